This design comes from an exercise in tuning for small area on the open sky130 flow, not from production work.
Runs are listed by start time; runs that overlapped did not see each other's results, and the first one shown may already differ from the original design.
Some runs may be left out. An edit can pass the tests and still lose a function that they never use.
No functional check of the RTL was part of any run shown here.
Power and IR drop assume default switching activity.

===== flow/config.mk =====
export PLATFORM = sky130hd
export DESIGN_NAME = mem_iso_top
export DESIGN_NICKNAME = mem_iso_top
export VERILOG_FILES = /design/flow/design.v
export SDC_FILE = /design/flow/constraint.sdc
export NUM_CORES = 4
export LEC_CHECK = 0
export CAP_MARGIN = 20
export CORE_MARGIN = 2
export CORE_UTILIZATION = 40
export SLEW_MARGIN = 20

===== flow/run.sh =====
#!/bin/bash
# synth_recipe.tcl (not shown) runs the flow's synth.tcl, then flattens the netlist and writes it again
# the make line also repeats each setting of config.mk as NAME=value (left out here)
make -C /OpenROAD-flow-scripts/flow DESIGN_CONFIG=/design/flow/config.mk WORK_HOME=/design/flow/orfs CLKGATE_MAP_FILE= SYNTH_SCRIPT=/design/flow/synth_recipe.tcl finish

===== flow/design.v =====
`timescale 1ns / 1ps
`default_nettype none
module simple_fifo
#(
    parameter DATA_WIDTH = 8,
    parameter BUFFER_DEPTH_LOG2 = 8
)
(
    input wire [DATA_WIDTH-1:0]     din,
    input wire                      wr_en,
    output wire                     full,
    output wire [DATA_WIDTH-1:0]    dout,
    input wire                      rd_en,
    output wire                     empty,
    input wire  clk,
    input wire  rst
);
    localparam BUFFER_DEPTH = 2 ** BUFFER_DEPTH_LOG2;
    localparam BUFFER_DEPTH_CBITS = BUFFER_DEPTH_LOG2 + 1;
    reg [DATA_WIDTH-1:0]   fifo_data [BUFFER_DEPTH-1:0];
    reg [BUFFER_DEPTH_CBITS-1:0]   fifo_count;
    reg [BUFFER_DEPTH_LOG2-1:0]    fifo_rd_pointer;
    reg [BUFFER_DEPTH_LOG2-1:0]    fifo_wr_pointer;
    assign empty = (fifo_count == 0);
    assign full = (fifo_count == BUFFER_DEPTH);
    wire fifo_wr_en = (wr_en && !full);
    wire fifo_rd_en = (rd_en && !empty);
    always@(posedge clk) begin
        if(rst) begin
            fifo_count <= 0;
            fifo_rd_pointer <= 0;
            fifo_wr_pointer <= 0;
        end
        else if(fifo_rd_en && fifo_wr_en) begin
            fifo_rd_pointer <= fifo_rd_pointer + 1;
            fifo_wr_pointer <= fifo_wr_pointer + 1;
        end
        else if(fifo_rd_en) begin
            fifo_count <= fifo_count - 1;
            fifo_rd_pointer <= fifo_rd_pointer + 1;
        end
        else if(fifo_wr_en) begin
            fifo_count <= fifo_count + 1;
            fifo_wr_pointer <= fifo_wr_pointer + 1;
        end
    end
    assign dout = fifo_data[fifo_rd_pointer];
    always@(posedge clk) begin
        if(fifo_wr_en) begin
            fifo_data[fifo_wr_pointer] <= din;
        end
    end
endmodule
`default_nettype wire
`timescale 1ns / 1ps
`default_nettype none
module reg_slice_full
#(
    parameter DATA_WIDTH = 64
)
(
    input wire [DATA_WIDTH-1:0]       in_data,
    input wire                        in_valid,
    output wire                       in_ready,
    output wire [DATA_WIDTH-1:0]      out_data,
    output wire                       out_valid,
    input wire                        out_ready,
    input wire  clk,
    input wire  resetn
);
    reg [DATA_WIDTH-1:0]      reg_data[1:0];
    reg [1:0]                 reg_count;
    always@(posedge clk) begin
        if(~resetn) reg_count <= 0;
        else if(in_valid && in_ready && out_valid && out_ready)
            reg_count <= reg_count;
        else if(in_valid && in_ready)
            reg_count <= reg_count + 1;
        else if(out_valid && out_ready)
            reg_count <= reg_count -1;
    end
    always@(posedge clk) begin
        if(in_valid && in_ready) begin
            reg_data[0] <= in_data;
            if(!out_ready) reg_data[1] <= reg_data[0];
        end
    end
    assign out_data = (reg_count >= 2 ? reg_data[1] : reg_data[0]);
    assign out_valid = (reg_count > 0);
    assign in_ready = (reg_count < 2);
endmodule
`default_nettype wire
`timescale 1ns / 1ps
`default_nettype none
module axi4_master_decoupler
#(
    parameter AXI_ID_WIDTH = 4,
    parameter AXI_ADDR_WIDTH = 32,
    parameter AXI_DATA_WIDTH = 128,
    parameter OUTSTANDING_WREQ = 8,
    parameter OUTSTANDING_RREQ = 8,
    parameter INCLUDE_BACKPRESSURE = 1,
    parameter W_BEFORE_AW_CAPABLE = 0
)
(
    input wire [AXI_ID_WIDTH-1:0]           axi_s_awid,
    input wire [AXI_ADDR_WIDTH-1:0]         axi_s_awaddr,
    input wire [7:0]                        axi_s_awlen,
    input wire [2:0]                        axi_s_awsize,
    input wire [1:0]                        axi_s_awburst,
    input wire                              axi_s_awvalid,
    output wire                             axi_s_awready,
    input wire [AXI_DATA_WIDTH-1:0]         axi_s_wdata,
    input wire [(AXI_DATA_WIDTH/8)-1:0]     axi_s_wstrb,
    input wire                              axi_s_wlast,
    input wire                              axi_s_wvalid,
    output wire                             axi_s_wready,
    output wire [AXI_ID_WIDTH-1:0]          axi_s_bid,
    output wire [1:0]                       axi_s_bresp,
    output wire                             axi_s_bvalid,
    input wire                              axi_s_bready,
    input wire [AXI_ID_WIDTH-1:0]           axi_s_arid,
    input wire [AXI_ADDR_WIDTH-1:0]         axi_s_araddr,
    input wire [7:0]                        axi_s_arlen,
    input wire [2:0]                        axi_s_arsize,
    input wire [1:0]                        axi_s_arburst,
    input wire                              axi_s_arvalid,
    output wire                             axi_s_arready,
    output wire [AXI_ID_WIDTH-1:0]          axi_s_rid,
    output wire [AXI_DATA_WIDTH-1:0]        axi_s_rdata,
    output wire [1:0]                       axi_s_rresp,
    output wire                             axi_s_rlast,
    output wire                             axi_s_rvalid,
    input wire                              axi_s_rready,
    output wire [AXI_ID_WIDTH-1:0]          axi_m_awid,
    output reg [AXI_ADDR_WIDTH-1:0]         axi_m_awaddr,
    output wire [7:0]                       axi_m_awlen,
    output reg [2:0]                        axi_m_awsize,
    output reg [1:0]                        axi_m_awburst,
    output wire                             axi_m_awvalid,
    input wire                              axi_m_awready,
    output wire [AXI_DATA_WIDTH-1:0]        axi_m_wdata,
    output reg [(AXI_DATA_WIDTH/8)-1:0]     axi_m_wstrb,
    output wire                             axi_m_wlast,
    output wire                             axi_m_wvalid,
    input wire                              axi_m_wready,
    input wire [AXI_ID_WIDTH-1:0]           axi_m_bid,
    input wire [1:0]                        axi_m_bresp,
    input wire                              axi_m_bvalid,
    output wire                             axi_m_bready,
    output wire [AXI_ID_WIDTH-1:0]          axi_m_arid,
    output wire [AXI_ADDR_WIDTH-1:0]        axi_m_araddr,
    output wire [7:0]                       axi_m_arlen,
    output wire [2:0]                       axi_m_arsize,
    output wire [1:0]                       axi_m_arburst,
    output wire                             axi_m_arvalid,
    input wire                              axi_m_arready,
    input wire [AXI_ID_WIDTH-1:0]           axi_m_rid,
    input wire [AXI_DATA_WIDTH-1:0]         axi_m_rdata,
    input wire [1:0]                        axi_m_rresp,
    input wire                              axi_m_rlast,
    input wire                              axi_m_rvalid,
    output wire                             axi_m_rready,
    input wire              decouple,
    input wire              decouple_force,
    output wire             decouple_done,
    output wire [4:0]       decouple_status_vector,
    input wire  aclk,
    input wire  aresetn
);
    wire decoup_any = decouple || decouple_force;
    wire safe_awdecoup;
    reg effective_awvalid;
    reg effective_awready;
    reg [7:0] effective_awlen;
    reg sticky_awvalid;
    always@(*) begin
        if(safe_awdecoup) begin
            effective_awvalid = 0;
            effective_awready = 0;
            effective_awlen = axi_s_awlen;
            axi_m_awburst = axi_s_awburst;
            axi_m_awaddr = axi_s_awaddr;
            axi_m_awsize = axi_s_awsize;
        end
        else if(decouple_force && W_BEFORE_AW_CAPABLE && !sticky_awvalid) begin
            effective_awready = axi_m_awready;
            effective_awlen = (4096/(AXI_DATA_WIDTH/8)) - 1;   
            axi_m_awburst = 2'b01;                           
            axi_m_awaddr[11:0] = 0;                          
            axi_m_awsize = $clog2(AXI_DATA_WIDTH/8);
            effective_awvalid = 1;
            axi_m_awaddr[AXI_ADDR_WIDTH-1:12] = axi_s_awaddr[AXI_ADDR_WIDTH-1:12];
        end
        else begin
            effective_awlen = axi_s_awlen;
            axi_m_awburst = axi_s_awburst;
            axi_m_awaddr = axi_s_awaddr;
            axi_m_awsize = axi_s_awsize;
            effective_awvalid = axi_s_awvalid || sticky_awvalid;  
            effective_awready = axi_m_awready;
        end
    end
    assign axi_m_awlen = effective_awlen;
    assign axi_m_awvalid = effective_awvalid;
    assign axi_s_awready = effective_awready;
    assign axi_m_awid = axi_s_awid;
    wire safe_wdecoup;
    reg effective_wvalid;
    reg effective_wready;
    always@(*) begin
        if(safe_wdecoup) begin
           effective_wvalid = 0;
           effective_wready = 0;
           axi_m_wstrb = axi_s_wstrb;
        end
        else if(decouple_force) begin
           effective_wready = axi_m_wready;
           axi_m_wstrb = 0;
           effective_wvalid = 1;
        end
        else begin
            axi_m_wstrb = axi_s_wstrb;
            effective_wvalid = axi_s_wvalid;
            effective_wready = axi_m_wready;
        end
    end
    assign axi_m_wvalid = effective_wvalid;
    assign axi_s_wready = effective_wready;
    assign axi_m_wdata = axi_s_wdata;
    assign axi_m_wlast = axi_s_wlast;  
    wire safe_bdecoup;
    reg effective_bvalid;
    reg effective_bready;
    always@(*) begin
        if(safe_bdecoup) begin
           effective_bvalid = 0;
           effective_bready = 0;
        end
        else if(decouple_force) begin
           effective_bvalid = axi_m_bvalid;
           effective_bready = 1;
        end
        else begin
            effective_bvalid = axi_m_bvalid;
            effective_bready = axi_s_bready;
        end
    end
    assign axi_m_bready = effective_bready;
    assign axi_s_bvalid = effective_bvalid;
    assign axi_s_bid = axi_m_bid;
    assign axi_s_bresp = axi_m_bresp;
    reg [$clog2(OUTSTANDING_WREQ+1)-1:0] outst_wresp;
    wire no_outst_wresp = (outst_wresp == 0);
    wire aw_full = (outst_wresp >= OUTSTANDING_WREQ);
    always @(posedge aclk) begin
        if(~aresetn) 
            outst_wresp <= 0;
        else if(effective_awvalid && effective_awready && effective_bvalid && effective_bready)
            outst_wresp <= outst_wresp;
        else if(effective_awvalid && effective_awready)
            outst_wresp <= outst_wresp + 1;
        else if(effective_bvalid && effective_bready)
            outst_wresp <= outst_wresp - 1;
    end
    localparam OUTSTANDING_BEATS = OUTSTANDING_WREQ * 256 * (1 + W_BEFORE_AW_CAPABLE);
    reg signed [$clog2(OUTSTANDING_BEATS+1)-1:0] outst_wdata;
    wire no_outst_wdata = (outst_wdata == 0);
    wire neg_outst_data = W_BEFORE_AW_CAPABLE && (outst_wdata < 1'sb0);
    always @(posedge aclk) begin
        if(~aresetn)
            outst_wdata <= 0;
        else if(effective_awvalid && effective_awready && effective_wvalid && effective_wready)
            outst_wdata <= outst_wdata + effective_awlen;
        else if(effective_awvalid && effective_awready)
            outst_wdata <= outst_wdata + effective_awlen + 1;
        else if(effective_wvalid && effective_wready)
            outst_wdata <= outst_wdata - 1;
    end
    always@(posedge aclk) begin
    	if(~aresetn) sticky_awvalid <= 0;
    	else if(axi_s_awvalid && !axi_m_awready && !decoup_any) sticky_awvalid <= 1;
    	else if(axi_m_awready) sticky_awvalid <= 0;
    end 
    assign safe_awdecoup = (decoup_any && !neg_outst_data && !sticky_awvalid) || (aw_full && INCLUDE_BACKPRESSURE);
    assign safe_wdecoup = (decoup_any && (no_outst_wdata || neg_outst_data));
    assign safe_bdecoup = (decoup_any && no_outst_wresp);
    wire awdecoupled = (decoup_any && !neg_outst_data && !sticky_awvalid);  
    wire wdecoupled  = safe_wdecoup && safe_awdecoup;
    wire bdecoupled = safe_bdecoup && safe_awdecoup;
    reg sticky_arvalid;
    wire safe_ardecoup;
    wire effective_arvalid = (safe_ardecoup ? 0 : axi_s_arvalid || sticky_arvalid);
    wire effective_arready = (safe_ardecoup ? 0 : axi_m_arready);
    assign axi_m_arvalid = effective_arvalid;
    assign axi_s_arready = effective_arready;
    assign axi_m_araddr = axi_s_araddr;
    assign axi_m_arid = axi_s_arid;
    assign axi_m_arburst = axi_s_arburst;
    assign axi_m_arsize = axi_s_arsize;
    assign axi_m_arlen = axi_s_arlen;
    wire safe_rdecoup;
    reg effective_rvalid;
    reg effective_rready;
    always@(*) begin
        if(safe_rdecoup) begin
           effective_rvalid = 0;
           effective_rready = 0;
        end
        else if(decouple_force) begin
           effective_rvalid = axi_m_rvalid;
           effective_rready = 1;
        end
        else begin
            effective_rvalid = axi_m_rvalid;
            effective_rready = axi_s_rready;
        end
    end
    assign axi_s_rvalid = effective_rvalid;
    assign axi_m_rready = effective_rready;
    assign axi_s_rid = axi_m_rid;
    assign axi_s_rresp = axi_m_rresp;
    assign axi_s_rdata = axi_m_rdata;
    assign axi_s_rlast = axi_m_rlast; 
    reg [$clog2(OUTSTANDING_RREQ+1)-1:0] outst_rresp_last;
    wire no_outst_rresp = (outst_rresp_last == 0);
    wire ar_full = (outst_rresp_last >= OUTSTANDING_RREQ);
    always @(posedge aclk) begin
        if(~aresetn)
            outst_rresp_last <= 0;
        else if(effective_arvalid && effective_arready && effective_rvalid && effective_rready && axi_m_rlast)
            outst_rresp_last <= outst_rresp_last;
        else if(effective_arvalid && effective_arready)
            outst_rresp_last <= outst_rresp_last + 1;
        else if(effective_rvalid && effective_rready && axi_m_rlast)
            outst_rresp_last <= outst_rresp_last - 1;
    end
    always@(posedge aclk) begin
    	if(~aresetn) sticky_arvalid <= 0;
    	else if(axi_s_arvalid && !axi_m_arready && !decoup_any) sticky_arvalid <= 1;
    	else if(axi_m_arready) sticky_arvalid <= 0;
    end 
    assign safe_ardecoup = (decoup_any && !sticky_arvalid) || (ar_full && INCLUDE_BACKPRESSURE);
    assign safe_rdecoup = (decoup_any & no_outst_rresp);
    wire ardecoupled = (decoup_any && !sticky_arvalid);  
    wire rdecoupled = safe_rdecoup;
    assign decouple_done = no_outst_wdata && no_outst_wresp && no_outst_rresp && !sticky_awvalid && !sticky_arvalid && decouple;
    assign decouple_status_vector[0] = awdecoupled;
    assign decouple_status_vector[1] = wdecoupled;
    assign decouple_status_vector[2] = bdecoupled;
    assign decouple_status_vector[3] = ardecoupled;
    assign decouple_status_vector[4] = rdecoupled;
endmodule
`default_nettype wire
`timescale 1ns / 1ps
`default_nettype none
module axi4_master_verifier
#(
    parameter AXI_ID_WIDTH = 4,
    parameter AXI_ADDR_WIDTH = 32,
    parameter AXI_DATA_WIDTH = 128,
    parameter WTIMEOUT_CYCLES = 15,
    parameter BTIMEOUT_CYCLES = 15,
    parameter RTIMEOUT_CYCLES = 15,
    parameter OUTSTANDING_WREQ = 8
)
(
    input wire [AXI_ID_WIDTH-1:0]           axi_s_awid,
    input wire [AXI_ADDR_WIDTH-1:0]         axi_s_awaddr,
    input wire [7:0]                        axi_s_awlen,
    input wire [2:0]                        axi_s_awsize,
    input wire [1:0]                        axi_s_awburst,
    input wire                              axi_s_awvalid,
    output wire                             axi_s_awready,
    input wire [AXI_DATA_WIDTH-1:0]         axi_s_wdata,
    input wire [(AXI_DATA_WIDTH/8)-1:0]     axi_s_wstrb,
    input wire                              axi_s_wlast,
    input wire                              axi_s_wvalid,
    output wire                             axi_s_wready,
    output wire [AXI_ID_WIDTH-1:0]          axi_s_bid,
    output wire [1:0]                       axi_s_bresp,
    output wire                             axi_s_bvalid,
    input wire                              axi_s_bready,
    input wire [AXI_ID_WIDTH-1:0]           axi_s_arid,
    input wire [AXI_ADDR_WIDTH-1:0]         axi_s_araddr,
    input wire [7:0]                        axi_s_arlen,
    input wire [2:0]                        axi_s_arsize,
    input wire [1:0]                        axi_s_arburst,
    input wire                              axi_s_arvalid,
    output wire                             axi_s_arready,
    output wire [AXI_ID_WIDTH-1:0]          axi_s_rid,
    output wire [AXI_DATA_WIDTH-1:0]        axi_s_rdata,
    output wire [1:0]                       axi_s_rresp,
    output wire                             axi_s_rlast,
    output wire                             axi_s_rvalid,
    input wire                              axi_s_rready,
    output wire [AXI_ID_WIDTH-1:0]          axi_m_awid,
    output wire [AXI_ADDR_WIDTH-1:0]        axi_m_awaddr,
    output wire [7:0]                       axi_m_awlen,
    output wire [2:0]                       axi_m_awsize,
    output wire [1:0]                       axi_m_awburst,
    output wire [0:0]                       axi_m_awuser,
    output wire                             axi_m_awvalid,
    input wire                              axi_m_awready,
    output wire [AXI_DATA_WIDTH-1:0]        axi_m_wdata,
    output wire [(AXI_DATA_WIDTH/8)-1:0]    axi_m_wstrb,
    output wire                             axi_m_wlast,
    output wire                             axi_m_wvalid,
    input wire                              axi_m_wready,
    input wire [AXI_ID_WIDTH-1:0]           axi_m_bid,
    input wire [1:0]                        axi_m_bresp,
    input wire                              axi_m_bvalid,
    output wire                             axi_m_bready,
    output wire [AXI_ID_WIDTH-1:0]          axi_m_arid,
    output wire [AXI_ADDR_WIDTH-1:0]        axi_m_araddr,
    output wire [7:0]                       axi_m_arlen,
    output wire [2:0]                       axi_m_arsize,
    output wire [1:0]                       axi_m_arburst,
    output wire [0:0]                       axi_m_aruser,
    output wire                             axi_m_arvalid,
    input wire                              axi_m_arready,
    input wire [AXI_ID_WIDTH-1:0]           axi_m_rid,
    input wire [AXI_DATA_WIDTH-1:0]         axi_m_rdata,
    input wire [1:0]                        axi_m_rresp,
    input wire                              axi_m_rlast,
    input wire                              axi_m_rvalid,
    output wire                             axi_m_rready,
    output wire         timeout_error_irq,
    output wire [2:0]   timeout_status_vector,
    input wire          timeout_error_clear,
    input wire  aclk,
    input wire  aresetn
);
    wire [2:0] effective_awsize;
    wire [1:0] effective_awburst;
    wire [AXI_ADDR_WIDTH-1:0] effective_awaddr;
    wire effective_awready;
    wire effective_awvalid;
    localparam MAX_AWSIZE = $clog2(AXI_DATA_WIDTH/8);
    assign effective_awsize = (axi_s_awsize <= MAX_AWSIZE ? axi_s_awsize : MAX_AWSIZE);
    wire write_is_burst = (axi_s_awburst == 2'b10);
    wire write_is_valid_burst_len = 
        (axi_s_awlen == 8'd15) ||
        (axi_s_awlen == 8'd7 ) ||
        (axi_s_awlen == 8'd3 ) ||
        (axi_s_awlen == 8'd1 );
    assign effective_awburst = ((write_is_burst && !write_is_valid_burst_len) ? 2'b01 : axi_s_awburst);
    wire [AXI_ADDR_WIDTH-1:0] awaddr_align_masks [7:0];
    genvar j;
    generate
        for(j = 0; j < 8; j = j + 1) begin : align_mask_asgn
            assign awaddr_align_masks[j] = {(AXI_ADDR_WIDTH){1'b1}} << j;
        end
    endgenerate
    wire [AXI_ADDR_WIDTH-1:0] awaddr_aligned = axi_s_awaddr & awaddr_align_masks[effective_awsize];
    assign effective_awaddr = (effective_awburst == 2'b10 ? awaddr_aligned : axi_s_awaddr);
    wire [AXI_ADDR_WIDTH:0] write_last_addrp1 =  awaddr_aligned + ((axi_s_awlen + 1) << effective_awsize);
    wire [AXI_ADDR_WIDTH:0] write_last_addr = write_last_addrp1 - 1;
    wire aw4kcrossing = (effective_awburst == 2'b01) && (write_last_addr[AXI_ADDR_WIDTH-1:12] != axi_s_awaddr[AXI_ADDR_WIDTH-1:12]);
    wire fifo_rd_en;
    wire fifo_wr_en;
    wire fifo_full;
    wire fifo_empty;
    wire [7:0] awlen_fifo_out;
    simple_fifo
    #(
        .DATA_WIDTH (8),
        .BUFFER_DEPTH_LOG2 ($clog2(OUTSTANDING_WREQ))
    )
    awlen_fifo
    (
        .din        (axi_s_awlen),
        .wr_en      (fifo_wr_en),
        .full       (fifo_full),
        .dout       (awlen_fifo_out),
        .rd_en      (fifo_rd_en),
        .empty      (fifo_empty),
        .clk        (aclk),
        .rst        (~aresetn)
    );
    assign fifo_wr_en = effective_awvalid && effective_awready;
    reg [AXI_ID_WIDTH-1:0]          reg_awid;
    reg [AXI_ADDR_WIDTH-1:0]        reg_awaddr;
    reg [7:0]                       reg_awlen;
    reg [2:0]                       reg_awsize;
    reg [1:0]                       reg_awburst;
    reg [0:0]                       reg_awuser;
    reg                             reg_awvalid;
    wire                            reg_awready;
    always@(posedge aclk) begin
        if(~aresetn) reg_awvalid <= 0;
        else if(effective_awvalid && reg_awready) begin
            reg_awid <= axi_s_awid;
            reg_awaddr <= effective_awaddr;
            reg_awlen <= axi_s_awlen;
            reg_awsize <= effective_awsize;
            reg_awburst <= effective_awburst;
            reg_awuser <= {aw4kcrossing};
            reg_awvalid <= 1;
        end 
        else if(axi_m_awready) reg_awvalid <= 0;
    end 
    assign reg_awready = (axi_m_awready || !reg_awvalid);
    assign effective_awvalid = axi_s_awvalid && !fifo_full;
    assign effective_awready = reg_awready && !fifo_full;
    assign axi_m_awid = reg_awid;
    assign axi_m_awaddr = reg_awaddr;
    assign axi_m_awlen = reg_awlen;
    assign axi_m_awsize = reg_awsize;
    assign axi_m_awburst = reg_awburst;
    assign axi_m_awuser = reg_awuser;
    assign axi_m_awvalid = reg_awvalid;
    assign axi_s_awready = effective_awready;
    wire effective_wready;
    wire effective_wvalid;
    wire effective_wlast;
    reg [8:0] write_count;
    assign effective_wlast = (write_count == awlen_fifo_out);
    assign fifo_rd_en = effective_wlast & effective_wready & effective_wvalid;
    always@(posedge aclk) begin
       if(~aresetn)
           write_count <= 0;
       else if(effective_wready & effective_wvalid)
           if(effective_wlast) write_count <= 0;
           else write_count <= write_count + 1;
    end
    reg [$clog2(WTIMEOUT_CYCLES+2)-1:0] wtime_count;
    wire wtimeout = (wtime_count > WTIMEOUT_CYCLES);
    always@(posedge aclk) begin
       if(~aresetn || (effective_wready && effective_wvalid) || timeout_error_clear)
           wtime_count <= 1;
       else if(effective_wready && ~effective_wvalid)
           wtime_count <= wtime_count + 1;
    end
    reg [AXI_DATA_WIDTH-1:0]        reg_wdata;
    reg [(AXI_DATA_WIDTH/8)-1:0]    reg_wstrb;
    reg                             reg_wlast;
    reg                             reg_wvalid;
    wire 							reg_wready;
    always@(posedge aclk) begin
        if(~aresetn) reg_wvalid <= 0;
        else if(effective_wvalid && reg_wready) begin
            reg_wdata <= axi_s_wdata;
            reg_wstrb <= axi_s_wstrb;
            reg_wlast <= effective_wlast;
            reg_wvalid <= 1;
        end
        else if(axi_m_wready) reg_wvalid <= 0;
    end 
    assign reg_wready = (axi_m_wready || !reg_wvalid);
    assign effective_wready = reg_wready && !fifo_empty;
    assign effective_wvalid = axi_s_wvalid && !fifo_empty;
    assign axi_m_wdata = reg_wdata;
    assign axi_m_wstrb = reg_wstrb;
    assign axi_m_wlast = reg_wlast;  
    assign axi_m_wvalid = reg_wvalid;
    assign axi_s_wready = effective_wready;
    reg [$clog2(BTIMEOUT_CYCLES+2)-1:0] btime_count;
    wire btimeout = (btime_count > BTIMEOUT_CYCLES);
    always@(posedge aclk) begin
        if(~aresetn || (axi_s_bready && axi_m_bvalid) || timeout_error_clear)
            btime_count <= 1;
        else if(axi_m_bvalid && !axi_s_bready)
            btime_count <= btime_count + 1;
    end
    assign axi_m_bready = axi_s_bready;
    assign axi_s_bid = axi_m_bid;
    assign axi_s_bresp = axi_m_bresp;
    assign axi_s_bvalid = axi_m_bvalid;
    wire [2:0] effective_arsize;
    wire [1:0] effective_arburst;
    wire [AXI_ADDR_WIDTH-1:0] effective_araddr;
    localparam MAX_ARSIZE = $clog2(AXI_DATA_WIDTH/8);
    assign effective_arsize = (axi_s_arsize <= MAX_ARSIZE ? axi_s_arsize : MAX_ARSIZE);
    wire read_is_burst = (axi_s_arburst == 2'b10);
    wire read_is_valid_burst_len = 
        (axi_s_arlen == 8'd15) ||
        (axi_s_arlen == 8'd7 ) ||
        (axi_s_arlen == 8'd3 ) ||
        (axi_s_arlen == 8'd1 );
    assign effective_arburst = ((read_is_burst && !read_is_valid_burst_len) ? 2'b01 : axi_s_arburst);
    wire [AXI_ADDR_WIDTH-1:0] araddr_align_masks [7:0];
    generate
        for(j = 0; j < 8; j = j + 1) begin : align_mask_asgn2
            assign araddr_align_masks[j] = {(AXI_ADDR_WIDTH){1'b1}} << j;
        end
    endgenerate
    wire [AXI_ADDR_WIDTH-1:0] araddr_aligned = axi_s_araddr & araddr_align_masks[effective_arsize];
    assign effective_araddr = (effective_arburst == 2'b10 ? araddr_aligned : axi_s_araddr);
    wire [AXI_ADDR_WIDTH:0] read_last_addrp1 =  araddr_aligned + ((axi_s_arlen + 1) << effective_arsize);
    wire [AXI_ADDR_WIDTH:0] read_last_addr = read_last_addrp1 - 1;
    wire ar4kcrossing = (effective_arburst == 2'b01) && (read_last_addr[AXI_ADDR_WIDTH-1:12] != axi_s_araddr[AXI_ADDR_WIDTH-1:12]);
    reg [AXI_ID_WIDTH-1:0]          reg_arid;
    reg [AXI_ADDR_WIDTH-1:0]        reg_araddr;
    reg [7:0]                       reg_arlen;
    reg [2:0]                       reg_arsize;
    reg [1:0]                       reg_arburst;
    reg [0:0]                       reg_aruser;
    reg                             reg_arvalid;
    wire 							reg_arready;
    always@(posedge aclk) begin
        if(~aresetn) reg_arvalid <= 0;
        else if(axi_s_arvalid && reg_arready) begin
            reg_arid <= axi_s_arid;
            reg_araddr <= effective_araddr;
            reg_arlen <= axi_s_arlen;
            reg_arsize <= effective_arsize;
            reg_arburst <= effective_arburst;
            reg_aruser <= {ar4kcrossing};
            reg_arvalid <= axi_s_arvalid;
        end 
        else if(axi_m_arready) reg_arvalid <= 0;
    end 
    assign reg_arready = (axi_m_arready || !reg_arvalid);
    assign axi_m_arid = reg_arid;
    assign axi_m_araddr = reg_araddr;
    assign axi_m_arlen = reg_arlen;
    assign axi_m_arsize = reg_arsize;
    assign axi_m_arburst = reg_arburst;
    assign axi_m_aruser = reg_aruser;
    assign axi_m_arvalid = reg_arvalid;  
    assign axi_s_arready = reg_arready;
    reg [$clog2(RTIMEOUT_CYCLES+2)-1:0] rtime_count;
    wire rtimeout = (rtime_count > RTIMEOUT_CYCLES);
    always@(posedge aclk) begin
        if(~aresetn || (axi_s_rready && axi_m_rvalid)  || timeout_error_clear)
            rtime_count <= 1;
        else if(axi_m_rvalid && !axi_s_rready)
            rtime_count <= rtime_count + 1;
    end
    assign axi_m_rready = axi_s_rready;
    assign axi_s_rid = axi_m_rid;
    assign axi_s_rdata = axi_m_rdata;
    assign axi_s_rresp = axi_m_rresp;
    assign axi_s_rlast = axi_m_rlast;
    assign axi_s_rvalid = axi_m_rvalid;
    reg wtimeout_error;
    reg btimeout_error;
    reg rtimeout_error;
    reg timeout_error;
    always@(posedge aclk) begin
        if(~aresetn || timeout_error_clear) begin
            wtimeout_error <= 0;
            btimeout_error <= 0;
            rtimeout_error <= 0;
            timeout_error <= 0;
        end
        else begin
            if(wtimeout) wtimeout_error <= 1;
            if(btimeout) btimeout_error <= 1;
            if(rtimeout) rtimeout_error <= 1;
            if(wtimeout || btimeout || rtimeout) timeout_error <= 1;
        end
    end
    assign timeout_status_vector[0] = (wtimeout_error);
    assign timeout_status_vector[1] = (btimeout_error);
    assign timeout_status_vector[2] = (rtimeout_error);
    assign timeout_error_irq = wtimeout || btimeout || rtimeout || timeout_error;
endmodule
`default_nettype wire
`timescale 1ns / 1ps
`default_nettype none
module axi4_bw_shaper
#(
    parameter AXI_ID_WIDTH = 4,
    parameter AXI_ADDR_WIDTH = 32,
    parameter AXI_DATA_WIDTH = 128,
    parameter AXI_AX_USER_WIDTH = 1,
    parameter TOKEN_COUNT_INT_WIDTH = 16,
    parameter TOKEN_COUNT_FRAC_WIDTH = 8,
    parameter WTIMEOUT_CYCLES = 15,
    parameter BTIMEOUT_CYCLES = 15,
    parameter RTIMEOUT_CYCLES = 15,
    parameter OUTSTANDING_WREQ = 8,
    parameter AW_RETIMING_STAGES = 1,
    parameter AR_RETIMING_STAGES = 1
)
(
    input wire [AXI_ID_WIDTH-1:0]           axi_s_awid,
    input wire [AXI_ADDR_WIDTH-1:0]         axi_s_awaddr,
    input wire [7:0]                        axi_s_awlen,
    input wire [2:0]                        axi_s_awsize,
    input wire [1:0]                        axi_s_awburst,
    input wire [AXI_AX_USER_WIDTH-1:0]      axi_s_awuser,
    input wire                              axi_s_awvalid,
    output wire                             axi_s_awready,
    input wire [AXI_DATA_WIDTH-1:0]         axi_s_wdata,
    input wire [(AXI_DATA_WIDTH/8)-1:0]     axi_s_wstrb,
    input wire                              axi_s_wlast,
    input wire                              axi_s_wvalid,
    output wire                             axi_s_wready,
    output wire [AXI_ID_WIDTH-1:0]          axi_s_bid,
    output wire [1:0]                       axi_s_bresp,
    output wire                             axi_s_bvalid,
    input wire                              axi_s_bready,
    input wire [AXI_ID_WIDTH-1:0]           axi_s_arid,
    input wire [AXI_ADDR_WIDTH-1:0]         axi_s_araddr,
    input wire [7:0]                        axi_s_arlen,
    input wire [2:0]                        axi_s_arsize,
    input wire [1:0]                        axi_s_arburst,
    input wire [AXI_AX_USER_WIDTH-1:0]      axi_s_aruser,
    input wire                              axi_s_arvalid,
    output wire                             axi_s_arready,
    output wire [AXI_ID_WIDTH-1:0]          axi_s_rid,
    output wire [AXI_DATA_WIDTH-1:0]        axi_s_rdata,
    output wire [1:0]                       axi_s_rresp,
    output wire                             axi_s_rlast,
    output wire                             axi_s_rvalid,
    input wire                              axi_s_rready,
    output wire [AXI_ID_WIDTH-1:0]          axi_m_awid,
    output wire [AXI_ADDR_WIDTH-1:0]        axi_m_awaddr,
    output wire [7:0]                       axi_m_awlen,
    output wire [2:0]                       axi_m_awsize,
    output wire [1:0]                       axi_m_awburst,
    output wire [AXI_AX_USER_WIDTH-1:0]     axi_m_awuser,
    output wire                             axi_m_awvalid,
    input wire                              axi_m_awready,
    output wire [AXI_DATA_WIDTH-1:0]        axi_m_wdata,
    output wire [(AXI_DATA_WIDTH/8)-1:0]    axi_m_wstrb,
    output wire                             axi_m_wlast,
    output wire                             axi_m_wvalid,
    input wire                              axi_m_wready,
    input wire [AXI_ID_WIDTH-1:0]           axi_m_bid,
    input wire [1:0]                        axi_m_bresp,
    input wire                              axi_m_bvalid,
    output wire                             axi_m_bready,
    output wire [AXI_ID_WIDTH-1:0]          axi_m_arid,
    output wire [AXI_ADDR_WIDTH-1:0]        axi_m_araddr,
    output wire [7:0]                       axi_m_arlen,
    output wire [2:0]                       axi_m_arsize,
    output wire [1:0]                       axi_m_arburst,
    output wire [AXI_AX_USER_WIDTH-1:0]     axi_m_aruser,
    output wire                             axi_m_arvalid,
    input wire                              axi_m_arready,
    input wire [AXI_ID_WIDTH-1:0]           axi_m_rid,
    input wire [AXI_DATA_WIDTH-1:0]         axi_m_rdata,
    input wire [1:0]                        axi_m_rresp,
    input wire                              axi_m_rlast,
    input wire                              axi_m_rvalid,
    output wire                             axi_m_rready,
    input wire [TOKEN_COUNT_INT_WIDTH-1:0]  aw_init_token,
    input wire [TOKEN_COUNT_FRAC_WIDTH:0]   aw_upd_token,
    input wire [TOKEN_COUNT_INT_WIDTH-1:0]  ar_init_token,
    input wire [TOKEN_COUNT_FRAC_WIDTH:0]   ar_upd_token,
    input wire  aclk,
    input wire  aresetn
);
    localparam TOKEN_COUNT_TOTAL_WIDTH = TOKEN_COUNT_INT_WIDTH + TOKEN_COUNT_FRAC_WIDTH;
    wire aw_decouple;
    wire w_decouple;
    wire ar_decouple;
    assign axi_m_awid = axi_s_awid;
    assign axi_m_awaddr = axi_s_awaddr;
    assign axi_m_awlen = axi_s_awlen;
    assign axi_m_awsize = axi_s_awsize;
    assign axi_m_awburst = axi_s_awburst;
    assign axi_m_awuser = axi_s_awuser;
    assign axi_m_awvalid = (aw_decouple ? 1'b0 : axi_s_awvalid);
    assign axi_s_awready = (aw_decouple ? 1'b0 : axi_m_awready);
    assign axi_m_wdata = axi_s_wdata;
    assign axi_m_wstrb = axi_s_wstrb;
    assign axi_m_wlast = axi_s_wlast;
    assign axi_m_wvalid = (w_decouple ? 1'b0 : axi_s_wvalid);
    assign axi_s_wready = (w_decouple ? 1'b0 : axi_m_wready);
    assign axi_s_bid = axi_m_bid;
    assign axi_s_bresp = axi_m_bresp;
    assign axi_s_bvalid = axi_m_bvalid;
    assign axi_m_bready = axi_s_bready;
    assign axi_m_arid = axi_s_arid;
    assign axi_m_araddr = axi_s_araddr;
    assign axi_m_arlen = axi_s_arlen;
    assign axi_m_arsize = axi_s_arsize;
    assign axi_m_arburst = axi_s_arburst;
    assign axi_m_aruser = axi_s_aruser;
    assign axi_m_arvalid = (ar_decouple ? 1'b0 : axi_s_arvalid);
    assign axi_s_arready = (ar_decouple ? 1'b0 : axi_m_arready);
    assign axi_s_rid = axi_m_rid;
    assign axi_s_rdata = axi_m_rdata;
    assign axi_s_rresp = axi_m_rresp;
    assign axi_s_rlast = axi_m_rlast;
    assign axi_s_rvalid = axi_m_rvalid;
    assign axi_m_rready = axi_s_rready;
    wire aw_accepted = (axi_s_awvalid && axi_m_awready && !aw_decouple);
    wire w_last = (axi_s_wvalid && axi_m_wready && axi_s_wlast && !w_decouple);
    localparam WREQ_CBITS = $clog2(OUTSTANDING_WREQ + 1);
    reg unsigned [WREQ_CBITS-1:0] outst_trans;
    assign w_decouple = (outst_trans == 0);
    wire aw_fifo_decouple = (outst_trans >= OUTSTANDING_WREQ);
    always @(posedge aclk) begin
        if(~aresetn)
            outst_trans <= 0;
        else if(aw_accepted && w_last)
            outst_trans <= outst_trans;
        else if(aw_accepted)
            outst_trans <= outst_trans + 1;
        else if(w_last)
            outst_trans <= outst_trans - 1;
    end
    localparam EXTRA_BITS_OF = 2;
    reg [TOKEN_COUNT_TOTAL_WIDTH-1:0] current_aw_tokens;
    wire [TOKEN_COUNT_TOTAL_WIDTH+EXTRA_BITS_OF-1:0] token_aw_update;
    wire aw_overflow = |(token_aw_update[TOKEN_COUNT_TOTAL_WIDTH+:EXTRA_BITS_OF]);
    wire aw_token_gt_init = (current_aw_tokens > { aw_init_token, {TOKEN_COUNT_FRAC_WIDTH{1'b0}} });
    always@(posedge aclk) begin
        if(~aresetn) current_aw_tokens <= 0;
        else if(axi_m_awready && aw_token_gt_init && !axi_s_awvalid && w_decouple)  
            current_aw_tokens <= { aw_init_token, {TOKEN_COUNT_FRAC_WIDTH{1'b0}} };
        else if(aw_overflow) current_aw_tokens <= '1;  
        else current_aw_tokens <= token_aw_update[TOKEN_COUNT_TOTAL_WIDTH-1:0];  
    end 
    wire [TOKEN_COUNT_TOTAL_WIDTH-1:0] w_add;
    wire [TOKEN_COUNT_TOTAL_WIDTH-1:0] b_add;
    reg [TOKEN_COUNT_TOTAL_WIDTH-1:0] aw_all_sum [AW_RETIMING_STAGES:0];
    assign aw_all_sum[0] = w_add + b_add + aw_upd_token;
    generate for(genvar j = 0; j < AW_RETIMING_STAGES; j = j + 1) begin :retim_aw
        always@(posedge aclk) begin
            if(~aresetn) aw_all_sum[j+1] <= 0;
            else aw_all_sum[j+1] <= aw_all_sum[j];
        end 
    end endgenerate
    wire [TOKEN_COUNT_TOTAL_WIDTH-1:0] aw_token_need =
        { ( (axi_s_awlen+1)*(WTIMEOUT_CYCLES+1) + BTIMEOUT_CYCLES ), {TOKEN_COUNT_FRAC_WIDTH{1'b0}} };
    wire do_aw = (axi_s_awvalid && axi_m_awready && !aw_decouple);
    assign token_aw_update = current_aw_tokens + aw_all_sum[AW_RETIMING_STAGES] - (do_aw ? aw_token_need : 0);
    reg [$clog2(WTIMEOUT_CYCLES+1)-1:0] w_add_back;
    always@(posedge aclk) begin
        if(~aresetn || axi_s_wvalid) w_add_back <= WTIMEOUT_CYCLES;
        else if(axi_m_wready && !w_decouple && w_add_back != 0) w_add_back <= w_add_back - 1;
    end  
    assign w_add = ((axi_s_wvalid && axi_m_wready && !w_decouple) ? { w_add_back, {TOKEN_COUNT_FRAC_WIDTH{1'b0}} } : 0);
    reg [$clog2(BTIMEOUT_CYCLES+1)-1:0] b_add_back;
    always@(posedge aclk) begin
        if(~aresetn || axi_s_bready) b_add_back <= BTIMEOUT_CYCLES;
        else if(axi_m_bvalid && b_add_back != 0) b_add_back <= b_add_back - 1;
    end  
    assign b_add = ((axi_m_bvalid && axi_s_bready) ? { b_add_back, {TOKEN_COUNT_FRAC_WIDTH{1'b0}} } : 0);
    wire aw_throttled = (aw_token_need > current_aw_tokens);
    assign aw_decouple = aw_fifo_decouple || aw_throttled;
    reg [TOKEN_COUNT_TOTAL_WIDTH-1:0] current_ar_tokens;
    wire [TOKEN_COUNT_TOTAL_WIDTH+EXTRA_BITS_OF-1:0] token_ar_update;
    wire ar_overflow = |(token_ar_update[TOKEN_COUNT_TOTAL_WIDTH+:EXTRA_BITS_OF]);
    wire ar_token_gt_init = (current_ar_tokens > { ar_init_token, {TOKEN_COUNT_FRAC_WIDTH{1'b0}} });
    always@(posedge aclk) begin
        if(~aresetn) current_ar_tokens <= 0;
        else if(axi_m_arready && ar_token_gt_init && !axi_s_arvalid) 
            current_ar_tokens <= { ar_init_token, {TOKEN_COUNT_FRAC_WIDTH{1'b0}} };
        else if(ar_overflow) current_ar_tokens <= '1;
        else current_ar_tokens <= token_ar_update[TOKEN_COUNT_TOTAL_WIDTH-1:0];
    end 
    wire [TOKEN_COUNT_TOTAL_WIDTH-1:0] r_add;
    reg [TOKEN_COUNT_TOTAL_WIDTH-1:0] ar_all_sum [AR_RETIMING_STAGES:0];
    assign ar_all_sum[0] = r_add + ar_upd_token;
    generate for(genvar j = 0; j < AR_RETIMING_STAGES; j = j + 1) begin :retime_ar
        always@(posedge aclk) begin
            if(~aresetn) ar_all_sum[j+1] <= 0;
            else ar_all_sum[j+1] <= ar_all_sum[j];
        end 
    end endgenerate
    wire [TOKEN_COUNT_TOTAL_WIDTH-1:0] ar_token_need =
        { ( (axi_s_arlen+1)*(RTIMEOUT_CYCLES+1) ), {TOKEN_COUNT_FRAC_WIDTH{1'b0}} };
    wire do_ar = (axi_s_arvalid && axi_m_arready && !ar_decouple);
    assign token_ar_update = current_ar_tokens + ar_all_sum[AR_RETIMING_STAGES] - (do_ar ? ar_token_need : 0);
    reg [$clog2(RTIMEOUT_CYCLES+1)-1:0] r_add_back;
    always@(posedge aclk) begin
        if(~aresetn || axi_s_rready) r_add_back <= RTIMEOUT_CYCLES;
        else if(axi_m_rvalid && r_add_back != 0) r_add_back <= r_add_back - 1;
    end  
    assign r_add = ((axi_m_rvalid && axi_s_rready) ? { r_add_back, {TOKEN_COUNT_FRAC_WIDTH{1'b0}} } : 0);
    wire ar_throttled = (ar_token_need > current_ar_tokens);
    assign ar_decouple =  ar_throttled;
endmodule
`default_nettype wire
`timescale 1ns / 1ps
`default_nettype none
module axi4_bw_shaper_unified
#(
    parameter AXI_ID_WIDTH = 4,
    parameter AXI_ADDR_WIDTH = 32,
    parameter AXI_DATA_WIDTH = 128,
    parameter AXI_AX_USER_WIDTH = 1,
    parameter TOKEN_COUNT_INT_WIDTH = 16,
    parameter TOKEN_COUNT_FRAC_WIDTH = 8,
    parameter WTIMEOUT_CYCLES = 15,
    parameter BTIMEOUT_CYCLES = 15,
    parameter RTIMEOUT_CYCLES = 15,
    parameter OUTSTANDING_WREQ = 8,
    parameter SUM_RETIMING_STAGES = 1,
    parameter ALLOW_RD_WR_SAME_TIME = 1
)
(
    input wire [AXI_ID_WIDTH-1:0]           axi_s_awid,
    input wire [AXI_ADDR_WIDTH-1:0]         axi_s_awaddr,
    input wire [7:0]                        axi_s_awlen,
    input wire [2:0]                        axi_s_awsize,
    input wire [1:0]                        axi_s_awburst,
    input wire [AXI_AX_USER_WIDTH-1:0]      axi_s_awuser,
    input wire                              axi_s_awvalid,
    output wire                             axi_s_awready,
    input wire [AXI_DATA_WIDTH-1:0]         axi_s_wdata,
    input wire [(AXI_DATA_WIDTH/8)-1:0]     axi_s_wstrb,
    input wire                              axi_s_wlast,
    input wire                              axi_s_wvalid,
    output wire                             axi_s_wready,
    output wire [AXI_ID_WIDTH-1:0]          axi_s_bid,
    output wire [1:0]                       axi_s_bresp,
    output wire                             axi_s_bvalid,
    input wire                              axi_s_bready,
    input wire [AXI_ID_WIDTH-1:0]           axi_s_arid,
    input wire [AXI_ADDR_WIDTH-1:0]         axi_s_araddr,
    input wire [7:0]                        axi_s_arlen,
    input wire [2:0]                        axi_s_arsize,
    input wire [1:0]                        axi_s_arburst,
    input wire [AXI_AX_USER_WIDTH-1:0]      axi_s_aruser,
    input wire                              axi_s_arvalid,
    output wire                             axi_s_arready,
    output wire [AXI_ID_WIDTH-1:0]          axi_s_rid,
    output wire [AXI_DATA_WIDTH-1:0]        axi_s_rdata,
    output wire [1:0]                       axi_s_rresp,
    output wire                             axi_s_rlast,
    output wire                             axi_s_rvalid,
    input wire                              axi_s_rready,
    output wire [AXI_ID_WIDTH-1:0]          axi_m_awid,
    output wire [AXI_ADDR_WIDTH-1:0]        axi_m_awaddr,
    output wire [7:0]                       axi_m_awlen,
    output wire [2:0]                       axi_m_awsize,
    output wire [1:0]                       axi_m_awburst,
    output wire [AXI_AX_USER_WIDTH-1:0]     axi_m_awuser,
    output wire                             axi_m_awvalid,
    input wire                              axi_m_awready,
    output wire [AXI_DATA_WIDTH-1:0]        axi_m_wdata,
    output wire [(AXI_DATA_WIDTH/8)-1:0]    axi_m_wstrb,
    output wire                             axi_m_wlast,
    output wire                             axi_m_wvalid,
    input wire                              axi_m_wready,
    input wire [AXI_ID_WIDTH-1:0]           axi_m_bid,
    input wire [1:0]                        axi_m_bresp,
    input wire                              axi_m_bvalid,
    output wire                             axi_m_bready,
    output wire [AXI_ID_WIDTH-1:0]          axi_m_arid,
    output wire [AXI_ADDR_WIDTH-1:0]        axi_m_araddr,
    output wire [7:0]                       axi_m_arlen,
    output wire [2:0]                       axi_m_arsize,
    output wire [1:0]                       axi_m_arburst,
    output wire [AXI_AX_USER_WIDTH-1:0]     axi_m_aruser,
    output wire                             axi_m_arvalid,
    input wire                              axi_m_arready,
    input wire [AXI_ID_WIDTH-1:0]           axi_m_rid,
    input wire [AXI_DATA_WIDTH-1:0]         axi_m_rdata,
    input wire [1:0]                        axi_m_rresp,
    input wire                              axi_m_rlast,
    input wire                              axi_m_rvalid,
    output wire                             axi_m_rready,
    input wire [TOKEN_COUNT_INT_WIDTH-1:0]  init_token,
    input wire [TOKEN_COUNT_FRAC_WIDTH:0]   upd_token,
    input wire  aclk,
    input wire  aresetn
);
    localparam TOKEN_COUNT_TOTAL_WIDTH = TOKEN_COUNT_INT_WIDTH + TOKEN_COUNT_FRAC_WIDTH;
    wire aw_decouple;
    wire w_decouple;
    wire ar_decouple;
    assign axi_m_awid = axi_s_awid;
    assign axi_m_awaddr = axi_s_awaddr;
    assign axi_m_awlen = axi_s_awlen;
    assign axi_m_awsize = axi_s_awsize;
    assign axi_m_awburst = axi_s_awburst;
    assign axi_m_awuser = axi_s_awuser;
    assign axi_m_awvalid = (aw_decouple ? 1'b0 : axi_s_awvalid);
    assign axi_s_awready = (aw_decouple ? 1'b0 : axi_m_awready);
    assign axi_m_wdata = axi_s_wdata;
    assign axi_m_wstrb = axi_s_wstrb;
    assign axi_m_wlast = axi_s_wlast;
    assign axi_m_wvalid = (w_decouple ? 1'b0 : axi_s_wvalid);
    assign axi_s_wready = (w_decouple ? 1'b0 : axi_m_wready);
    assign axi_s_bid = axi_m_bid;
    assign axi_s_bresp = axi_m_bresp;
    assign axi_s_bvalid = axi_m_bvalid;
    assign axi_m_bready = axi_s_bready;
    assign axi_m_arid = axi_s_arid;
    assign axi_m_araddr = axi_s_araddr;
    assign axi_m_arlen = axi_s_arlen;
    assign axi_m_arsize = axi_s_arsize;
    assign axi_m_arburst = axi_s_arburst;
    assign axi_m_aruser = axi_s_aruser;
    assign axi_m_arvalid = (ar_decouple ? 1'b0 : axi_s_arvalid);
    assign axi_s_arready = (ar_decouple ? 1'b0 : axi_m_arready);
    assign axi_s_rid = axi_m_rid;
    assign axi_s_rdata = axi_m_rdata;
    assign axi_s_rresp = axi_m_rresp;
    assign axi_s_rlast = axi_m_rlast;
    assign axi_s_rvalid = axi_m_rvalid;
    assign axi_m_rready = axi_s_rready;
    wire aw_accepted = (axi_s_awvalid && axi_m_awready && !aw_decouple);
    wire ar_accepted = (axi_s_arvalid && axi_m_arready && !ar_decouple);
    wire w_last = (axi_s_wvalid && axi_m_wready && axi_s_wlast && !w_decouple);
    localparam WREQ_CBITS = $clog2(OUTSTANDING_WREQ + 1);
    reg unsigned [WREQ_CBITS-1:0] outst_trans;
    assign w_decouple = (outst_trans == 0);
    wire aw_fifo_decouple = (outst_trans >= OUTSTANDING_WREQ);
    always @(posedge aclk) begin
        if(~aresetn)
            outst_trans <= 0;
        else if(aw_accepted && w_last)
            outst_trans <= outst_trans;
        else if(aw_accepted)
            outst_trans <= outst_trans + 1;
        else if(w_last)
            outst_trans <= outst_trans - 1;
    end
    localparam EXTRA_BITS_OF = 2;
    reg [TOKEN_COUNT_TOTAL_WIDTH-1:0] current_tokens;
    wire [TOKEN_COUNT_TOTAL_WIDTH+EXTRA_BITS_OF-1:0] token_update;
    wire token_overflow = |(token_update[TOKEN_COUNT_TOTAL_WIDTH+:EXTRA_BITS_OF]);
    wire token_gt_init = (current_tokens > { init_token, {TOKEN_COUNT_FRAC_WIDTH{1'b0}} });
    always@(posedge aclk) begin
        if(~aresetn) current_tokens <= 0;
        else if(  ( (axi_m_awready && !axi_s_awvalid) ||
                    (axi_m_arready && !axi_s_arvalid) ) &&
                  w_decouple && token_gt_init )
            current_tokens <= { init_token, {TOKEN_COUNT_FRAC_WIDTH{1'b0}} };
        else if(token_overflow) current_tokens <= '1;
        else current_tokens <= token_update[TOKEN_COUNT_TOTAL_WIDTH-1:0];
    end 
    wire [TOKEN_COUNT_TOTAL_WIDTH-1:0] w_add;
    wire [TOKEN_COUNT_TOTAL_WIDTH-1:0] b_add;
    wire [TOKEN_COUNT_TOTAL_WIDTH-1:0] r_add;
    reg [TOKEN_COUNT_TOTAL_WIDTH-1:0] all_sum [SUM_RETIMING_STAGES:0];
    assign all_sum[0] = w_add + b_add + r_add + upd_token;
    generate for(genvar j = 0; j < SUM_RETIMING_STAGES; j = j + 1) begin :retim
        always@(posedge aclk) begin
            if(~aresetn) all_sum[j+1] <= 0;
            else all_sum[j+1] <= all_sum[j];
        end 
    end endgenerate
    wire [TOKEN_COUNT_TOTAL_WIDTH-1:0] aw_token_need =
        { ( (axi_s_awlen+1)*(WTIMEOUT_CYCLES+1) + BTIMEOUT_CYCLES ), {TOKEN_COUNT_FRAC_WIDTH{1'b0}} };
    wire [TOKEN_COUNT_TOTAL_WIDTH-1:0] ar_token_need =
        { ( (axi_s_arlen+1)*(RTIMEOUT_CYCLES+1) ), {TOKEN_COUNT_FRAC_WIDTH{1'b0}} };
    wire do_aw = (axi_s_awvalid && axi_m_awready && !aw_decouple);
    wire do_ar = (axi_s_arvalid && axi_m_arready && !ar_decouple);
    generate if(ALLOW_RD_WR_SAME_TIME)
        assign token_update = current_tokens + all_sum[SUM_RETIMING_STAGES] - (do_aw ? aw_token_need : 0) - (do_ar ? ar_token_need : 0);
    else
        assign token_update = current_tokens + all_sum[SUM_RETIMING_STAGES] - ( do_aw ? aw_token_need : (do_ar ? ar_token_need : 0) );
    endgenerate
    reg [$clog2(WTIMEOUT_CYCLES+1)-1:0] w_add_back;
    always@(posedge aclk) begin
        if(~aresetn || axi_s_wvalid) w_add_back <= WTIMEOUT_CYCLES;
        else if(axi_m_wready && !w_decouple && w_add_back != 0) w_add_back <= w_add_back - 1;
    end  
    assign w_add = ((axi_s_wvalid && axi_m_wready && !w_decouple) ? { w_add_back, {TOKEN_COUNT_FRAC_WIDTH{1'b0}} } : 0);
    reg [$clog2(BTIMEOUT_CYCLES+1)-1:0] b_add_back;
    always@(posedge aclk) begin
        if(~aresetn || axi_s_bready) b_add_back <= BTIMEOUT_CYCLES;
        else if(axi_m_bvalid && b_add_back != 0) b_add_back <= b_add_back - 1;
    end  
    assign b_add = (axi_m_bvalid && axi_s_bready) ? { b_add_back, {TOKEN_COUNT_FRAC_WIDTH{1'b0}} } : 0;
    reg [$clog2(RTIMEOUT_CYCLES+1)-1:0] r_add_back;
    always@(posedge aclk) begin
        if(~aresetn || axi_s_rready) r_add_back <= RTIMEOUT_CYCLES;
        else if(axi_m_rvalid && r_add_back != 0) r_add_back <= r_add_back - 1;
    end  
    assign r_add = ((axi_m_rvalid && axi_s_rready) ? { r_add_back, {TOKEN_COUNT_FRAC_WIDTH{1'b0}} } : 0);
    wire aw_throttled = (aw_token_need > current_tokens) || aw_fifo_decouple;
    wire ar_throttled = (ar_token_need > current_tokens);
    wire enough_for_both = ( (aw_token_need + ar_token_need) <= current_tokens);
    reg aw_has_priority;
    always@(posedge aclk) begin
        if(~aresetn) aw_has_priority <= 0;
        else if(aw_accepted) aw_has_priority <= 0;
        else if(ar_accepted) aw_has_priority <= 1;
    end
    reg sticky_awvalid;
    always@(posedge aclk) begin
        if(~aresetn) sticky_awvalid <= 0;
        else if(axi_m_awready) sticky_awvalid <= 0;
        else if(axi_s_awvalid && !aw_decouple) sticky_awvalid <= 1;
    end
    reg sticky_arvalid;
    always@(posedge aclk) begin
        if(~aresetn) sticky_arvalid <= 0;
        else if(axi_m_arready) sticky_arvalid <= 0;
        else if(axi_s_arvalid && !ar_decouple) sticky_arvalid <= 1;
    end
    assign aw_decouple =    !sticky_awvalid &&  
                            !( enough_for_both && ALLOW_RD_WR_SAME_TIME ) &&  
                            ( aw_throttled || sticky_arvalid || (!aw_has_priority && axi_s_arvalid && !ar_throttled) );  
    assign ar_decouple =    !sticky_arvalid &&  
                            !( enough_for_both && ALLOW_RD_WR_SAME_TIME ) &&  
                            ( ar_throttled || sticky_awvalid || (aw_has_priority && axi_s_awvalid && !aw_throttled) );  
endmodule
`default_nettype wire
`timescale 1ns / 1ps
`default_nettype none
module mem_iso_reg_file
#(
    parameter TOKEN_COUNT_INT_WIDTH = 16,
    parameter TOKEN_COUNT_FRAC_WIDTH = 8
)
(
    input wire  [31:0]                 awaddr,
    input wire                         awvalid,
    output reg                         awready,
    input wire  [31:0]                 wdata,
    input wire                         wvalid,
    output reg                         wready,
    output reg [1:0]                   bresp,
    output reg                         bvalid,
    input wire                         bready,
    input wire  [31:0]                 araddr,
    input wire                         arvalid,
    output reg                         arready,
    output reg [31:0]                  rdata,
    output reg [1:0]                   rresp,
    output reg                         rvalid,
    input wire                         rready,
    output reg          decouple,
    input wire          decouple_done,
    input wire [4:0]    decouple_status_vector,
    input wire          timeout_error_irq,
    output reg          timeout_error_clear,
    input wire [2:0]    timeout_status_vector,
    output reg [TOKEN_COUNT_INT_WIDTH-1:0]  aw_init_token,
    output reg [TOKEN_COUNT_FRAC_WIDTH:0]   aw_upd_token,
    output reg [TOKEN_COUNT_INT_WIDTH-1:0]  ar_init_token,
    output reg [TOKEN_COUNT_FRAC_WIDTH:0]   ar_upd_token,
    input wire aclk,
    input wire aresetn
);
    localparam DECOUPLE_REG_ADDR = 0;  
    localparam VERIFIER_REG_ADDR = 1;  
    localparam AW_INIT_REG_ADDR = 2;
    localparam AW_UPD_REG_ADDR = 3;
    localparam AR_INIT_REG_ADDR = 4;
    localparam AR_UPD_REG_ADDR = 5;
    reg [31:0]         awaddr_reg;
    reg [31:0]         araddr_reg;
    reg [31:0]         reg_data_out;
    always @(posedge aclk) begin
        if (~aresetn) awready <= 1'b0;
        else if (~awready && awvalid && wvalid) awready <= 1'b1;
        else awready <= 1'b0;
    end 
    always @(posedge aclk) begin
        if (~aresetn) awaddr_reg <= 0;
        else if (~awready && awvalid && wvalid) awaddr_reg <= awaddr; 
    end
    always @(posedge aclk) begin
        if (~aresetn) wready <= 1'b0;
        else if (~wready && wvalid && awvalid) wready <= 1'b1;
        else wready <= 1'b0;
    end
    always @(posedge aclk) begin
        if (~aresetn) begin
            bvalid  <= 1'b0;
            bresp   <= 2'b0;
        end else if (awready && awvalid && ~bvalid && wready && wvalid) begin
            bvalid <= 1'b1;
            bresp  <= 2'b0;  
        end else if (bready && bvalid)  begin
            bvalid <= 1'b0; 
            bresp  <= 2'b0;
        end  
    end
    always @(posedge aclk) begin
        if (~aresetn) arready <= 1'b0;
        else if (~arready && arvalid) arready <= 1'b1;
        else arready <= 1'b0;
    end
    always @(posedge aclk) begin
        if (~aresetn) araddr_reg  <= 32'b0;
        else if (~arready && arvalid) araddr_reg  <= araddr;
    end
    always @(posedge aclk) begin
        if (~aresetn) begin
            rvalid <= 1'b0;
            rresp  <= 1'b0;
        end else if (arready && arvalid && ~rvalid) begin
            rvalid <= 1'b1;
            rresp  <= 2'b0;  
        end else if (rvalid && rready) begin
            rvalid <= 1'b0;
            rresp  <= 2'b0;
        end                
    end
    wire slv_reg_wren = wready && wvalid && awready && awvalid;
    wire slv_reg_rden = arready & arvalid & ~rvalid;
    always @(posedge aclk) begin
        if (~aresetn) rdata  <= 0;
        else if (slv_reg_rden) rdata <= reg_data_out;
    end
    localparam ADDR_LSB = 2;
    localparam ADDR_WIDTH_ALIGNED = 12 - ADDR_LSB;
    wire [ADDR_WIDTH_ALIGNED-1:0]   wr_addr = awaddr_reg[ADDR_LSB+:ADDR_WIDTH_ALIGNED];
    always @(posedge aclk) begin
        timeout_error_clear <= 0;
        if(~aresetn) begin
            decouple <= 0;
            timeout_error_clear <= 0;
            aw_init_token <= 0;
            ar_init_token <= 0;
            aw_upd_token <= 0;
            ar_upd_token <= 0;
        end else if(slv_reg_wren) begin
            if(wr_addr == DECOUPLE_REG_ADDR) begin
                decouple <= wdata[0];
            end
            else if(wr_addr == VERIFIER_REG_ADDR) begin
                timeout_error_clear <= wdata[0];
            end
            else if(wr_addr == AW_INIT_REG_ADDR) begin
                aw_init_token <= wdata[0+:TOKEN_COUNT_INT_WIDTH];
            end 
            else if(wr_addr == AW_UPD_REG_ADDR) begin
                aw_upd_token <= wdata[0+:TOKEN_COUNT_FRAC_WIDTH+1];
            end
            else if(wr_addr == AR_INIT_REG_ADDR) begin
                ar_init_token <= wdata[0+:TOKEN_COUNT_INT_WIDTH];
            end 
            else if(wr_addr == AR_UPD_REG_ADDR) begin
                ar_upd_token <= wdata[0+:TOKEN_COUNT_FRAC_WIDTH+1];
            end
        end
    end 
    wire [ADDR_WIDTH_ALIGNED-1:0]   rd_addr = araddr_reg[ADDR_LSB+:ADDR_WIDTH_ALIGNED];
    always @(*) begin
        reg_data_out = 0;
        if(rd_addr == DECOUPLE_REG_ADDR) begin
            reg_data_out = {decouple_status_vector,decouple_done,decouple};
        end
        else if(rd_addr == VERIFIER_REG_ADDR) begin
            reg_data_out = {timeout_status_vector,timeout_error_irq,timeout_error_clear};
        end
        else if(rd_addr == AW_INIT_REG_ADDR) begin
            reg_data_out = aw_init_token;
        end 
        else if(rd_addr == AW_UPD_REG_ADDR) begin
            reg_data_out = aw_upd_token;
        end
        else if(rd_addr == AR_INIT_REG_ADDR) begin
            reg_data_out = ar_init_token;
        end 
        else if(rd_addr == AR_UPD_REG_ADDR) begin
            reg_data_out = ar_upd_token;
        end
    end 
endmodule
`default_nettype wire
`timescale 1ns / 1ps
`default_nettype none
module mem_iso_top
#(
    parameter AXI_ID_WIDTH = 5,
    parameter AXI_ADDR_WIDTH = 33,
    parameter AXI_DATA_WIDTH = 128,
    parameter INCLUDE_BW_SHAPER_SEP = 1,
    parameter INCLUDE_BW_SHAPER_UNI = 0,
    parameter OUTSTANDING_WREQ = 8,
    parameter OUTSTANDING_RREQ = 8,
    parameter WTIMEOUT_CYCLES = 15,
    parameter BTIMEOUT_CYCLES = 15,
    parameter RTIMEOUT_CYCLES = 15,
    parameter TOKEN_COUNT_INT_WIDTH = 16,
    parameter TOKEN_COUNT_FRAC_WIDTH = 8,
    parameter SUM_RETIMING_STAGES = 1
)
(
    input wire [AXI_ID_WIDTH-1:0]           axi_s_awid,
    input wire [AXI_ADDR_WIDTH-1:0]         axi_s_awaddr,
    input wire [7:0]                        axi_s_awlen,
    input wire [2:0]                        axi_s_awsize,
    input wire [1:0]                        axi_s_awburst,
    input wire                              axi_s_awvalid,
    output wire                             axi_s_awready,
    input wire [AXI_DATA_WIDTH-1:0]         axi_s_wdata,
    input wire [(AXI_DATA_WIDTH/8)-1:0]     axi_s_wstrb,
    input wire                              axi_s_wlast,
    input wire                              axi_s_wvalid,
    output wire                             axi_s_wready,
    output wire [AXI_ID_WIDTH-1:0]          axi_s_bid,
    output wire [1:0]                       axi_s_bresp,
    output wire                             axi_s_bvalid,
    input wire                              axi_s_bready,
    input wire [AXI_ID_WIDTH-1:0]           axi_s_arid,
    input wire [AXI_ADDR_WIDTH-1:0]         axi_s_araddr,
    input wire [7:0]                        axi_s_arlen,
    input wire [2:0]                        axi_s_arsize,
    input wire [1:0]                        axi_s_arburst,
    input wire                              axi_s_arvalid,
    output wire                             axi_s_arready,
    output wire [AXI_ID_WIDTH-1:0]          axi_s_rid,
    output wire [AXI_DATA_WIDTH-1:0]        axi_s_rdata,
    output wire [1:0]                       axi_s_rresp,
    output wire                             axi_s_rlast,
    output wire                             axi_s_rvalid,
    input wire                              axi_s_rready,
    output wire [AXI_ID_WIDTH-1:0]          axi_m_awid,
    output wire [AXI_ADDR_WIDTH-1:0]        axi_m_awaddr,
    output wire [7:0]                       axi_m_awlen,
    output wire [2:0]                       axi_m_awsize,
    output wire [1:0]                       axi_m_awburst,
    output wire                             axi_m_awuser,  
    output wire                             axi_m_awvalid,
    input wire                              axi_m_awready,
    output wire [AXI_DATA_WIDTH-1:0]        axi_m_wdata,
    output wire [(AXI_DATA_WIDTH/8)-1:0]    axi_m_wstrb,
    output wire                             axi_m_wlast,
    output wire                             axi_m_wvalid,
    input wire                              axi_m_wready,
    input wire [AXI_ID_WIDTH-1:0]           axi_m_bid,
    input wire [1:0]                        axi_m_bresp,
    input wire                              axi_m_bvalid,
    output wire                             axi_m_bready,
    output wire [AXI_ID_WIDTH-1:0]          axi_m_arid,
    output wire [AXI_ADDR_WIDTH-1:0]        axi_m_araddr,
    output wire [7:0]                       axi_m_arlen,
    output wire [2:0]                       axi_m_arsize,
    output wire [1:0]                       axi_m_arburst,
    output wire                             axi_m_aruser,
    output wire                             axi_m_arvalid,
    input wire                              axi_m_arready,
    input wire [AXI_ID_WIDTH-1:0]           axi_m_rid,
    input wire [AXI_DATA_WIDTH-1:0]         axi_m_rdata,
    input wire [1:0]                        axi_m_rresp,
    input wire                              axi_m_rlast,
    input wire                              axi_m_rvalid,
    output wire                             axi_m_rready,
    input wire  [31:0]                      ctrl_awaddr,
    input wire                              ctrl_awvalid,
    output reg                              ctrl_awready,
    input wire  [31:0]                      ctrl_wdata,
    input wire                              ctrl_wvalid,
    output reg                              ctrl_wready,
    output reg [1:0]                        ctrl_bresp,
    output reg                              ctrl_bvalid,
    input wire                              ctrl_bready,
    input wire  [31:0]                      ctrl_araddr,
    input wire                              ctrl_arvalid,
    output reg                              ctrl_arready,
    output reg [31:0]                       ctrl_rdata,
    output reg [1:0]                        ctrl_rresp,
    output reg                              ctrl_rvalid,
    input wire                              ctrl_rready,
    input wire  aclk,
    input wire  aresetn
);
    wire [AXI_ID_WIDTH-1:0]          axi_decoupled_awid;
    wire [AXI_ADDR_WIDTH-1:0]        axi_decoupled_awaddr;
    wire [7:0]                       axi_decoupled_awlen;
    wire [2:0]                       axi_decoupled_awsize;
    wire [1:0]                       axi_decoupled_awburst;
    wire                             axi_decoupled_awvalid;
    wire                             axi_decoupled_awready;
    wire [AXI_DATA_WIDTH-1:0]        axi_decoupled_wdata;
    wire [(AXI_DATA_WIDTH/8)-1:0]    axi_decoupled_wstrb;
    wire                             axi_decoupled_wlast;
    wire                             axi_decoupled_wvalid;
    wire                             axi_decoupled_wready;
    wire [AXI_ID_WIDTH-1:0]          axi_decoupled_bid;
    wire [1:0]                       axi_decoupled_bresp;
    wire                             axi_decoupled_bvalid;
    wire                             axi_decoupled_bready;
    wire [AXI_ID_WIDTH-1:0]          axi_decoupled_arid;
    wire [AXI_ADDR_WIDTH-1:0]        axi_decoupled_araddr;
    wire [7:0]                       axi_decoupled_arlen;
    wire [2:0]                       axi_decoupled_arsize;
    wire [1:0]                       axi_decoupled_arburst;
    wire                             axi_decoupled_arvalid;
    wire                             axi_decoupled_arready;
    wire [AXI_ID_WIDTH-1:0]          axi_decoupled_rid;
    wire [AXI_DATA_WIDTH-1:0]        axi_decoupled_rdata;
    wire [1:0]                       axi_decoupled_rresp;
    wire                             axi_decoupled_rlast;
    wire                             axi_decoupled_rvalid;
    wire                             axi_decoupled_rready;
    wire             decouple;
    wire             decouple_force;
    wire             decouple_done;
    wire [4:0]       decouple_status_vector;
    axi4_master_decoupler
    #(
        .AXI_ID_WIDTH            (AXI_ID_WIDTH),
        .AXI_ADDR_WIDTH          (AXI_ADDR_WIDTH),
        .AXI_DATA_WIDTH          (AXI_DATA_WIDTH),
        .OUTSTANDING_WREQ        (OUTSTANDING_WREQ),
        .OUTSTANDING_RREQ        (OUTSTANDING_RREQ),
        .INCLUDE_BACKPRESSURE    (1),
        .W_BEFORE_AW_CAPABLE     (0)  
    )
    decoupler_inst
    (
        .axi_s_awid             (axi_s_awid),
        .axi_s_awaddr           (axi_s_awaddr),
        .axi_s_awlen            (axi_s_awlen),
        .axi_s_awsize           (axi_s_awsize),
        .axi_s_awburst          (axi_s_awburst),
        .axi_s_awvalid          (axi_s_awvalid),
        .axi_s_awready          (axi_s_awready),
        .axi_s_wdata            (axi_s_wdata),
        .axi_s_wstrb            (axi_s_wstrb),
        .axi_s_wlast            (axi_s_wlast),
        .axi_s_wvalid           (axi_s_wvalid),
        .axi_s_wready           (axi_s_wready),
        .axi_s_bid              (axi_s_bid),
        .axi_s_bresp            (axi_s_bresp),
        .axi_s_bvalid           (axi_s_bvalid),
        .axi_s_bready           (axi_s_bready),
        .axi_s_arid             (axi_s_arid),
        .axi_s_araddr           (axi_s_araddr),
        .axi_s_arlen            (axi_s_arlen),
        .axi_s_arsize           (axi_s_arsize),
        .axi_s_arburst          (axi_s_arburst),
        .axi_s_arvalid          (axi_s_arvalid),
        .axi_s_arready          (axi_s_arready),
        .axi_s_rid              (axi_s_rid),
        .axi_s_rdata            (axi_s_rdata),
        .axi_s_rresp            (axi_s_rresp),
        .axi_s_rlast            (axi_s_rlast),
        .axi_s_rvalid           (axi_s_rvalid),
        .axi_s_rready           (axi_s_rready),
        .axi_m_awid           (axi_decoupled_awid),
        .axi_m_awaddr         (axi_decoupled_awaddr),
        .axi_m_awlen          (axi_decoupled_awlen),
        .axi_m_awsize         (axi_decoupled_awsize),
        .axi_m_awburst        (axi_decoupled_awburst),
        .axi_m_awvalid        (axi_decoupled_awvalid),
        .axi_m_awready        (axi_decoupled_awready),
        .axi_m_wdata          (axi_decoupled_wdata),
        .axi_m_wstrb          (axi_decoupled_wstrb),
        .axi_m_wlast          (axi_decoupled_wlast),
        .axi_m_wvalid         (axi_decoupled_wvalid),
        .axi_m_wready         (axi_decoupled_wready),
        .axi_m_bid            (axi_decoupled_bid),
        .axi_m_bresp          (axi_decoupled_bresp),
        .axi_m_bvalid         (axi_decoupled_bvalid),
        .axi_m_bready         (axi_decoupled_bready),
        .axi_m_arid           (axi_decoupled_arid),
        .axi_m_araddr         (axi_decoupled_araddr),
        .axi_m_arlen          (axi_decoupled_arlen),
        .axi_m_arsize         (axi_decoupled_arsize),
        .axi_m_arburst        (axi_decoupled_arburst),
        .axi_m_arvalid        (axi_decoupled_arvalid),
        .axi_m_arready        (axi_decoupled_arready),
        .axi_m_rid            (axi_decoupled_rid),
        .axi_m_rdata          (axi_decoupled_rdata),
        .axi_m_rresp          (axi_decoupled_rresp),
        .axi_m_rlast          (axi_decoupled_rlast),
        .axi_m_rvalid         (axi_decoupled_rvalid),
        .axi_m_rready         (axi_decoupled_rready),
        .decouple               (decouple),
        .decouple_force         (decouple_force),
        .decouple_done          (decouple_done),
        .decouple_status_vector (decouple_status_vector),
        .aclk                   (aclk),
        .aresetn                (aresetn)
    );
    wire [AXI_ID_WIDTH-1:0]          axi_verified_awid;
    wire [AXI_ADDR_WIDTH-1:0]        axi_verified_awaddr;
    wire [7:0]                       axi_verified_awlen;
    wire [2:0]                       axi_verified_awsize;
    wire [1:0]                       axi_verified_awburst;
    wire                             axi_verified_awuser;  
    wire                             axi_verified_awvalid;
    wire                             axi_verified_awready;
    wire [AXI_DATA_WIDTH-1:0]        axi_verified_wdata;
    wire [(AXI_DATA_WIDTH/8)-1:0]    axi_verified_wstrb;
    wire                             axi_verified_wlast;
    wire                             axi_verified_wvalid;
    wire                             axi_verified_wready;
    wire [AXI_ID_WIDTH-1:0]          axi_verified_bid;
    wire [1:0]                       axi_verified_bresp;
    wire                             axi_verified_bvalid;
    wire                             axi_verified_bready;
    wire [AXI_ID_WIDTH-1:0]          axi_verified_arid;
    wire [AXI_ADDR_WIDTH-1:0]        axi_verified_araddr;
    wire [7:0]                       axi_verified_arlen;
    wire [2:0]                       axi_verified_arsize;
    wire [1:0]                       axi_verified_arburst;
    wire                             axi_verified_aruser;  
    wire                             axi_verified_arvalid;
    wire                             axi_verified_arready;
    wire [AXI_ID_WIDTH-1:0]          axi_verified_rid;
    wire [AXI_DATA_WIDTH-1:0]        axi_verified_rdata;
    wire [1:0]                       axi_verified_rresp;
    wire                             axi_verified_rlast;
    wire                             axi_verified_rvalid;
    wire                             axi_verified_rready;
    wire          timeout_error_irq;
    wire [2:0]    timeout_status_vector;
    wire          timeout_error_clear;
    axi4_master_verifier
    #(
        .AXI_ID_WIDTH           (AXI_ID_WIDTH),
        .AXI_ADDR_WIDTH         (AXI_ADDR_WIDTH),
        .AXI_DATA_WIDTH         (AXI_DATA_WIDTH),
        .WTIMEOUT_CYCLES        (WTIMEOUT_CYCLES),
        .BTIMEOUT_CYCLES        (BTIMEOUT_CYCLES),
        .RTIMEOUT_CYCLES        (RTIMEOUT_CYCLES),
        .OUTSTANDING_WREQ       (OUTSTANDING_WREQ)
    )
    verifier_inst
    (
        .axi_s_awid            (axi_decoupled_awid),
        .axi_s_awaddr          (axi_decoupled_awaddr),
        .axi_s_awlen           (axi_decoupled_awlen),
        .axi_s_awsize          (axi_decoupled_awsize),
        .axi_s_awburst         (axi_decoupled_awburst),
        .axi_s_awvalid         (axi_decoupled_awvalid),
        .axi_s_awready         (axi_decoupled_awready),
        .axi_s_wdata           (axi_decoupled_wdata),
        .axi_s_wstrb           (axi_decoupled_wstrb),
        .axi_s_wlast           (axi_decoupled_wlast),
        .axi_s_wvalid          (axi_decoupled_wvalid),
        .axi_s_wready          (axi_decoupled_wready),
        .axi_s_bid             (axi_decoupled_bid),
        .axi_s_bresp           (axi_decoupled_bresp),
        .axi_s_bvalid          (axi_decoupled_bvalid),
        .axi_s_bready          (axi_decoupled_bready),
        .axi_s_arid            (axi_decoupled_arid),
        .axi_s_araddr          (axi_decoupled_araddr),
        .axi_s_arlen           (axi_decoupled_arlen),
        .axi_s_arsize          (axi_decoupled_arsize),
        .axi_s_arburst         (axi_decoupled_arburst),
        .axi_s_arvalid         (axi_decoupled_arvalid),
        .axi_s_arready         (axi_decoupled_arready),
        .axi_s_rid             (axi_decoupled_rid),
        .axi_s_rdata           (axi_decoupled_rdata),
        .axi_s_rresp           (axi_decoupled_rresp),
        .axi_s_rlast           (axi_decoupled_rlast),
        .axi_s_rvalid          (axi_decoupled_rvalid),
        .axi_s_rready          (axi_decoupled_rready),
        .axi_m_awid           (axi_verified_awid),
        .axi_m_awaddr         (axi_verified_awaddr),
        .axi_m_awlen          (axi_verified_awlen),
        .axi_m_awsize         (axi_verified_awsize),
        .axi_m_awburst        (axi_verified_awburst),
        .axi_m_awuser         (axi_verified_awuser),
        .axi_m_awvalid        (axi_verified_awvalid),
        .axi_m_awready        (axi_verified_awready),
        .axi_m_wdata          (axi_verified_wdata),
        .axi_m_wstrb          (axi_verified_wstrb),
        .axi_m_wlast          (axi_verified_wlast),
        .axi_m_wvalid         (axi_verified_wvalid),
        .axi_m_wready         (axi_verified_wready),
        .axi_m_bid            (axi_verified_bid),
        .axi_m_bresp          (axi_verified_bresp),
        .axi_m_bvalid         (axi_verified_bvalid),
        .axi_m_bready         (axi_verified_bready),
        .axi_m_arid           (axi_verified_arid),
        .axi_m_araddr         (axi_verified_araddr),
        .axi_m_arlen          (axi_verified_arlen),
        .axi_m_arsize         (axi_verified_arsize),
        .axi_m_arburst        (axi_verified_arburst),
        .axi_m_aruser         (axi_verified_aruser),
        .axi_m_arvalid        (axi_verified_arvalid),
        .axi_m_arready        (axi_verified_arready),
        .axi_m_rid            (axi_verified_rid),
        .axi_m_rdata          (axi_verified_rdata),
        .axi_m_rresp          (axi_verified_rresp),
        .axi_m_rlast          (axi_verified_rlast),
        .axi_m_rvalid         (axi_verified_rvalid),
        .axi_m_rready         (axi_verified_rready),
        .timeout_error_irq      (timeout_error_irq),
        .timeout_status_vector  (timeout_status_vector),
        .timeout_error_clear    (timeout_error_clear),
        .aclk                   (aclk),
        .aresetn                (aresetn)
    );
    assign decouple_force = timeout_error_irq;
    wire [AXI_ID_WIDTH-1:0]          axi_shaped_awid;
    wire [AXI_ADDR_WIDTH-1:0]        axi_shaped_awaddr;
    wire [7:0]                       axi_shaped_awlen;
    wire [2:0]                       axi_shaped_awsize;
    wire [1:0]                       axi_shaped_awburst;
    wire                             axi_shaped_awuser;
    wire                             axi_shaped_awvalid;
    wire                             axi_shaped_awready;
    wire [AXI_DATA_WIDTH-1:0]        axi_shaped_wdata;
    wire [(AXI_DATA_WIDTH/8)-1:0]    axi_shaped_wstrb;
    wire                             axi_shaped_wlast;
    wire                             axi_shaped_wvalid;
    wire                             axi_shaped_wready;
    wire [AXI_ID_WIDTH-1:0]          axi_shaped_bid;
    wire [1:0]                       axi_shaped_bresp;
    wire                             axi_shaped_bvalid;
    wire                             axi_shaped_bready;
    wire [AXI_ID_WIDTH-1:0]          axi_shaped_arid;
    wire [AXI_ADDR_WIDTH-1:0]        axi_shaped_araddr;
    wire [7:0]                       axi_shaped_arlen;
    wire [2:0]                       axi_shaped_arsize;
    wire [1:0]                       axi_shaped_arburst;
    wire                             axi_shaped_aruser;
    wire                             axi_shaped_arvalid;
    wire                             axi_shaped_arready;
    wire [AXI_ID_WIDTH-1:0]          axi_shaped_rid;
    wire [AXI_DATA_WIDTH-1:0]        axi_shaped_rdata;
    wire [1:0]                       axi_shaped_rresp;
    wire                             axi_shaped_rlast;
    wire                             axi_shaped_rvalid;
    wire                             axi_shaped_rready;
    wire [TOKEN_COUNT_INT_WIDTH-1:0]  aw_init_token;
    wire [TOKEN_COUNT_FRAC_WIDTH:0]   aw_upd_token;
    wire [TOKEN_COUNT_INT_WIDTH-1:0]  ar_init_token;
    wire [TOKEN_COUNT_FRAC_WIDTH:0]   ar_upd_token;
    generate if(INCLUDE_BW_SHAPER_SEP) begin : bw_shaper_sep_gen
        axi4_bw_shaper
        #(
            .AXI_ID_WIDTH               (AXI_ID_WIDTH),
            .AXI_ADDR_WIDTH             (AXI_ADDR_WIDTH),
            .AXI_DATA_WIDTH             (AXI_DATA_WIDTH),
            .AXI_AX_USER_WIDTH          (1),
            .TOKEN_COUNT_INT_WIDTH      (TOKEN_COUNT_INT_WIDTH),
            .TOKEN_COUNT_FRAC_WIDTH     (TOKEN_COUNT_FRAC_WIDTH),
            .WTIMEOUT_CYCLES            (WTIMEOUT_CYCLES),
            .BTIMEOUT_CYCLES            (BTIMEOUT_CYCLES),
            .RTIMEOUT_CYCLES            (RTIMEOUT_CYCLES),
            .OUTSTANDING_WREQ           (OUTSTANDING_WREQ),
            .AW_RETIMING_STAGES         (SUM_RETIMING_STAGES),
            .AR_RETIMING_STAGES         (SUM_RETIMING_STAGES)
        )
        bw_shaper_sep_inst
        (
            .axi_s_awid            (axi_verified_awid),
            .axi_s_awaddr          (axi_verified_awaddr),
            .axi_s_awlen           (axi_verified_awlen),
            .axi_s_awsize          (axi_verified_awsize),
            .axi_s_awburst         (axi_verified_awburst),
            .axi_s_awuser          (axi_verified_awuser),
            .axi_s_awvalid         (axi_verified_awvalid),
            .axi_s_awready         (axi_verified_awready),
            .axi_s_wdata           (axi_verified_wdata),
            .axi_s_wstrb           (axi_verified_wstrb),
            .axi_s_wlast           (axi_verified_wlast),
            .axi_s_wvalid          (axi_verified_wvalid),
            .axi_s_wready          (axi_verified_wready),
            .axi_s_bid             (axi_verified_bid),
            .axi_s_bresp           (axi_verified_bresp),
            .axi_s_bvalid          (axi_verified_bvalid),
            .axi_s_bready          (axi_verified_bready),
            .axi_s_arid            (axi_verified_arid),
            .axi_s_araddr          (axi_verified_araddr),
            .axi_s_arlen           (axi_verified_arlen),
            .axi_s_arsize          (axi_verified_arsize),
            .axi_s_arburst         (axi_verified_arburst),
            .axi_s_aruser          (axi_verified_aruser),
            .axi_s_arvalid         (axi_verified_arvalid),
            .axi_s_arready         (axi_verified_arready),
            .axi_s_rid             (axi_verified_rid),
            .axi_s_rdata           (axi_verified_rdata),
            .axi_s_rresp           (axi_verified_rresp),
            .axi_s_rlast           (axi_verified_rlast),
            .axi_s_rvalid          (axi_verified_rvalid),
            .axi_s_rready          (axi_verified_rready),
            .axi_m_awid           (axi_shaped_awid),
            .axi_m_awaddr         (axi_shaped_awaddr),
            .axi_m_awlen          (axi_shaped_awlen),
            .axi_m_awsize         (axi_shaped_awsize),
            .axi_m_awburst        (axi_shaped_awburst),
            .axi_m_awuser         (axi_shaped_awuser),
            .axi_m_awvalid        (axi_shaped_awvalid),
            .axi_m_awready        (axi_shaped_awready),
            .axi_m_wdata          (axi_shaped_wdata),
            .axi_m_wstrb          (axi_shaped_wstrb),
            .axi_m_wlast          (axi_shaped_wlast),
            .axi_m_wvalid         (axi_shaped_wvalid),
            .axi_m_wready         (axi_shaped_wready),
            .axi_m_bid            (axi_shaped_bid),
            .axi_m_bresp          (axi_shaped_bresp),
            .axi_m_bvalid         (axi_shaped_bvalid),
            .axi_m_bready         (axi_shaped_bready),
            .axi_m_arid           (axi_shaped_arid),
            .axi_m_araddr         (axi_shaped_araddr),
            .axi_m_arlen          (axi_shaped_arlen),
            .axi_m_arsize         (axi_shaped_arsize),
            .axi_m_arburst        (axi_shaped_arburst),
            .axi_m_aruser         (axi_shaped_aruser),
            .axi_m_arvalid        (axi_shaped_arvalid),
            .axi_m_arready        (axi_shaped_arready),
            .axi_m_rid            (axi_shaped_rid),
            .axi_m_rdata          (axi_shaped_rdata),
            .axi_m_rresp          (axi_shaped_rresp),
            .axi_m_rlast          (axi_shaped_rlast),
            .axi_m_rvalid         (axi_shaped_rvalid),
            .axi_m_rready         (axi_shaped_rready),
            .aw_init_token          (aw_init_token),
            .aw_upd_token           (aw_upd_token),
            .ar_init_token          (ar_init_token),
            .ar_upd_token           (ar_upd_token),
            .aclk                   (aclk),
            .aresetn                (aresetn)
        );
    end else if(INCLUDE_BW_SHAPER_UNI) begin : bw_shaper_uni_gen
        axi4_bw_shaper_unified
        #(
            .AXI_ID_WIDTH               (AXI_ID_WIDTH),
            .AXI_ADDR_WIDTH             (AXI_ADDR_WIDTH),
            .AXI_DATA_WIDTH             (AXI_DATA_WIDTH),
            .AXI_AX_USER_WIDTH          (1),
            .TOKEN_COUNT_INT_WIDTH      (TOKEN_COUNT_INT_WIDTH),
            .TOKEN_COUNT_FRAC_WIDTH     (TOKEN_COUNT_FRAC_WIDTH),
            .WTIMEOUT_CYCLES            (WTIMEOUT_CYCLES),
            .BTIMEOUT_CYCLES            (BTIMEOUT_CYCLES),
            .RTIMEOUT_CYCLES            (RTIMEOUT_CYCLES),
            .OUTSTANDING_WREQ           (OUTSTANDING_WREQ),
            .SUM_RETIMING_STAGES        (SUM_RETIMING_STAGES),
            .ALLOW_RD_WR_SAME_TIME      (1)
        )
        bw_shaper_uni_inst
        (
            .axi_s_awid            (axi_verified_awid),
            .axi_s_awaddr          (axi_verified_awaddr),
            .axi_s_awlen           (axi_verified_awlen),
            .axi_s_awsize          (axi_verified_awsize),
            .axi_s_awburst         (axi_verified_awburst),
            .axi_s_awuser          (axi_verified_awuser),
            .axi_s_awvalid         (axi_verified_awvalid),
            .axi_s_awready         (axi_verified_awready),
            .axi_s_wdata           (axi_verified_wdata),
            .axi_s_wstrb           (axi_verified_wstrb),
            .axi_s_wlast           (axi_verified_wlast),
            .axi_s_wvalid          (axi_verified_wvalid),
            .axi_s_wready          (axi_verified_wready),
            .axi_s_bid             (axi_verified_bid),
            .axi_s_bresp           (axi_verified_bresp),
            .axi_s_bvalid          (axi_verified_bvalid),
            .axi_s_bready          (axi_verified_bready),
            .axi_s_arid            (axi_verified_arid),
            .axi_s_araddr          (axi_verified_araddr),
            .axi_s_arlen           (axi_verified_arlen),
            .axi_s_arsize          (axi_verified_arsize),
            .axi_s_arburst         (axi_verified_arburst),
            .axi_s_aruser          (axi_verified_aruser),
            .axi_s_arvalid         (axi_verified_arvalid),
            .axi_s_arready         (axi_verified_arready),
            .axi_s_rid             (axi_verified_rid),
            .axi_s_rdata           (axi_verified_rdata),
            .axi_s_rresp           (axi_verified_rresp),
            .axi_s_rlast           (axi_verified_rlast),
            .axi_s_rvalid          (axi_verified_rvalid),
            .axi_s_rready          (axi_verified_rready),
            .axi_m_awid           (axi_shaped_awid),
            .axi_m_awaddr         (axi_shaped_awaddr),
            .axi_m_awlen          (axi_shaped_awlen),
            .axi_m_awsize         (axi_shaped_awsize),
            .axi_m_awburst        (axi_shaped_awburst),
            .axi_m_awuser         (axi_shaped_awuser),
            .axi_m_awvalid        (axi_shaped_awvalid),
            .axi_m_awready        (axi_shaped_awready),
            .axi_m_wdata          (axi_shaped_wdata),
            .axi_m_wstrb          (axi_shaped_wstrb),
            .axi_m_wlast          (axi_shaped_wlast),
            .axi_m_wvalid         (axi_shaped_wvalid),
            .axi_m_wready         (axi_shaped_wready),
            .axi_m_bid            (axi_shaped_bid),
            .axi_m_bresp          (axi_shaped_bresp),
            .axi_m_bvalid         (axi_shaped_bvalid),
            .axi_m_bready         (axi_shaped_bready),
            .axi_m_arid           (axi_shaped_arid),
            .axi_m_araddr         (axi_shaped_araddr),
            .axi_m_arlen          (axi_shaped_arlen),
            .axi_m_arsize         (axi_shaped_arsize),
            .axi_m_arburst        (axi_shaped_arburst),
            .axi_m_aruser         (axi_shaped_aruser),
            .axi_m_arvalid        (axi_shaped_arvalid),
            .axi_m_arready        (axi_shaped_arready),
            .axi_m_rid            (axi_shaped_rid),
            .axi_m_rdata          (axi_shaped_rdata),
            .axi_m_rresp          (axi_shaped_rresp),
            .axi_m_rlast          (axi_shaped_rlast),
            .axi_m_rvalid         (axi_shaped_rvalid),
            .axi_m_rready         (axi_shaped_rready),
            .init_token             (aw_init_token),
            .upd_token              (aw_upd_token),
            .aclk                   (aclk),
            .aresetn                (aresetn)
        );
    end else begin : no_nw_shaper_gen
        assign axi_shaped_awid = axi_verified_awid;
        assign axi_shaped_awaddr = axi_verified_awaddr;
        assign axi_shaped_awlen = axi_verified_awlen;
        assign axi_shaped_awsize = axi_verified_awsize;
        assign axi_shaped_awburst = axi_verified_awburst;
        assign axi_shaped_awuser = axi_verified_awuser;
        assign axi_shaped_awvalid = axi_verified_awvalid;
        assign axi_verified_awready = axi_shaped_awready;
        assign axi_shaped_wdata = axi_verified_wdata;
        assign axi_shaped_wstrb = axi_verified_wstrb;
        assign axi_shaped_wlast = axi_verified_wlast;
        assign axi_shaped_wvalid = axi_verified_wvalid;
        assign axi_verified_wready = axi_shaped_wready;
        assign axi_verified_bid = axi_shaped_bid;
        assign axi_verified_bresp = axi_shaped_bresp;
        assign axi_verified_bvalid = axi_shaped_bvalid;
        assign axi_shaped_bready = axi_verified_bready;
        assign axi_shaped_arid = axi_verified_arid;
        assign axi_shaped_araddr = axi_verified_araddr;
        assign axi_shaped_arlen = axi_verified_arlen;
        assign axi_shaped_arsize = axi_verified_arsize;
        assign axi_shaped_arburst = axi_verified_arburst;
        assign axi_shaped_aruser = axi_verified_aruser;
        assign axi_shaped_arvalid = axi_verified_arvalid;
        assign axi_verified_arready = axi_shaped_arready;
        assign axi_verified_rid = axi_shaped_rid;
        assign axi_verified_rdata = axi_shaped_rdata;
        assign axi_verified_rresp = axi_shaped_rresp;
        assign axi_verified_rlast = axi_shaped_rlast;
        assign axi_verified_rvalid = axi_shaped_rvalid;
        assign axi_shaped_rready = axi_verified_rready;
    end endgenerate
    reg_slice_full
    #(
        .DATA_WIDTH(AXI_ID_WIDTH + AXI_ADDR_WIDTH + 8 + 3 + 2 + 1)
    )
    aw_reg_slice
    (
        .in_data    ( { axi_shaped_awid,
                        axi_shaped_awaddr,
                        axi_shaped_awlen,
                        axi_shaped_awsize,
                        axi_shaped_awburst,
                        axi_shaped_awuser} ),
        .in_valid   (axi_shaped_awvalid),
        .in_ready   (axi_shaped_awready),
        .out_data   ( { axi_m_awid,
                        axi_m_awaddr,
                        axi_m_awlen,
                        axi_m_awsize,
                        axi_m_awburst,
                        axi_m_awuser} ),
        .out_valid  (axi_m_awvalid),
        .out_ready  (axi_m_awready),
        .clk        (aclk),
        .resetn     (aresetn)
    );
    reg_slice_full
    #(
        .DATA_WIDTH(AXI_DATA_WIDTH + (AXI_DATA_WIDTH/8) + 1)
    )
    w_reg_slice
    (
        .in_data    ( { axi_shaped_wdata,
                        axi_shaped_wstrb,
                        axi_shaped_wlast} ),
        .in_valid   (axi_shaped_wvalid),
        .in_ready   (axi_shaped_wready),
        .out_data   ( { axi_m_wdata,
                        axi_m_wstrb,
                        axi_m_wlast} ),
        .out_valid  (axi_m_wvalid),
        .out_ready  (axi_m_wready),
        .clk        (aclk),
        .resetn     (aresetn)
    );
    reg_slice_full
    #(
        .DATA_WIDTH(AXI_ID_WIDTH + 2)
    )
    b_reg_slice
    (
        .in_data    ( { axi_m_bid,
                        axi_m_bresp}),
        .in_valid   (axi_m_bvalid),
        .in_ready   (axi_m_bready),
        .out_data   ( { axi_shaped_bid,
                        axi_shaped_bresp}),
        .out_valid  (axi_shaped_bvalid),
        .out_ready  (axi_shaped_bready),
        .clk        (aclk),
        .resetn     (aresetn)
    );
    reg_slice_full
    #(
        .DATA_WIDTH(AXI_ID_WIDTH + AXI_ADDR_WIDTH + 8 + 3 + 2 + 1)
    )
    ar_reg_slice
    (
        .in_data    ( { axi_shaped_arid,
                        axi_shaped_araddr,
                        axi_shaped_arlen,
                        axi_shaped_arsize,
                        axi_shaped_arburst,
                        axi_shaped_aruser} ),
        .in_valid   (axi_shaped_arvalid),
        .in_ready   (axi_shaped_arready),
        .out_data   ( { axi_m_arid,
                        axi_m_araddr,
                        axi_m_arlen,
                        axi_m_arsize,
                        axi_m_arburst,
                        axi_m_aruser} ),
        .out_valid  (axi_m_arvalid),
        .out_ready  (axi_m_arready),
        .clk        (aclk),
        .resetn     (aresetn)
    );
    reg_slice_full
    #(
        .DATA_WIDTH(AXI_ID_WIDTH + AXI_DATA_WIDTH + 2 + 1)
    )
    r_reg_slice
    (
        .in_data    ( { axi_m_rid,
                        axi_m_rdata,
                        axi_m_rresp,
                        axi_m_rlast}),
        .in_valid   (axi_m_rvalid),
        .in_ready   (axi_m_rready),
        .out_data   ( { axi_shaped_rid,
                        axi_shaped_rdata,
                        axi_shaped_rresp,
                        axi_shaped_rlast}),
        .out_valid  (axi_shaped_rvalid),
        .out_ready  (axi_shaped_rready),
        .clk        (aclk),
        .resetn     (aresetn)
    );
    mem_iso_reg_file
    #(
        .TOKEN_COUNT_INT_WIDTH  (TOKEN_COUNT_INT_WIDTH),
        .TOKEN_COUNT_FRAC_WIDTH (TOKEN_COUNT_FRAC_WIDTH)
    )
    reg_file_inst
    (
        .awaddr        (ctrl_awaddr),
        .awvalid       (ctrl_awvalid),
        .awready       (ctrl_awready),
        .wdata         (ctrl_wdata),
        .wvalid        (ctrl_wvalid),
        .wready        (ctrl_wready),
        .bresp         (ctrl_bresp),
        .bvalid        (ctrl_bvalid),
        .bready        (ctrl_bready),
        .araddr        (ctrl_araddr),
        .arvalid       (ctrl_arvalid),
        .arready       (ctrl_arready),
        .rdata         (ctrl_rdata),
        .rresp         (ctrl_rresp),
        .rvalid        (ctrl_rvalid),
        .rready        (ctrl_rready),
        .decouple               (decouple),
        .timeout_error_clear    (timeout_error_clear),
        .aw_init_token          (aw_init_token),
        .aw_upd_token           (aw_upd_token),
        .ar_init_token          (ar_init_token),
        .ar_upd_token           (ar_upd_token),
        .decouple_done          (decouple_done),
        .decouple_status_vector (decouple_status_vector),
        .timeout_error_irq      (timeout_error_irq),
        .timeout_status_vector  (timeout_status_vector),
        .aclk               (aclk),
        .aresetn            (aresetn)
    );
endmodule
`default_nettype wire

===== flow/constraint.sdc =====
create_clock -name core_clock -period 5.5 [get_ports {aclk}]
set_input_delay 1.1000 -clock core_clock [delete_from_list [all_inputs] [get_ports {aclk}]]
set_output_delay 1.1000 -clock core_clock [all_outputs]
set_load 0.01 [all_outputs]

==> impl_metrics.py, run 1 <==
metrics = {
    "worst_setup_path": {
        "cp_cell_sequence": "ha_2 -> nand3_2 -> nor2_4 -> xor2_2 -> ha_1 -> a21o_1 -> a21o_1 -> a221o_1 -> a2bb2oi_2 -> o21ba_2 -> nor2b_4 -> and2_4 -> clkinvlp_4 -> ha_1 -> nor2b_1 -> o31a_1 -> o21a_1 -> o21ai_2 -> a31oi_2 -> a21o_1 -> a21o_1 -> a2111oi_4 -> xnor2_1 -> a31oi_1",
        "end_kind": "register",
        "rrSetupSlack_ns": 0.21,
        "worst_path_max_delay_cell": "edfxtp_1",
        "critPathMaxFanout": 4,
        "crit_arrival_ns": 5.95,
        "path_class": "reg -> reg",
        "regToRegStartpoint": "verifier_inst.reg_awlen[1]",
        "critPathMaxStageDelay_ns": 0.48,
        "worstPathRequired_ns": 6.16,
        "cp-startpoint": "verifier_inst.reg_awlen[1]",
        "worstSetupStartpointType": "register",
        "cpMostUsedCell": "a21o_1",
        "rr_worst_depth": 24,
    },
    "drt": {
        "vias": 39408,
        "wl_um": 166000,
        "drtIter0Drc": 2594,
        "drc": 0,
        "wire_per_inst_um": 21.7,
        "via_per_inst": 5.15,
        "dr.pass1.iters": 6,
        "ant_nets": 0,
    },
    "power_and_ir_drop": {
        "switching_share": 0.309,
        "power.switching_uw": 10400,
        "pwr-share-comb": 0.285,
        "power_density_nw_per_um2": 434,
        "intPower_uw": 23200,
        "power_frac_clock": 0.302,
        "ir_drop_mv": 0.329,
        "power_frac_seq": 0.414,
        "leakagePower_uw": 0.0277,
    },
    "timing": {
        "worstMarginPinSlew_ns": 1.13,
        "timing.final.crit_share": 0.961,
        "hold_viol_final": 0,
        "fmax_mhz": 189,
        "finClkSkew_ns": 0.0542,
        "holdWs_ns": 0.392,
        "final-max-slew-violation-count": 0,
        "setup_viol": 0,
        "slew_headroom": 0.245,
        "period_minus_slack_ns": 5.29,
    },
    "logic_synthesis": {
        "seq_area_frac_synth": 0.636,
        "synth_top_area_share": 0.550,
        "synth_common_cells": "edfxtp_1, mux2_2, nand2_1, a21oi_1, dfxtp_1",
        "synth_edf_count": 1097,
        "synthTopCellsByArea": "edfxtp_1, dfxtp_1, mux2_2, ha_1, a21oi_1",
        "yosysWarnings": 17,
        "avgSynthCellArea_um2": 13.2,
        "yosysTopAreaCell": "edfxtp_1",
        "yosys.cell_count.top_type": "edfxtp_1",
        "synth_cell_type_count": 94,
        "syn_inst": 4525,
        "syn_area_um2": 59900,
        "synth_async_sr_flop_share": 0,
        "yosys_most_used_dff": "edfxtp_1",
        "synth_seq_cells": 1357,
    },
    "global_routing": {
        "gr-usage-met2": 0.339,
        "grt_pass1_wl_um": 244000,
        "antenna_found_initial": 27,
        "global_route.usage.met1": 0.278,
        "grtUsageMet3": 0.0637,
        "grt_use_total": 0.211,
        "grt_max_degree": 145,
        "grt_pass1_vias": 38918,
        "grt_busiest_layer": "met2",
        "overflow": 0,
    },
    "layout": {
        "drive_gt1_frac": 0.165,
        "utilization": 0.519,
        "final_nets": 6332,
        "nFillCells": 12861,
        "instances_no_fill": 7659,
        "regMostFlops": "w_reg_slice.reg_data",
        "largestRegisters": "w_reg_slice.reg_data (290), r_reg_slice.reg_data (272), verifier_inst.reg_wdata (128)",
        "largest_reg_flops": 290,
        "area_growth_pct": 29.2,
    },
    "place": {
        "dp.cells": 7358,
        "dpl.hpwl_um": 122000,
        "place_congestion": 0.865,
        "port_buffers": 864,
    },
    "die": {
        "rows": 142,
        "start_util": 0.402,
        "dieArea_um2": 153000,
        "ios": 946,
        "fp.dieW_um": 391,
        "core_um2": 149000,
        "die_h_um": 391,
    },
    "clock_network": {
        "clockRootBuffer": "clkbuf_16",
        "cts_hold_buffers": 0,
        "insertion_delay_ns": 0.80,
        "cts_tree": "yes",
        "cts.clk_slew.worst_paths_ns": 0.06,
        "clockBufferDepth": 3,
        "htree_levels": 4,
        "clkSinkCount": 1357,
        "cts_buffers": 149,
    },
    "worst_hold_path": {
        "min_path_type": "reg -> reg",
    },
    "status": {
        "status": "timing/DRC/antenna clean",
    },
    "job": {
        "drv_cap": 0,
    },
}
[routing by layer]
metal	vias to the layer above	routed length, um
met5	-	184
met4	30	3490
met3	225	12700
met2	1098	77700
met1	19271	71900
li1	18784	-
[through the flow]
stage / cell area (um^2) / power (uW) / setup slack, ns / TNS, ns
final: 77400 / 33600 / 0.214 / 0
after global routing: 77400 / 35400 / -0.0771 / -0.474
after CTS: 77000 / 33600 / 0.0127 / 0
after detailed placement: 72000 / 23300 / -0.502 / -2.78
after global placement: 72000 / 23100 / -0.399 / -2.54
after floorplan: 60100 / 19400 / 0.0351 / 0
[area by class of cell]
type / instances / area, um^2 / area share
Antenna cell: 10 / 25.0 / 0.000323
Timing Repair Buffer: 1073 / 10400 / 0.135
Clock buffer: 185 / 3890 / 0.0503
Multi-Input combinational cell: 2743 / 20400 / 0.263
Sequential cell: 1357 / 38200 / 0.493
Inverter: 258 / 980 / 0.0127
Tap cell: 1944 / 2430 / 0.0314
Clock inverter: 89 / 1120 / 0.0145
[power groups by stage]
stage / Sequential [uW] / Clock [uW] / Combinational (uW)
floorplan: 13900 / 0 / 5460
global placement: 14000 / 0 / 9070
detailed placement: 14100 / 0 / 9140
CTS: 13900 / 10400 / 9230
global route: 14100 / 10800 / 10500
finish: 13900 / 10100 / 9580
[worst min path at each step]
stage | startpoint | to | slack [ns] | cells after the start
6_report | verifier_inst.reg_wdata[36] | w_reg_slice.reg_data[0][53] | 0.39 | 0
5_1_grt | verifier_inst.reg_araddr[22] | ar_reg_slice.reg_data[0][36] | 0.41 | 0
4_1_cts | verifier_inst.reg_wdata[38] | w_reg_slice.reg_data[0][55] | 0.38 | 0
3_5_place_dp | verifier_inst.reg_araddr[2] | ar_reg_slice.reg_data[0][16] | 0.40 | 0
3_3_place_gp | verifier_inst.reg_arburst[0] | ar_reg_slice.reg_data[0][1] | 0.40 | 0
2_1_floorplan | verifier_inst.reg_aruser | ar_reg_slice.reg_data[0][0] | 0.40 | 0
[cells by family (layout without fill, tap and decap cells)]
group	after synthesis	in the layout	synth area share
flops	1357	1357	0.636
simple gates	1062	1062	0.0843
compound gates	750	750	0.0769
mux	472	472	0.0914
buf+inv	449	1605	0.0305
fa+ha+maj	247	247	0.0531
xor+xnor	186	186	0.0273
other cells	2	36	0.000125
[placed cells by master, fill, tap and decap left out, drive strengths merged, types with 55 or more instances in the layout]
| cell | instances |
|---|---|
| xor2 | 88 |
| mux2 | 403 |
| nand2 | 352 |
| o21ai | 166 |
| xnor2 | 98 |
| inv | 263 |
| nor2b | 55 |
| dfxtp | 260 |
| clkinv | 61 |
| nor3 | 84 |
| ha | 235 |
| clkbuf | 188 |
| nor2 | 252 |
| buf | 209 |
| nand3 | 73 |
| edfxtp | 1097 |
| a21oi | 278 |
| clkdlybuf4s50 | 861 |
[critical path, delay by kind of cell, from the launching register on]
kind / cells / cell delay [ns]
xor gates and xnor gates: 2 / 0.33
buffers and inverters: 1 / 0.14
and+or+nand+nor: 5 / 0.70
adders and majority gates: 3 / 0.83
DFF: 1 / 0.48
AOI/OAI and AO/OA: 13 / 2.66
[what timing repair did]
item	4_1_cts	5_1_grt
pin swaps	1	20
gates resized for setup	8	51
gates cloned	0	2
buffers inserted	2	13
endpoints found under the setup margin	25	50
==> run 2: changes to the inputs <==
--- a/flow/config.mk
+++ b/flow/config.mk
@@ -5,6 +5,7 @@
 export SDC_FILE = /design/flow/constraint.sdc
 export NUM_CORES = 4
 export LEC_CHECK = 0
+export ABC_AREA = 1
 export CAP_MARGIN = 20
 export CORE_MARGIN = 2
 export CORE_UTILIZATION = 40
==> impl_metrics.py, run 2 <==
metrics = {
    "drt": {
        "drc": 0,
        "wire_per_inst_um": 19.1,
        "dr.pass1.iters": 8,
        "drtIter0Drc": 3130,
        "via_per_inst": 4.87,
        "ant_nets": 0,
        "wl_um": 178000,
        "vias": 45310,
    },
    "timing": {
        "holdWs_ns": 0.411,
        "layout_setup_ws_ns": 0.423,
        "fmax_mhz": 197,
        "slew_headroom": 0.292,
        "worstMarginPinSlew_ns": 1.05,
        "setup_viol": 0,
        "final-max-slew-violation-count": 0,
        "timing.final.crit_share": 0.923,
        "period_minus_slack_ns": 5.08,
        "finClkSkew_ns": 0.0507,
        "rsz0062_at_grt": "false",
        "hold_viol_final": 0,
    },
    "power_and_ir_drop": {
        "pwr-share-comb": 0.295,
        "power_frac_seq": 0.411,
        "switching_share": 0.335,
        "leakagePower_uw": 0.0317,
        "power_density_nw_per_um2": 441,
        "ir_drop_mv": 0.288,
        "power_frac_clock": 0.293,
        "total_power_uw": 34600,
        "intPower_uw": 23000,
        "power.switching_uw": 11600,
    },
    "layout": {
        "largest_reg_flops": 290,
        "nFillCells": 13937,
        "drive_gt1_frac": 0.0635,
        "final_nets": 7853,
        "final_common_cell": "nand2_1",
        "area_growth_pct": 26.4,
        "layout_common_cells": "nand2_1, edfxtp_1, clkdlybuf4s50_1",
        "utilization": 0.509,
        "largestRegisters": "w_reg_slice.reg_data (290), r_reg_slice.reg_data (272), verifier_inst.reg_wdata (128)",
        "final_area_um2": 78500,
        "multiInputGateArea_um2": 20700,
        "ff_latch_area_um2": 38200,
        "regMostFlops": "w_reg_slice.reg_data",
    },
    "logic_synthesis": {
        "yosys.cell_count.top_type": "nand2_1",
        "avgSynthCellArea_um2": 10.1,
        "synthTopCellsByArea": "edfxtp_1, nand2_1, dfxtp_1, ha_1, inv_1",
        "synth_async_sr_flop_share": 0,
        "syn_inst": 6166,
        "yosysTopAreaCell": "edfxtp_1",
        "synth_edf_count": 1097,
        "syn_area_um2": 62000,
        "synth_top_area_share": 0.531,
        "synth_cell_type_count": 72,
        "seq_area_frac_synth": 0.615,
        "synth_seq_cells": 1357,
        "yosys_most_used_dff": "edfxtp_1",
        "synth_common_cells": "nand2_1, edfxtp_1, inv_1, nor2_1, a21oi_1",
        "yosysWarnings": 17,
    },
    "clock_network": {
        "cts_tree": "yes",
        "clockRootBuffer": "clkbuf_16",
        "cts_buffers": 148,
        "cts_setup_buffers": 0,
        "clockBufferDepth": 3,
        "clkSinkCount": 1357,
        "cts_hold_buffers": 0,
        "insertion_delay_ns": 0.81,
        "cts.clk_slew.worst_paths_ns": 0.06,
        "htree_levels": 4,
        "cts_resized": 0,
    },
    "worst_setup_path": {
        "crit_arrival_ns": 3.98,
        "path_class": "reg -> out",
        "critPathMaxFanout": 9,
        "end_kind": "output pin",
        "worstPathRequired_ns": 4.40,
        "worstSetupStartpointType": "register",
    },
    "global_routing": {
        "antenna_found_initial": 47,
        "grt_pass1_vias": 44256,
        "grt_pass1_wl_um": 265000,
        "overflow": 0,
        "grt_use_total": 0.220,
        "grt_max_degree": 137,
    },
    "die": {
        "start_util": 0.403,
        "ios": 946,
        "core_um2": 154000,
        "dieArea_um2": 158000,
        "die_h_um": 398,
        "fp.dieW_um": 398,
        "rows": 144,
    },
    "place": {
        "place_ws_ns": -0.130,
        "dpl.hpwl_um": 132000,
        "place_congestion": 0.898,
        "port_buffers": 864,
        "placed_area_um2": 73300,
    },
    "job": {
        "drv_cap": 0,
    },
    "status": {
        "status": "timing/DRC/antenna clean",
    },
    "worst_hold_path": {
        "min_path_type": "reg -> reg",
    },
}
[run 2: cell types whose count changed in the layout (fill, tap and decap cells not counted), moves of 88 or more]
cell,delta
nand2_1,+1609
nor2_1,+175
buf_4,-114
mux2_2,-403
inv_1,+383
nand3_1,+88
o21ai_0,+125
[run 2: critical path, stage by stage (launching register included)]
cell             delay, ns
edfxtp_1              0.46
nand3_1               0.16
nor2_1                0.16
nand4_1               0.11
xor2_1                0.24
ha_1                  0.31
a21oi_1               0.15
o21ai_0               0.13
a21oi_1               0.19
nand2_1               0.07
nand2_1               0.08
nand3_1               0.08
nand2_2               0.22
nand2_1               0.11
nor2_1                0.11
clkdlybuf4s50_1       0.64
[run 2: layer usage]
layer / share of wire / vias up / GRT usage
met1: 0.42 / 21203 / 0.282
met2: 0.47 / 1325 / 0.362
li1: - / 22475 / -
met4: 0.033 / 18 / 0.0846
met3: 0.068 / 289 / 0.0489
met5: 0.00068 / - / 0
[run 2: power groups by stage]
stage                     clock network, uW  registers, uW  logic [uW]
after floorplan                           0          14300        6610
after global placement                    0          14400       10100
after detailed placement                  0          14400       10200
after CTS                             10400          14200       10300
after global routing                  10800          14400       11300
final                                 10100          14200       10200
[run 2: cell families after synthesis]
kind of cell	count (synthesis)	share of synthesized area
XOR/XNOR	156	0.0220
AO/OA/AOI/OAI	786	0.0761
AND/OR/NAND/NOR	2766	0.181
flip-flops	1357	0.615
other	2	0.000121
buffers and inverters	852	0.0544
adder cells (fa/ha/maj)	247	0.0513
[run 2: through the flow]
stage          setup TNS [ns]  std cells
5_1_grt                     0       9292
6_report                    0       9296
2_1_floorplan          -66.98       6190
3_5_place_dp           -0.130       8997
3_3_place_gp                0       8997
4_1_cts                     0       9271
[run 2: path summary, 6_finish.rpt]
| path | from | end | slack, ns | cells past startpoint |
|---|---|---|---|---|
| worst min-delay path | verifier_inst.reg_wdata[33] | w_reg_slice.reg_data[0][50] | 0.41 | 0 |
| worst min register to register | verifier_inst.reg_wdata[33] | w_reg_slice.reg_data[0][50] | 0.41 | 0 |
| worst max register to register | verifier_inst.reg_awlen[0] | register | 0.52 | 24 |
| worst max-delay path | verifier_inst.reg_awlen[0] | axi_s_awready | 0.42 | 15 |
[run 2: layout make-up]
type | count | area share
Multi-Input combinational cell | 3981 | 0.264
Sequential cell | 1357 | 0.486
Clock buffer | 193 | 0.0511
Inverter | 666 | 0.0322
Tap cell | 2044 | 0.0326
Clock inverter | 81 | 0.0133
Antenna cell | 25 | 0.000797
Timing Repair Buffer | 949 | 0.120
==> run 3: changes to the inputs <==
==> flow/flow/run.sh (new file) <==
#!/bin/bash
set -euo pipefail
export BUFFER_PORTS_ARGS="-buffer_cell sky130_fd_sc_hd__buf_1"
export CTS_ARGS="-sink_clustering_enable -repair_clock_nets -dont_use_dummy_load"
bash standard.sh > standard.log 2>&1
==> flow/standard.sh (new file) <==
#!/bin/bash
# synth_recipe.tcl (not shown) runs the flow's synth.tcl, then flattens the netlist and writes it again
# the make line also repeats each setting of config.mk as NAME=value (left out here)
make -C /OpenROAD-flow-scripts/flow DESIGN_CONFIG=/design/flow/config.mk WORK_HOME=/design/flow/orfs CLKGATE_MAP_FILE= SYNTH_SCRIPT=/design/flow/synth_recipe.tcl "${@:-finish}"
--- a/flow/config.mk
+++ b/flow/config.mk
@@ -5,7 +5,6 @@
 export SDC_FILE = /design/flow/constraint.sdc
 export NUM_CORES = 4
 export LEC_CHECK = 0
-export ABC_AREA = 1
 export CAP_MARGIN = 20
 export CORE_MARGIN = 2
 export CORE_UTILIZATION = 40
removed: flow/run.sh
==> impl_metrics.py, run 3 <==
metrics = {
    "status": {
        "status": "timing/DRC/antenna clean",
    },
    "timing": {
        "holdWs_ns": 0.383,
        "period_minus_slack_ns": 5.27,
        "final-max-slew-violation-count": 0,
        "timing.final.crit_share": 0.958,
        "hold_viol_final": 0,
        "finClkSkew_ns": 0.115,
        "fmax_mhz": 190,
        "tns_ns": 0,
        "worstMarginPinSlew_ns": 1.11,
        "setup_viol": 0,
        "slew_headroom": 0.260,
    },
    "place": {
        "dp.cells": 7284,
        "port_buffers": 864,
        "dpl.hpwl_um": 115000,
        "place_congestion": 0.910,
    },
    "logic_synthesis": {
        "yosysWarnings": 17,
        "seq_area_frac_synth": 0.636,
        "syn_area_um2": 59900,
        "synthTopCellsByArea": "edfxtp_1, dfxtp_1, mux2_2, ha_1, a21oi_1",
        "synth_edf_count": 1097,
        "synth_cell_type_count": 94,
        "yosysTopAreaCell": "edfxtp_1",
        "synth_async_sr_flop_share": 0,
        "synth_seq_cells": 1357,
        "yosys.cell_count.top_type": "edfxtp_1",
        "avgSynthCellArea_um2": 13.2,
        "syn_inst": 4525,
        "synth_common_cells": "edfxtp_1, mux2_2, nand2_1, a21oi_1, dfxtp_1",
        "yosys_most_used_dff": "edfxtp_1",
        "synth_top_area_share": 0.550,
    },
    "clock_network": {
        "clkSinkCount": 1357,
        "cts_buffers": 150,
        "clockBufferDepth": 3,
        "cts_tree": "yes",
        "insertion_delay_ns": 0.82,
        "htree_levels": 4,
        "cts.clk_slew.worst_paths_ns": 0.06,
        "clockRootBuffer": "clkbuf_16",
        "cts_hold_buffers": 0,
    },
    "global_routing": {
        "overflow": 0,
        "grt_use_total": 0.198,
        "grt_busiest_layer": "met2",
        "antenna_found_initial": 32,
        "grt_max_degree": 143,
        "global_route.usage.met1": 0.253,
        "grt_pass1_wl_um": 231000,
        "grt_pass1_vias": 38027,
        "gr-usage-met2": 0.320,
        "grtUsageMet3": 0.0667,
    },
    "drt": {
        "wire_per_inst_um": 20.9,
        "dr.pass1.iters": 5,
        "vias": 38705,
        "wl_um": 156000,
        "via_per_inst": 5.20,
        "ant_nets": 0,
        "drc": 0,
        "drtIter0Drc": 2538,
    },
    "die": {
        "ios": 946,
        "core_um2": 149000,
        "fp.dieW_um": 391,
        "start_util": 0.402,
        "die_h_um": 391,
        "rows": 142,
        "dieArea_um2": 153000,
    },
    "worst_setup_path": {
        "critPathMaxFanout": 8,
        "rrSetupSlack_ns": 0.23,
        "crit_arrival_ns": 5.87,
        "worstPathRequired_ns": 6.10,
        "regToRegStartpoint": "verifier_inst.reg_arlen[1]",
        "end_kind": "register",
        "worstSetupStartpointType": "register",
        "path_class": "reg -> reg",
        "rr_worst_depth": 22,
    },
    "worst_hold_path": {
        "min_to": "w_reg_slice.reg_data[0][124]",
        "hold_start": "verifier_inst.reg_wdata[107]",
        "min_path_cells": 0,
        "min_path_type": "reg -> reg",
    },
    "layout": {
        "largest_reg_flops": 290,
        "utilization": 0.469,
        "area_growth_pct": 16.7,
        "instances_no_fill": 7448,
        "final_nets": 6246,
        "drive_gt1_frac": 0.138,
        "final_common_cell": "edfxtp_1",
        "layout_common_cells": "edfxtp_1, buf_1, mux2_2",
        "regMostFlops": "w_reg_slice.reg_data",
        "largestRegisters": "w_reg_slice.reg_data (290), r_reg_slice.reg_data (272), verifier_inst.reg_wdata (128)",
    },
    "job": {
        "drv_cap": 0,
    },
    "power_and_ir_drop": {
        "total_power_uw": 30600,
        "power_density_nw_per_um2": 437,
        "leakagePower_uw": 0.0244,
        "ir_drop_mv": 0.358,
    },
}
[run 3: changes by cell type after synthesis, moves of 30 or more]
| cell | change |
|---|---|
| nand2_1 | -1609 |
| mux2_2 | +403 |
| inv_1 | -388 |
| nor2_1 | -179 |
| o21ai_0 | -121 |
| nand3_1 | -84 |
| xnor2_1 | +58 |
| nor2b_1 | +55 |
| mux2i_1 | +53 |
| nand2b_1 | +31 |
| a21o_1 | +30 |
| and2_1 | +30 |
| o21a_1 | +30 |
[run 3: worst max path at each step]
stage | cells after the start | to | start | slack, ns
finish | 22 | register | verifier_inst.reg_arlen[1] | 0.23
global route | 24 | register | register | -0.1
CTS | 24 | register | verifier_inst.reg_awlen[0] | 0.005
detailed placement | 21 | verifier_inst.reg_aruser | axi_s_arlen[3] | -0.13
global placement | 21 | verifier_inst.reg_aruser | axi_s_arlen[0] | -0.05
floorplan | 26 | register | verifier_inst.reg_awlen[0] | 0.04
[run 3: cell families after synthesis]
logic type               count (synthesis)  synth area share
AO/OA/AOI/OAI                          750            0.0769
XOR/XNOR                               186            0.0273
adder cells (fa/ha/maj)                247            0.0531
buffers and inverters                  449            0.0305
flip-flops                            1357             0.636
multiplexers                           472            0.0914
other                                    2          0.000125
AND/OR/NAND/NOR                       1062            0.0843
[run 3: layer usage]
metal / share of wire / vias up / routed length (um)
met5: 0.0014 / - / 223
met1: 0.42 / 18818 / 66100
met2: 0.47 / 1075 / 72600
met3: 0.086 / 253 / 13300
met4: 0.022 / 34 / 3460
li1: - / 18525 / -
[run 3: stage by stage]
step                cell area (um^2)  setup WS (ns)
detailed placement             66000         -0.134
CTS                            69800        0.00490
global placement               66000        -0.0460
global route                   69900        -0.0951
finish                         69900          0.228
floorplan                      60100         0.0351
[run 3: timing repair]
| action | CTS | global route |
|---|---|---|
| gates resized for setup | 1 | 31 |
| gates cloned | 0 | 1 |
| pin swaps | 0 | 3 |
| buffers inserted | 0 | 3 |
| endpoints found under the setup margin | 2 | 47 |
[run 3: cell type report]
cell class	count	area, um^2
Clock buffer	150	3750
Antenna cell	10	25.0
Sequential cell	1357	38200
Inverter	258	976
Tap cell	1944	2430
Multi-Input combinational cell	2743	20300
Timing Repair Buffer	986	4340
Fill cell	13480	79300
[run 3: critical path: stages (launching register included)]
cell,delay [ns]
edfxtp_1,0.41
and3_1,0.17
nand3_1,0.10
or2_2,0.34
xnor2_2,0.15
ha_1,0.31
a211o_1,0.30
a31o_2,0.24
a21oi_1,0.18
and3_1,0.18
ha_1,0.17
inv_1,0.06
fa_1,0.42
a211o_1,0.31
o211ai_1,0.18
a21oi_1,0.12
o21a_1,0.21
o21ai_1,0.15
or3b_4,0.42
o211a_1,0.25
nor2_4,0.19
clkbuf_4,0.22
a21oi_1,0.08
[run 3: where the power goes]
group | leakage (uW) | switching, uW | internal, uW
combinational | 0.0103 | 5090 | 3130
sequential | 0.0122 | 730 | 13200
clock | 0.00185 | 3710 | 4750
total | 0.0244 | 9530 | 21100
==> run 4: changes to the inputs <==
==> flow/flow/run.sh (replaced) <==
#!/bin/bash
set -euo pipefail
export BUFFER_PORTS_ARGS="-buffer_cell sky130_fd_sc_hd__buf_1"
export CTS_ARGS="-sink_clustering_enable -repair_clock_nets -dont_use_dummy_load -buf_list sky130_fd_sc_hd__clkbuf_4"
bash standard.sh > standard.log 2>&1
==> impl_metrics.py, run 4 <==
metrics = {
    "drt": {
        "wl_um": 160000,
        "ant_nets": 0,
        "drc": 0,
        "vias": 41026,
        "dr.pass1.iters": 5,
        "drtIter0Drc": 2652,
        "via_per_inst": 5.15,
        "wire_per_inst_um": 20.1,
    },
    "die": {
        "rows": 142,
        "fp.dieW_um": 391,
        "core_um2": 149000,
        "dieArea_um2": 153000,
        "start_util": 0.402,
        "die_h_um": 391,
        "ios": 946,
    },
    "clock_network": {
        "clockRootBuffer": "clkbuf_4",
        "htree_levels": 5,
        "cts.clk_slew.worst_paths_ns": 0.06,
        "cts_tree": "yes",
        "clkSinkCount": 1357,
        "cts_buffers": 373,
        "insertion_delay_ns": 1.31,
        "clockBufferDepth": 4,
    },
    "power_and_ir_drop": {
        "power_frac_clock": 0.230,
        "pwr-share-comb": 0.291,
        "leakagePower_uw": 0.0255,
        "intPower_uw": 19500,
        "power.switching_uw": 9530,
        "ir_drop_mv": 0.261,
        "switching_share": 0.328,
        "total_power_uw": 29100,
        "power_density_nw_per_um2": 404,
        "power_frac_seq": 0.479,
    },
    "worst_setup_path": {
        "end_kind": "register",
        "worstSetupStartpointType": "register",
        "critPathMaxFanout": 6,
        "worstPathRequired_ns": 6.49,
        "crit_arrival_ns": 6.23,
        "path_class": "reg -> reg",
    },
    "logic_synthesis": {
        "avgSynthCellArea_um2": 13.2,
        "synth_adder_area_share": 0.0531,
        "synth_top_area_share": 0.550,
        "synth_seq_cells": 1357,
        "synth_cell_type_count": 94,
        "yosys.area_share.simple": 0.0843,
        "yosys.cell_count.top_type": "edfxtp_1",
        "synth_mux_area_frac": 0.0914,
        "synth_edf_count": 1097,
        "synthTopCellsByArea": "edfxtp_1, dfxtp_1, mux2_2, ha_1, a21oi_1",
        "yosysTopAreaCell": "edfxtp_1",
        "yosysWarnings": 17,
        "syn_area_um2": 59900,
        "syn_inst": 4525,
        "yosys_most_used_dff": "edfxtp_1",
        "synth_top_family_by_area": "multiplexers",
        "synth_common_cells": "edfxtp_1, mux2_2, nand2_1, a21oi_1, dfxtp_1",
        "synth_compound_area_frac": 0.0769,
        "seq_area_frac_synth": 0.636,
        "synth-xor-area-share": 0.0273,
        "synth_async_sr_flop_share": 0,
    },
    "job": {
        "drv_cap": 0,
    },
    "layout": {
        "regMostFlops": "w_reg_slice.reg_data",
        "layout_common_cells": "edfxtp_1, buf_1, mux2_2",
        "final_area_um2": 72000,
        "area_growth_pct": 20.1,
        "final_nets": 6765,
        "largest_reg_flops": 290,
        "instances_no_fill": 7973,
        "final_common_cell": "edfxtp_1",
        "drive_gt1_frac": 0.164,
        "largestRegisters": "w_reg_slice.reg_data (290), r_reg_slice.reg_data (272), verifier_inst.reg_wdata (128)",
    },
    "timing": {
        "fmax_mhz": 191,
        "final-max-slew-violation-count": 0,
        "worstMarginPinSlew_ns": 1.05,
        "hold_viol_final": 0,
        "tns_ns": 0,
        "period_minus_slack_ns": 5.24,
        "layout_setup_ws_ns": 0.261,
        "finClkSkew_ns": 0.204,
        "slew_headroom": 0.301,
        "timing.final.crit_share": 0.953,
        "setup_viol": 0,
    },
    "worst_hold_path": {
        "min_path_type": "in -> reg",
    },
    "global_routing": {
        "grt_pass1_vias": 41565,
        "grt_use_total": 0.203,
        "antenna_found_initial": 26,
        "overflow": 0,
        "grt_pass1_wl_um": 240000,
        "grt_max_degree": 143,
    },
    "status": {
        "status": "timing/DRC/antenna clean",
    },
    "place": {
        "dpl.hpwl_um": 115000,
        "place_ws_ns": -0.134,
        "dp.cells": 7284,
        "placed_area_um2": 66000,
        "place_congestion": 0.910,
        "port_buffers": 864,
    },
}
[run 4: cell counts after synthesis]
No cell type changed its count.
[run 4: cell type report]
class	count	area (um^2)
tap	1944	2430
antenna	16	40.0
timing repair buffer	1282	7310
fill	13412	77300
sequential	1357	38200
clock buffer	373	2800
inverter	258	976
multi-input combinational	2743	20300
[run 4: worst paths after layout]
path | cells after the start | startpoint | endpoint | slack (ns)
max | 21 | verifier_inst.reg_arlen[1] | register | 0.26
min | 1 | axi_s_araddr[4] | verifier_inst.reg_araddr[4] | 0.18
min reg2reg | 0 | verifier_inst.reg_wdata[115] | w_reg_slice.reg_data[0][132] | 0.34
max reg2reg | 21 | verifier_inst.reg_arlen[1] | register | 0.26
[run 4: cell families after synthesis]
| kind of cell | count (synthesis) |
|---|---|
| adders and majority gates | 247 |
| AOI/OAI and AO/OA | 750 |
| xor gates and xnor gates | 186 |
| buffers and inverters | 449 |
| muxes | 472 |
| DFF | 1357 |
| other | 2 |
| and+or+nand+nor | 1062 |
[run 4: worst max-delay path: stages (launching register included)]
cell and delay, ns:
edfxtp_1 0.41, and3_1 0.17, nand3_1 0.11, or2_2 0.34
xnor2_2 0.15, ha_1 0.31, a211o_1 0.30, a31o_2 0.24
a21oi_1 0.18, and2_2 0.23, nand2_1 0.12, ha_1 0.28
nor2b_1 0.14, o2111ai_1 0.16, nand3_1 0.15, or4_1 0.49
a31o_2 0.29, a21oi_4 0.18, mux2_2 0.35, a31oi_1 0.21
xor2_1 0.16, a31oi_1 0.09
[run 4: per-stage QoR]
step,util,hold slack (ns)
floorplan,-,0.400
global route,0.482,0.0244
finish,0.482,0.180
global placement,0.442,0.400
CTS,0.481,0.00322
detailed placement,0.442,0.405
[run 4: repair_timing]
action                     4_1_cts  5_1_grt
hold endpoints to repair       296        0
pin swaps                        0        3
gates cloned                     0        1
setup endpoints to repair        9       49
setup buffers                    0        3
gates resized for setup          5       34
hold buffers                   296        0
[run 4: power by group through the flow]
stage	registers [uW]	logic, uW	clock network (uW)
after detailed placement	14100	8070	0
after CTS	13900	8320	6980
after global routing	14100	9330	7460
final	13900	8450	6690
after floorplan	13900	5460	0
after global placement	14000	7970	0
[run 4: per-layer routing]
layer | track usage | up-vias | share of wire
met2 | 0.331 | 1285 | 0.48
li1 | - | 19693 | -
met1 | 0.256 | 19773 | 0.42
met3 | 0.0661 | 255 | 0.082
met4 | 0.0643 | 20 | 0.020
met5 | 0 | - | 0.00081

port drivers added, routing unchanged:
No port has a modelled driver above. Below, the same layouts with a new extraction and two added sets of constraints.
Step 1, drivers: a clkbuf_16 drives aclk and a buf_2 each remaining input, both assumed.
Step 2 times the ports against the registers' clock, not the clock port: input delays grow and output delays shrink by t, the midpoint of the rising clock arrivals with the driver on.
a / b / c = ideal / step 1 / step 2; a / b = the first two.
run	t (ns)	setup slack, ns	hold WS [ns]
run 1	0.855	0.214 / 0.214 / -0.501	0.392 / 0.392 / 0.392
run 2	0.868	0.423 / 0.340 / -0.161	0.411 / 0.411 / 0.411
run 3	0.843	0.228 / 0.228 / -0.242	0.383 / 0.382 / 0.383
run 4	1.273	0.261 / 0.261 / -0.241	0.180 / 0.127 / 0.335
With both steps, setup timing fails in every run listed, where it was met with ideal ports. The setup slack of run 1, which loses most, moves by 0.000 ns with the drivers and by -0.715 ns with both steps.
